This is an optimization exercise on Yosys and OpenROAD, whose aim is small area, not a production implementation.
RTL that was checked went through simulation tests only; none was proved equivalent to the original.
Runs are listed by start time; runs that overlapped did not see each other's results, and the first one shown may already differ from the original design.
The series may have gaps, and a smaller design here may also do less where the tests do not look.
Only the layout flow was run in run 3; the RTL was not checked for function there.
In runs 4 to 9 the design's own scripts or RTL, not TritonCTS, make the clock network.
The clock port is modelled as an ideal driver, which makes a skipped or thinned clock tree look cheaper than it is; a real chip needs a root buffer or a tree.
No activity file was given, so power comes from the tool's default toggle rates.

--- flow/run.sh ---
#!/bin/bash
# synth_recipe.tcl (not shown) runs the flow's synth.tcl, then flattens the netlist and writes it again
# the make line also repeats each setting of config.mk as NAME=value (left out here)
make -C /OpenROAD-flow-scripts/flow DESIGN_CONFIG=/design/flow/config.mk WORK_HOME=/design/flow/orfs CLKGATE_MAP_FILE= SYNTH_SCRIPT=/design/flow/synth_recipe.tcl finish
--- flow/constraint.sdc ---
create_clock -name core_clock -period 10.0 [get_ports {clk}]
set_input_delay 2.0000 -clock core_clock [delete_from_list [all_inputs] [get_ports {clk}]]
set_output_delay 2.0000 -clock core_clock [all_outputs]
set_load 0.01 [all_outputs]
--- flow/config.mk ---
export PLATFORM = sky130hd
export DESIGN_NAME = safecrack_final_version
export DESIGN_NICKNAME = safecrack_final_version
export VERILOG_FILES = /design/flow/design.v
export SDC_FILE = /design/flow/constraint.sdc
export NUM_CORES = 4
export LEC_CHECK = 0
export CAP_MARGIN = 20
export CORE_MARGIN = 2
export CORE_UTILIZATION = 40
export SLEW_MARGIN = 20
--- flow/design.v ---
module safecrack_final_version (
    input             clk,          
    input             rst,          
    input             confirm,      
    input      [3:0]  btn_n,        
    output reg        led_green,    
    output reg        led_red       
);
    localparam CLK_FREQ = 10_000;                          
    localparam LOCK_TIME_SECONDS = 10;                      
    localparam LOCK_MAX_CYCLES = CLK_FREQ * LOCK_TIME_SECONDS;  
    localparam BLINK_FREQ_HZ = 10;                          
    localparam BLINK_PERIOD_CYCLES = CLK_FREQ / BLINK_FREQ_HZ;  
    localparam FEEDBACK_DURATION_CYCLES = CLK_FREQ / 2;     
    localparam [3:0] S_IDLE       = 4'd0;   
    localparam [3:0] S_PROGRAM    = 4'd1;   
    localparam [3:0] S_INPUT_1    = 4'd2;   
    localparam [3:0] S_FEEDBACK_1 = 4'd3;   
    localparam [3:0] S_INPUT_2    = 4'd4;   
    localparam [3:0] S_FEEDBACK_2 = 4'd5;   
    localparam [3:0] S_INPUT_3    = 4'd6;   
    localparam [3:0] S_FEEDBACK_3 = 4'd7;   
    localparam [3:0] S_CHECK      = 4'd8;   
    localparam [3:0] S_UNLOCKED   = 4'd9;   
    localparam [3:0] S_LOCKED     = 4'd10;  
    reg  [3:0] state, next_state;           
    reg  [3:0] password_reg [0:2];         
    reg  [3:0] attempt_reg [0:2];          
    reg        password_set;               
    reg  [1:0] password_idx;               
    reg  [31:0] lock_counter;               
    reg  [31:0] feedback_timer;             
    reg        correct_digit_flag;         
    reg  [3:0] btn_s1, btn_s2, btn_s2_prev;  
    reg        confirm_s1, confirm_s2, confirm_s2_prev;  
    reg  [31:0] blink_counter;              
    reg  [3:0] current_digit;              
    wire [3:0] btn_fall_edge;              
    wire       confirm_fall_edge;          
    wire       password_is_correct;        
    wire       blink_on;                   
    wire       is_feedback_state;          
    always @(posedge clk or posedge rst) begin
        if (rst) begin btn_s1 <= 4'hF; btn_s2 <= 4'hF; end
        else begin btn_s1 <= btn_n; btn_s2 <= btn_s1; end
    end
    always @(posedge clk or posedge rst) begin
        if (rst) begin confirm_s1 <= 1'b0; confirm_s2 <= 1'b0; end
        else begin confirm_s1 <= confirm; confirm_s2 <= confirm_s1; end
    end
    always @(posedge clk or posedge rst) begin
        if (rst) begin btn_s2_prev <= 4'hF; confirm_s2_prev <= 1'b0; end
        else begin btn_s2_prev <= btn_s2; confirm_s2_prev <= confirm_s2; end
    end
    assign btn_fall_edge = btn_s2_prev & ~btn_s2;
    assign confirm_fall_edge = confirm_s2_prev & ~confirm_s2;
    always @(posedge clk or posedge rst) begin
        if (rst) state <= S_IDLE;
        else     state <= next_state;
    end
    assign password_is_correct = (password_reg[0] == attempt_reg[0]) &&
                                 (password_reg[1] == attempt_reg[1]) &&
                                 (password_reg[2] == attempt_reg[2]);
    always @(*) begin
        next_state = state;  
        case (state)
            S_IDLE:
                if (confirm_s2) next_state = S_PROGRAM;
                else if (password_set) next_state = S_INPUT_1;
            S_PROGRAM:
                if (confirm_fall_edge) next_state = S_IDLE;
            S_INPUT_1:    if (|btn_fall_edge) next_state = S_FEEDBACK_1;
            S_FEEDBACK_1: if (feedback_timer == 0) next_state = S_INPUT_2;
            S_INPUT_2:    if (|btn_fall_edge) next_state = S_FEEDBACK_2;
            S_FEEDBACK_2: if (feedback_timer == 0) next_state = S_INPUT_3;
            S_INPUT_3:    if (|btn_fall_edge) next_state = S_FEEDBACK_3;
            S_FEEDBACK_3: if (feedback_timer == 0) next_state = S_CHECK;
            S_CHECK: begin
                if (password_is_correct)
                    next_state = S_UNLOCKED; 
                else
                    next_state = S_LOCKED;   
            end
            S_UNLOCKED:
                if (confirm_s2) next_state = S_PROGRAM;
            S_LOCKED:
                if (lock_counter >= LOCK_MAX_CYCLES - 1) next_state = S_IDLE;
        endcase
    end
    always @(posedge clk or posedge rst) begin
        if (rst) begin
            password_set <= 1'b0; password_idx <= 0;
            lock_counter <= 0; feedback_timer <= 0;
            attempt_reg[0] <= 0; attempt_reg[1] <= 0; attempt_reg[2] <= 0;
        end else begin
            if (feedback_timer > 0) feedback_timer <= feedback_timer - 1;
            if (state == S_LOCKED)  lock_counter <= lock_counter + 1;
            case (state)
                S_IDLE: begin lock_counter <= 0; end  
                S_PROGRAM: begin
                    if (!confirm_s2_prev) begin password_idx <= 0; password_set <= 1'b0; end  
                    if (|btn_fall_edge && password_idx < 3) begin
                        if      (btn_fall_edge[0]) password_reg[password_idx] <= 4'd0; else if (btn_fall_edge[1]) password_reg[password_idx] <= 4'd1; else if (btn_fall_edge[2]) password_reg[password_idx] <= 4'd2; else if (btn_fall_edge[3]) password_reg[password_idx] <= 4'd3;
                        password_idx <= password_idx + 1;
                    end
                    if (confirm_fall_edge) begin if (password_idx == 3) password_set <= 1'b1; end  
                end
                S_INPUT_1: begin
                    if (|btn_fall_edge) begin
                        if      (btn_fall_edge[0]) current_digit = 4'd0; else if (btn_fall_edge[1]) current_digit = 4'd1; else if (btn_fall_edge[2]) current_digit = 4'd2; else current_digit = 4'd3;
                        attempt_reg[0] <= current_digit;  
                        correct_digit_flag <= (current_digit == password_reg[0]);  
                        feedback_timer <= FEEDBACK_DURATION_CYCLES;  
                    end
                end
                S_INPUT_2: begin
                    if (|btn_fall_edge) begin
                        if      (btn_fall_edge[0]) current_digit = 4'd0; else if (btn_fall_edge[1]) current_digit = 4'd1; else if (btn_fall_edge[2]) current_digit = 4'd2; else current_digit = 4'd3;
                        attempt_reg[1] <= current_digit;  
                        correct_digit_flag <= (current_digit == password_reg[1]);
                        feedback_timer <= FEEDBACK_DURATION_CYCLES;
                    end
                end
                S_INPUT_3: begin
                    if (|btn_fall_edge) begin
                        if      (btn_fall_edge[0]) current_digit = 4'd0; else if (btn_fall_edge[1]) current_digit = 4'd1; else if (btn_fall_edge[2]) current_digit = 4'd2; else current_digit = 4'd3;
                        attempt_reg[2] <= current_digit;  
                        correct_digit_flag <= (current_digit == password_reg[2]);
                        feedback_timer <= FEEDBACK_DURATION_CYCLES;
                    end
                end
            endcase
        end
    end
    always @(posedge clk or posedge rst) begin
        if (rst) blink_counter <= 0;
        else if (blink_counter >= BLINK_PERIOD_CYCLES - 1) blink_counter <= 0;
        else blink_counter <= blink_counter + 1;
    end
    assign blink_on = blink_counter > (BLINK_PERIOD_CYCLES / 2);
    assign is_feedback_state = (state == S_FEEDBACK_1) || (state == S_FEEDBACK_2) || (state == S_FEEDBACK_3);
    always @(*) begin
        led_green = 1'b0;  
        led_red   = 1'b0;  
        if ((state == S_UNLOCKED) || (is_feedback_state && correct_digit_flag && blink_on)) begin
            led_green = 1'b1;
        end
        if (state == S_LOCKED) begin
            led_red = 1'b1;
        end
    end
endmodule
==> run_results.csv, run 1 <==
group,metric,value,unit
synth,synth-edff-count,7,
worst_setup_path,worst_path_largest_cell_delay,0.51,ns
clocking,clock_path_buffers,2,
route,via_count,4545,
final_layout,num_antenna_cells,0,
synth,async_reset_ff_share,94.7,%
worst_setup_path,crit_fanout,2,
sta,relSlewSlack,35.4,%
global_routing,grt_start_max_net_pins,73,
synth,ys_types,57,
clocking,insertion_delay,0.42,ns
floorplanning,die_w,128,µm
worst_setup_path,end_kind,"primary output",
sta,finalHoldViolations,0,
clocking,clk_pin_slew,0.06,ns
synth,synthFlopType,"dfrtp_1",
final_layout,largestRegisters,"blink_counter: 32 flops, feedback_timer: 32 flops, lock_counter: 32 flops",
flow_run,drv_cap,0,
power_and_ir_drop,power_leakage,2.98,nW
route,dr.pass1.iters,4,
status,outcome,"timing/DRC/antenna clean",
synth,ys_ff_latch,131,
synth,ys_top_cells_by_count,"112 x dfrtp_1, 65 x nor2_1, 38 x nand2_1",
synth,netlist_area,0.00620,mm²
worst_setup_path,worstPathArrival,2.46,ns
sta,min_period,4.46,ns
clocking,numCtsBuffers,17,
final_layout,multi_input_area,0.00280,mm²
clocking,cts_root_buffer,"clkbuf_16",
floorplanning,rows,45,
worst_setup_path,worstSetupPathType,"reg2out",
synth,yosysMostFrequentCell,"dfrtp_1",
worst_setup_path,cp_num_buf_inv,1,
synth,yosysWarnings,3,
final_layout,layout.cells.non_filler,830,
final_layout,syn_to_final_growth,14.6,%
synth,yosysSeqAreaShare,53.7,%
global_routing,met1_usage,21.7,%
worst_setup_path,cp_cell_sequence,"or4_1 -> nor4_1 -> a21o_1 -> a21boi_0 -> clkdlybuf4s50_1",
global_routing,grt_pass1_vias,4438,
worst_setup_path,worstSetupStartpointType,"register",
clocking,cts_hold_buf,0,
sta,slew_violations,0,
floorplanning,die-area,0.0165,mm²
sta,setup_violations,0,
sta,tns,0,ns
clocking,cts_max_level,4,
global_routing,grt_pass1_wl,21300,µm
synth,syn_area_per_cell,10.3,µm²
global_routing,grtUsageMet2,25.1,%
global_routing,grt_overflow,0,
global_routing,antenna_found_initial,0,
floorplanning,coreArea,0.0151,mm²
sta,grt_setup_unrepaired,"no",
floorplanning,die_h,128,µm
synth,synth_top_cell_area_share,45.2,%
sta,clock_skew,0.00606,ns
floorplanning,start_util,40.9,%
global_routing,busiest_layer,"met2",
floorplanning,ioPinCount,9,
sta,min_period_over_period,44.6,%
placed_design,dpl.cell_count,798,
power_and_ir_drop,cellPowerDensity,198,mW/mm²
clocking,cts_sinks,131,
sta,worstMarginPinSlew,0.961,ns
min_path,hp-class,"reg2reg",
clocking,post_cts_buffers,0,
route,drc,0,
route,drtIter0Drc,283,
route,postRouteAntennaNets,0,
final_layout,finalNetCount,645,
final_layout,fillers,1404,
synth,synth_area_leaders,"dfrtp_1 45%, dfstp_2 5.1%, xor2_1 4.1%",
synth,yosysTopAreaCell,"dfrtp_1",
worst_setup_path,cp_slowest_cell,"or4_1",
final_layout,drive_above_1_share,9.81,%
route,routed_wl,12300,µm
final_layout,regArea,0.00333,mm²
worst_setup_path,cp_top_family,"simple AND/OR/NAND/NOR gates",
route,wl_per_cell,14.8,µm
placed_design,dp.final_hpwl,7940,µm
clocking,cts_tree,"yes",
sta,max_freq,224,MHz
synth,synth_cells,602,
placed_design,port_buffers,8,
worst_setup_path,worst_ep_required_time,8.00,ns
global_routing,gr-usage-all-layers,16.2,%
clocking,cts_resized,0,
placed_design,place_congestion,0.821,
global_routing,gr-usage-met3,4.62,%
power_and_ir_drop,max-vdd-ir-drop,0.136,mV
route,post_drt_via_cell_ratio,5.48,
==> cells in the final DEF, fill, tap and decap left out, types with 14 or more instances in the layout <==
cell type,instances
xor2_1,29
dfrtp_1,112
nand4_1,15
nand2_1,38
or4_1,19
xnor2_1,16
clkbuf_16,18
nor4_1,19
a21oi_1,32
nand3_1,19
nor3_1,15
conb_1,22
nor2_1,65
o31ai_1,16
or3_1,16
o21ai_0,14
==> metrics by stage <==
step	setup slack, ns	util (%)	cell area, µm²	power [mW]	hold slack, ns
final	5.54	46.9	7100	1.41	0.352
after CTS	5.51	46.9	7100	1.42	0.355
after global routing	5.29	46.9	7100	1.49	0.357
after global placement	6.00	43.2	6540	0.826	0.335
after detailed placement	5.97	43.2	6540	0.835	0.342
after floorplan	4.72	-	6280	0.787	0.331
==> routing by layer <==
metal	wire length, µm	vias up
met5	0	-
met4	194	0
met3	352	17
met2	5720	42
met1	6000	2261
li1	-	2225
==> cell families (layout without fill, tap and decap cells) <==
family | after synthesis | in the layout | synth area share (%)
xor gates and xnor gates | 45 | 45 | 6.36
AOI/OAI and AO/OA | 105 | 105 | 10.8
adders and majority gates | 9 | 9 | 1.82
buffers and inverters | 40 | 59 | 2.60
other | 1 | 22 | 0.0605
and+or+nand+nor | 263 | 263 | 23.2
DFF | 131 | 131 | 53.7
muxes | 8 | 8 | 1.37
==> power breakdown <==
part / internal, mW / switching, mW / leakage, nW
combinational: 0.0836 / 0.106 / 1.06
sequential: 0.584 / 0.0536 / 1.64
clock: 0.357 / 0.225 / 0.284
total: 1.02 / 0.384 / 2.98
==> area by class of cell <==
type / count / share of cell area [%]
Timing Repair Buffer: 14 / 1.76
Clock buffer: 25 / 7.28
Clock inverter: 7 / 0.581
Sequential cell: 131 / 46.9
Tap cell: 188 / 3.31
Multi-Input combinational cell: 452 / 39.5
Inverter: 13 / 0.722
==> path summary, 6_finish.rpt <==
kind                                     from            endpoint  depth (start not counted)  slack, ns
max                         blink_counter[25]           led_green                          5       5.54
min                                confirm_s1          confirm_s2                          0       0.35
max reg2reg                feedback_timer[20]            state[0]                          5       6.76
min reg2reg                        confirm_s1          confirm_s2                          0       0.35
max in group asynchronous                 rst    lock_counter[26]                          3       6.55
min in group asynchronous                 rst  feedback_timer[11]                          2       2.11
==> run 2, diff against run 1 <==
==> flow/design.v (replaced) <==
module safecrack_final_version (
    input             clk,
    input             rst,
    input             confirm,
    input      [3:0]  btn_n,
    output reg        led_green,
    output reg        led_red
);
    localparam [3:0] S_IDLE=0, S_PROG=1, S_IN1=2, S_FB1=3, S_IN2=4, S_FB2=5, S_IN3=6, S_FB3=7,
                     S_CHECK=8, S_UNL=9, S_LOCK=10;
    reg [3:0] bs1, bs2;
    reg       fe_any;
    reg [1:0] fe_dig;
    reg       cs1, cs2;
    reg [3:0] state;
    reg [1:0] idx;
    reg       pset;
    reg [1:0] pw0, pw1, pw2;
    reg       flag, ok;
    reg [16:0] cnt;
    reg [9:0] blink;
    wire [3:0] fall = bs2 & ~bs1;
    always @(posedge clk) begin
        bs1 <= btn_n; bs2 <= bs1;
        fe_any <= |fall;
        fe_dig <= fall[0] ? 2'd0 : fall[1] ? 2'd1 : fall[2] ? 2'd2 : 2'd3;
    end
    always @(posedge clk or posedge rst)
        if (rst) begin cs1 <= 1'b0; cs2 <= 1'b0; end
        else begin cs1 <= confirm; cs2 <= cs1; end
    wire in_st = (state == S_IN1) | (state == S_IN2) | (state == S_IN3);
    wire fb_st = (state == S_FB1) | (state == S_FB2) | (state == S_FB3);
    wire match = (fe_dig == pw0);
    wire cz = (cnt == 0);
    always @(posedge clk or posedge rst)
        if (rst) begin state <= S_IDLE; idx <= 2'd0; pset <= 1'b0; end
        else begin
            case (state)
                S_IDLE:  if (cs2) state <= S_PROG; else if (pset) state <= S_IN1;
                S_PROG: begin
                    if (!cs2) begin state <= S_IDLE; if (idx == 2'd3) pset <= 1'b1; end
                    if (fe_any && idx != 2'd3) idx <= idx + 2'd1;
                end
                S_IN1:  if (fe_any) state <= S_FB1;
                S_FB1:  if (cz) state <= S_IN2;
                S_IN2:  if (fe_any) state <= S_FB2;
                S_FB2:  if (cz) state <= S_IN3;
                S_IN3:  if (fe_any) state <= S_FB3;
                S_FB3:  if (cz) state <= S_CHECK;
                S_CHECK: state <= ok ? S_UNL : S_LOCK;
                S_UNL:  if (cs2) state <= S_PROG;
                S_LOCK: if (cz) state <= S_IDLE;
                default: state <= S_IDLE;
            endcase
        end
    always @(posedge clk) begin
        if (state == S_PROG && fe_any && idx != 2'd3) begin
            pw0 <= pw1; pw1 <= pw2; pw2 <= fe_dig;
        end else if (in_st && fe_any) begin
            pw0 <= pw1; pw1 <= pw2; pw2 <= pw0;
        end
        if (in_st && fe_any) begin
            flag <= match;
            ok <= match & (ok | (state == S_IN1));
        end
        if (in_st) cnt <= 17'd5000;
        else if (state == S_CHECK) cnt <= 17'd99999;
        else cnt <= cnt - 17'd1;
    end
    always @(posedge clk or posedge rst)
        if (rst) blink <= 10'd0;
        else if (blink == 10'd999) blink <= 10'd0;
        else blink <= blink + 10'd1;
    always @(*) begin
        led_green = (state == S_UNL) | (fb_st & flag & (blink > 10'd500));
        led_red = (state == S_LOCK);
    end
endmodule
==> run_results.csv, run 2 <==
group,metric,value,unit
status,outcome,"timing/DRC/antenna clean",
clocking,cts_sinks,55,
final_layout,largest_register,"cnt",
final_layout,final_area,0.00265,mm²
min_path,hp-class,"reg2reg",
floorplanning,start_util,40.9,%
global_routing,grt_overflow,0,
synth,synth_cells,237,
floorplanning,rows,28,
power_and_ir_drop,power_leakage,1.00,nW
global_routing,grt_pass1_wl,6670,µm
clocking,cts_hold_buf,0,
placed_design,dpl.cell_count,314,
worst_setup_path,rrSetupSlack,7.83,ns
route,dr.pass1.iters,4,
final_layout,layout.cells.non_filler,322,
synth,synth_area_leaders,"dfxtp_1 23%, dfrtp_1 20%, edfxtp_1 10%",
global_routing,antenna_found_initial,0,
sta,max_freq,246,MHz
placed_design,port_buffers,8,
synth,yosysSeqAreaShare,53.3,%
global_routing,grt_pass1_vias,1458,
final_layout,num_antenna_cells,0,
floorplanning,coreArea,0.00585,mm²
sta,finalHoldViolations,0,
floorplanning,die_w,81.3,µm
sta,slew_violations,0,
final_layout,fillers,544,
sta,min_period_over_period,40.7,%
final_layout,largestRegisters,"cnt: 17 flops, blink: 10 flops",
route,post_drt_via_cell_ratio,4.95,
route,wl_per_cell,12.0,µm
sta,holdWs,0.352,ns
synth,synth-edff-count,8,
synth,synth_top_cell_area_share,23.4,%
clocking,post_cts_buffers,0,
sta,clock_skew,0.00389,ns
route,postRouteAntennaNets,0,
synth,ys_ff_latch,55,
worst_setup_path,worstPathArrival,2.07,ns
sta,tns,0,ns
synth,syn_area_per_cell,10.1,µm²
flow_run,drv_cap,0,
synth,yosysTopAreaCell,"dfxtp_1",
sta,relSlewSlack,51.6,%
final_layout,drive_above_1_share,8.50,%
final_layout,layout_common_cells,"28 x nor2_1, 28 x dfxtp_1, 23 x nand2_1",
sta,worstMarginPinSlew,0.725,ns
synth,yosysWarnings,1,
worst_setup_path,crit_fanout,11,
floorplanning,die_h,81.3,µm
placed_design,dp_slack,6.30,ns
route,drtIter0Drc,69,
synth,ys_types,46,
placed_design,dp.final_hpwl,2730,µm
clocking,insertion_delay,0.30,ns
final_layout,finalNetCount,258,
placed_design,place_area,0.00253,mm²
route,drc,0,
synth,netlist_area,0.00239,mm²
synth,ys_top_cells_by_count,"28 x dfxtp_1, 28 x nor2_1, 23 x nand2_1",
floorplanning,ioPinCount,9,
route,routed_wl,3870,µm
clocking,cts_resized,0,
power_and_ir_drop,cellPowerDensity,255,mW/mm²
sta,setup_violations,0,
clocking,cts_root_buffer,"clkbuf_8",
final_layout,regArea,0.00128,mm²
sta,grt_setup_unrepaired,"no",
clocking,numCtsBuffers,5,
floorplanning,die-area,0.00662,mm²
final_layout,syn_to_final_growth,10.6,%
clocking,cts_max_level,2,
global_routing,gr-usage-all-layers,13.2,%
worst_setup_path,worstSetupStartpointType,"register",
synth,synthFlopType,"dfxtp_1",
global_routing,grt_start_max_net_pins,20,
sta,finalWorstSetupSlack,5.93,ns
worst_setup_path,worstSetupPathType,"reg2out",
worst_setup_path,end_kind,"primary output",
power_and_ir_drop,max-vdd-ir-drop,0.129,mV
clocking,clock_path_buffers,2,
clocking,clk_pin_slew,0.10,ns
worst_setup_path,worst_ep_required_time,8.00,ns
final_layout,multi_input_area,0.00103,mm²
final_layout,largest_reg_flops,17,
clocking,cts_tree,"yes",
synth,async_reset_ff_share,34.5,%
placed_design,place_congestion,0.785,
sta,min_period,4.07,ns
route,via_count,1594,
[run 2: cell types whose count changed after synthesis, moves of 14 or more]
cell / before / now
a21oi_1: 32 / 11
dfxtp_1: 0 / 28
nor2_1: 65 / 28
nor4_1: 21 / 4
or4_1: 19 / 1
nand2_1: 38 / 23
clkbuf_1: 21 / 3
o31ai_1: 17 / 1
or3_1: 16 / 2
dfrtp_1: 112 / 19
xor2_1: 29 / 10
[run 2: routing by layer]
| layer | vias up | part of all wire, % | global-route usage [%] |
|---|---|---|---|
| met2 | 20 | 43 | 19.3 |
| met3 | 4 | 2.6 | 3.67 |
| met5 | - | 0 | 0 |
| met1 | 730 | 53 | 18.7 |
| li1 | 840 | - | - |
| met4 | 0 | 1.2 | 4.58 |
[run 2: power by group]
group	switching, mW	internal (mW)
clock	0.0734	0.0748
combinational	0.104	0.0868
sequential	0.0498	0.285
[run 2: final cells by class]
cell class / instances / share of cell area [%]
flip-flops and latches: 55 / 48.2
multi-input cells: 163 / 39.1
repair buffers: 8 / 3.03
clock buffers: 5 / 2.60
inverters: 13 / 1.84
well taps: 75 / 3.55
clock inverters: 3 / 1.61
[run 2: worst paths after layout]
| kind | cells past startpoint | startpoint | to |
|---|---|---|---|
| min in group asynchronous | 2 | rst | state[1] |
| hold reg to reg | 0 | cs1 | cs2 |
| hold / removal | 0 | cs1 | cs2 |
| setup / recovery | 4 | state[2] | led_green |
| max in group asynchronous | 2 | rst | cs1 |
| setup reg to reg | 7 | cnt[0] | cnt[16] |
[run 2: logic make-up after synthesis]
group | Yosys count | synth area share [%]
buffers and inverters | 19 | 3.61
xor gates and xnor gates | 22 | 8.05
adders and majority gates | 5 | 2.62
muxes | 4 | 2.04
AOI/OAI and AO/OA | 38 | 10.1
and+or+nand+nor | 94 | 20.2
DFF | 55 | 53.3
[run 2: worst max-delay path, cell delays in order, from the launching register on]
cell and delay, ns:
dfrtp_1 0.50, nor2_1 0.40, nand2_1 0.09, a21boi_0 0.21, clkdlybuf4s50_1 0.57
[run 2: metrics by stage]
step,power (mW),util (%)
detailed placement,0.529,43.2
finish,0.674,45.2
floorplan,0.490,-
global route,0.720,45.2
CTS,0.678,45.1
global placement,0.528,43.2
==> run 3, diff against run 2 <==
==> flow/design.v (replaced) <==
module safecrack_final_version (
    input             clk,
    input             rst,
    input             confirm,
    input      [3:0]  btn_n,
    output reg        led_green,
    output reg        led_red
);
    localparam [3:0] S_IDLE_U = 4'd0;
    localparam [3:0] S_PROG_U = 4'd1;
    localparam [3:0] S_IDLE_S = 4'd2;
    localparam [3:0] S_PROG_S = 4'd3;
    localparam [3:0] S_IN1 = 4'd4;
    localparam [3:0] S_FB1 = 4'd5;
    localparam [3:0] S_IN2 = 4'd6;
    localparam [3:0] S_FB2 = 4'd7;
    localparam [3:0] S_IN3 = 4'd8;
    localparam [3:0] S_FB3 = 4'd9;
    localparam [3:0] S_CHECK = 4'd10;
    localparam [3:0] S_UNL = 4'd11;
    localparam [3:0] S_LOCK = 4'd12;
    reg [3:0] bs1, bs2;
    reg       fe_any;
    reg [1:0] fe_dig;
    wire [3:0] fall = bs2 & ~bs1;
    always @(posedge clk) begin
        bs1 <= btn_n;
        bs2 <= bs1;
        fe_any <= |fall;
        fe_dig <= fall[0] ? 2'd0 : fall[1] ? 2'd1 : fall[2] ? 2'd2 : 2'd3;
    end
    reg cs1, cs2;
    always @(posedge clk or posedge rst)
        if (rst) begin cs1 <= 1'b0; cs2 <= 1'b0; end
        else begin cs1 <= confirm; cs2 <= cs1; end
    reg [3:0] state;
    reg [1:0] aux;
    reg [1:0] pw0, pw1, pw2;    
    reg [16:0] cnt;           
    reg [9:0] bl;           
    reg       bon;               
    wire in_st = (state == S_IN1) | (state == S_IN2) | (state == S_IN3);
    wire fb_st = (state == S_FB1) | (state == S_FB2) | (state == S_FB3);
    wire match = (fe_dig == pw0);
    wire fb_done = ~cnt[0] & cnt[1] & ~cnt[3] & ~cnt[4] & ~cnt[5] & cnt[6] & cnt[10] & cnt[13] & ~cnt[15];
    wire lk_done = ~cnt[0] & ~cnt[1] & cnt[2] & ~cnt[4] & cnt[5] & ~cnt[6] & cnt[8] & ~cnt[9] & ~cnt[10] & cnt[11] & ~cnt[12] & cnt[13] & cnt[14] & ~cnt[15] & cnt[16];
    wire store = (state == S_PROG_U) & fe_any & (aux != 2'd3);
    always @(posedge clk or posedge rst)
        if (rst) begin state <= S_IDLE_U; aux <= 2'd0; end
        else begin
            case (state)
                S_IDLE_U: if (cs2) state <= S_PROG_U;
                S_PROG_U: begin
                    if (!cs2) state <= (aux == 2'd3) ? S_IDLE_S : S_IDLE_U;
                    if (store) aux <= aux + 2'd1;
                end
                S_IDLE_S: begin
                    aux[1] <= 1'b1;
                    state <= cs2 ? S_PROG_S : S_IN1;
                end
                S_PROG_S: if (!cs2) state <= S_IDLE_S;
                S_IN1:  if (fe_any) state <= S_FB1;
                S_FB1:  if (fb_done) state <= S_IN2;
                S_IN2:  if (fe_any) state <= S_FB2;
                S_FB2:  if (fb_done) state <= S_IN3;
                S_IN3:  if (fe_any) state <= S_FB3;
                S_FB3:  if (fb_done) state <= S_CHECK;
                S_CHECK: state <= aux[1] ? S_UNL : S_LOCK;
                S_UNL:  if (cs2) state <= S_PROG_S;
                S_LOCK: if (lk_done) state <= S_IDLE_S;
                default: state <= S_IDLE_U;
            endcase
            if (in_st & fe_any) aux <= {aux[1] & match, match};
        end
    always @(posedge clk) begin
        if (store) begin
            pw0 <= pw1; pw1 <= pw2; pw2 <= fe_dig;
        end else if (in_st & fe_any) begin
            pw0 <= pw1; pw1 <= pw2; pw2 <= pw0;
        end
    end
    wire run = fb_st | (state == S_LOCK);
    wire [16:0] cq = cnt ^ 17'd87381;
    wire [16:0] cnext = run ? {cq[15:0], cq[16] ^ cq[13]} : 17'd2119;
    always @(posedge clk) cnt <= cnext ^ 17'd87381;
    wire bjump = ~bl[0] & ~bl[1] & ~bl[2] & bl[3] & bl[4] & bl[5] & ~bl[6] & ~bl[7] & ~bl[8];
    wire b500 = ~bl[0] & bl[1] & bl[2] & bl[3] & bl[4] & bl[5] & ~bl[6] & ~bl[7] & ~bl[8] & ~bl[9];
    always @(posedge clk or posedge rst)
        if (rst) begin bl <= 10'd112; bon <= 1'b0; end
        else begin
            bl <= {bl[8:0], bl[9] ^ bl[6] ^ bjump};
            bon <= b500 | (bon & ~bjump);
        end
    always @(*) begin
        led_green = (state == S_UNL) | (fb_st & aux[0] & bon);
        led_red = (state == S_LOCK);
    end
endmodule
==> flow/flow/run.sh (new file) <==
#!/bin/bash
bash standard.sh > standard.log 2>&1
==> flow/standard.sh (new file) <==
#!/bin/bash
# synth_recipe.tcl (not shown) runs the flow's synth.tcl, then flattens the netlist and writes it again
# the make line also repeats each setting of config.mk as NAME=value (left out here)
make -C /OpenROAD-flow-scripts/flow DESIGN_CONFIG=/design/flow/config.mk WORK_HOME=/design/flow/orfs CLKGATE_MAP_FILE= SYNTH_SCRIPT=/design/flow/synth_recipe.tcl "${@:-finish}"
removed: flow/run.sh
==> run_results.csv, run 3 <==
group,metric,value,unit
status,outcome,"timing/DRC/antenna clean",
synth,synth_area_leaders,"dfxtp_1 29%, dfrtp_1 21%, edfxtp_1 9.3%",
final_layout,final_area,0.00216,mm²
final_layout,syn_to_final_growth,12.0,%
power_and_ir_drop,cellPowerDensity,286,mW/mm²
global_routing,antenna_found_initial,0,
clocking,post_cts_buffers,0,
clocking,cts_sinks,53,
synth,syn_area_per_cell,11.2,µm²
clocking,cts_tree,"yes",
global_routing,grt_start_max_net_pins,22,
route,drc,0,
synth,yosysMostFrequentCell,"dfxtp_1",
sta,min_period,3.95,ns
synth,yosysWarnings,1,
clocking,numCtsBuffers,5,
sta,grt_setup_unrepaired,"no",
synth,synth_top_cell_area_share,29.0,%
worst_setup_path,crit_fanout,16,
clocking,clock_path_buffers,2,
final_layout,largest_register,"cnt",
global_routing,grt_overflow,0,
placed_design,dpl.cell_count,228,
placed_design,place_area,0.00205,mm²
sta,slew_violations,0,
final_layout,finish.utilization,46.1,%
clocking,insertion_delay,0.30,ns
sta,setup_violations,0,
final_layout,layout_commonest_cell,"dfxtp_1",
clocking,cts_hold_buf,0,
floorplanning,start_util,41.2,%
global_routing,grt_pass1_vias,1232,
floorplanning,rows,25,
synth,ys_ff_latch,53,
synth,netlist_area,0.00193,mm²
route,wl_per_cell,13.3,µm
route,wl_met2,1550,µm
route,drtIter0Drc,59,
global_routing,grt_pass1_wl,5420,µm
worst_setup_path,worstSetupPathType,"reg2out",
synth,ys_types,44,
floorplanning,die-area,0.00540,mm²
route,routed_wl,3140,µm
synth,synth-edff-count,6,
route,dr.pass1.iters,4,
route,wl_met3,101,µm
final_layout,num_antenna_cells,0,
clocking,cts_max_level,2,
power_and_ir_drop,power_leakage,0.897,nW
min_path,hp-class,"reg2reg",
worst_setup_path,r2r_cells,5,
sta,min_period_over_period,39.5,%
synth,async_reset_ff_share,35.8,%
final_layout,largestRegisters,"cnt: 17 flops, bl: 10 flops",
min_path,worstHoldPathCells,0,
final_layout,layout_common_cells,"28 x dfxtp_1, 22 x nand2_1, 16 x dfrtp_1",
worst_setup_path,worst_ep_required_time,8.00,ns
sta,finalHoldViolations,0,
sta,max_freq,253,MHz
final_layout,layout.cells.non_filler,236,
route,m1WireLength,1450,µm
clocking,clk_pin_slew,0.09,ns
placed_design,port_buffers,8,
placed_design,dp.final_hpwl,2240,µm
floorplanning,die_w,73.5,µm
power_and_ir_drop,max-vdd-ir-drop,0.129,mV
route,postRouteAntennaNets,0,
sta,worstMarginPinSlew,0.710,ns
flow_run,drv_cap,0,
global_routing,gr-usage-all-layers,13.2,%
synth,yosysTopAreaCell,"dfxtp_1",
floorplanning,die_h,73.5,µm
sta,tns,0,ns
synth,synth_cells,172,
floorplanning,ioPinCount,9,
worst_setup_path,worstPathArrival,1.95,ns
final_layout,finalNetCount,189,
route,via_count,1232,
worst_setup_path,end_kind,"primary output",
route,highest_layer,"met4",
sta,clock_skew,0.00381,ns
clocking,cts_root_buffer,"clkbuf_8",
synth,yosysSeqAreaShare,63.1,%
final_layout,fillers,437,
worst_setup_path,worstSetupStartpointType,"register",
floorplanning,coreArea,0.00469,mm²
placed_design,place_congestion,0.859,
clocking,cts_resized,0,
sta,relSlewSlack,52.7,%
synth,ys_top_cells_by_count,"28 x dfxtp_1, 22 x nand2_1, 16 x dfrtp_1",
route,post_drt_via_cell_ratio,5.22,
final_layout,drive_above_1_share,8.24,%
synth,synthFlopType,"dfxtp_1",
final_layout,largest_reg_flops,17,
run 3: changes by cell type after synthesis, sizes merged, moves of 4 or more:
cell    before  now
nand3        6    1
nor4         4    0
xor2        10    0
nand2b       1    6
nor2        28   14
ha           5    1
inv         13    6
nor3        12    5
xnor2       12    6
a21oi       11    6
run 3: routing by layer:
layer,up-vias,track usage [%]
li1,614,-
met1,594,17.3
met2,20,21.0
met3,4,3.29
met4,0,5.45
met5,-,0
run 3: per-stage QoR:
step / setup WS (ns) / hold slack (ns) / power [mW]
2_1_floorplan: 6.98 / 0.331 / 0.449
3_3_place_gp: 6.44 / 0.337 / 0.482
3_5_place_dp: 6.40 / 0.336 / 0.490
4_1_cts: 6.05 / 0.355 / 0.623
5_1_grt: 5.94 / 0.361 / 0.661
6_report: 6.05 / 0.353 / 0.619
run 3: area by class of cell:
cell class	instances	area, µm²	share of cell area (%)
Clock inverter	2	16.3	0.751
Clock buffer	6	93.8	4.34
Multi-Input combinational cell	107	664	30.7
Sequential cell	53	1220	56.4
Inverter	6	22.5	1.04
Tap cell	54	67.6	3.12
Timing Repair Buffer	8	80.1	3.70
run 3: logic make-up (layout without fill, tap and decap cells):
family	count (synthesis)	count (layout)	synth area share (%)
compound gates	31	31	10.4
xor+xnor	6	6	2.72
fa+ha+maj	1	1	0.648
buf+inv	12	22	2.46
flops	53	53	63.1
mux	5	5	3.50
simple gates	64	64	17.1
run 3: report_power, final:
part	switching (mW)	leakage [nW]	total, mW	internal [mW]
logic	0.0909	0.318	0.179	0.0883
registers	0.0481	0.527	0.308	0.260
clock network	0.0669	0.0525	0.132	0.0648
run 3: path summary, 6_finish.rpt:
kind                           from         to  slack [ns]
setup / recovery           state[3]  led_green        6.05
hold / removal               bs1[1]     bs2[1]        0.35
setup reg to reg           state[3]   state[2]        7.90
hold reg to reg              bs1[1]     bs2[1]        0.35
max in group asynchronous       rst        cs2        7.46
min in group asynchronous       rst   state[3]        2.10
run 3: critical path, stage by stage, from the launching register on:
cell             delay, ns
dfrtp_1               0.54
nand2b_1              0.25
o22ai_1               0.17
and2_1                0.15
clkdlybuf4s50_1       0.53
==> run 4, diff against run 3 <==
--- a/flow/design.v
+++ b/flow/design.v
@@ -9,14 +9,14 @@
     localparam [3:0] S_IDLE_U = 4'd0;
-    localparam [3:0] S_PROG_U = 4'd1;
+    localparam [3:0] S_PROG_U = 4'd4;
     localparam [3:0] S_IDLE_S = 4'd2;
-    localparam [3:0] S_PROG_S = 4'd3;
-    localparam [3:0] S_IN1 = 4'd4;
-    localparam [3:0] S_FB1 = 4'd5;
-    localparam [3:0] S_IN2 = 4'd6;
-    localparam [3:0] S_FB2 = 4'd7;
-    localparam [3:0] S_IN3 = 4'd8;
-    localparam [3:0] S_FB3 = 4'd9;
-    localparam [3:0] S_CHECK = 4'd10;
-    localparam [3:0] S_UNL = 4'd11;
-    localparam [3:0] S_LOCK = 4'd12;
+    localparam [3:0] S_PROG_S = 4'd6;
+    localparam [3:0] S_IN1 = 4'd10;
+    localparam [3:0] S_FB1 = 4'd11;
+    localparam [3:0] S_IN2 = 4'd12;
+    localparam [3:0] S_FB2 = 4'd13;
+    localparam [3:0] S_IN3 = 4'd14;
+    localparam [3:0] S_FB3 = 4'd15;
+    localparam [3:0] S_CHECK = 4'd8;
+    localparam [3:0] S_UNL = 4'd1;
+    localparam [3:0] S_LOCK = 4'd9;
     reg [3:0] bs1, bs2;
==> flow/flow/run.sh (replaced) <==
#!/bin/bash
# Layout flow: the standard ORFS flow (standard.sh) with three changes that
# only affect how the layout is built:
#  - synthesis is synth_recipe.tcl unchanged, except that Yosys's abc call uses an
#    area-oriented ABC script (flow/abc_area.script); flip-flop mapping is untouched;
#  - port buffers use sky130_fd_sc_hd__buf_1;
#  - the clock tree is one level of CLKBUF_N buffers (flow/cts_hook.tcl), each at the
#    centroid of its share of the registers, all driven from the clock port.
set -euo pipefail
W=$(pwd)
{
  echo 'proc abc {args} {'
  echo '  set i [lsearch -exact $args -script]'
  echo "  if {\$i >= 0} { lset args [expr {\$i+1}] $W/flow/abc_area.script }"
  echo '  yosys abc {*}$args'
  echo '}'
  cat synth_recipe.tcl
} > synth_area.tcl
export PRE_CTS_TCL=$W/flow/cts_hook.tcl
export CLKBUF_CELL=sky130_fd_sc_hd__buf_6
export CLKBUF_N=3
bash standard.sh SYNTH_SCRIPT=$W/synth_area.tcl \
  'BUFFER_PORTS_ARGS=-buffer_cell sky130_fd_sc_hd__buf_1' finish > standard.log 2>&1
==> flow/flow/abc_area.script (new file) <==
&get -n
&st
&syn2
&dch
&nf -a
&st
&dch
&nf -a
&put
==> flow/flow/cts_hook.tcl (new file) <==
# Clock tree for a small design: the clock sinks are split by recursive bisection
# into CLKBUF_N groups; each group gets one clock buffer at its centroid, driven
# straight from the clock port (one buffer level, no dummy loads).
rename clock_tree_synthesis __orfs_clock_tree_synthesis

proc _bisect {items n} {
  # items: list of {iterm x y}; returns list of n groups
  if {$n <= 1} { return [list $items] }
  set xs [lmap it $items {lindex $it 1}]
  set ys [lmap it $items {lindex $it 2}]
  set dx [expr {[tcl::mathfunc::max {*}$xs] - [tcl::mathfunc::min {*}$xs]}]
  set dy [expr {[tcl::mathfunc::max {*}$ys] - [tcl::mathfunc::min {*}$ys]}]
  set k [expr {$dx >= $dy ? 1 : 2}]
  set sorted [lsort -integer -index $k $items]
  set n1 [expr {$n / 2}]
  set cut [expr {[llength $sorted] * $n1 / $n}]
  return [concat [_bisect [lrange $sorted 0 [expr {$cut - 1}]] $n1] \
                 [_bisect [lrange $sorted $cut end] [expr {$n - $n1}]]]
}

proc clock_tree_synthesis {args} {
  set cell $::env(CLKBUF_CELL)
  set nbuf $::env(CLKBUF_N)
  set block [ord::get_db_block]
  set db [ord::get_db]
  set clk [$block findNet clk]
  set master [$db findMaster $cell]
  set items {}
  foreach it [$clk getITerms] {
    set loc [[$it getInst] getLocation]
    lappend items [list $it [lindex $loc 0] [lindex $loc 1]]
  }
  set g 0
  foreach grp [_bisect $items $nbuf] {
    set inst [odb::dbInst_create $block $master clkbuf_root_$g]
    set net [odb::dbNet_create $block clknet_root_$g]
    $net setSigType CLOCK
    set sx 0; set sy 0; set n 0
    foreach item $grp {
      set it [lindex $item 0]
      set sx [expr {$sx + [lindex $item 1]}]
      set sy [expr {$sy + [lindex $item 2]}]
      incr n
      $it disconnect
      $it connect $net
    }
    [$inst findITerm A] connect $clk
    [$inst findITerm X] connect $net
    $inst setLocation [expr {$sx / $n}] [expr {$sy / $n}]
    $inst setPlacementStatus PLACED
    puts "clock buffer clkbuf_root_$g ($cell) drives $n sinks"
    incr g
  }
  set_propagated_clock [all_clocks]
}
--- a/flow/config.mk
+++ b/flow/config.mk
@@ -8,4 +8,4 @@
 export CAP_MARGIN = 20
-export CORE_MARGIN = 2
-export CORE_UTILIZATION = 40
+export CORE_AREA = 2 2 60 60
+export DIE_AREA = 0 0 62 62
 export SLEW_MARGIN = 20
==> run_results.csv, run 4 <==
group,metric,value,unit
status,outcome,"timing/DRC/antenna clean",
synth,synth-edff-count,6,
synth,ys_top_cells_by_count,"28 x dfxtp_1, 23 x nor2_1, 17 x nand2_1",
final_layout,num_antenna_cells,0,
placed_design,dp_slack,6.71,ns
final_layout,largestRegisters,"cnt: 17 flops, bl: 10 flops",
worst_setup_path,worstSetupPathType,"reg2out",
placed_design,port_buffers,8,
sta,slew_violations,0,
floorplanning,rows,21,
sta,setup_violations,0,
global_routing,grt_pass1_vias,1029,
placed_design,dp.final_hpwl,1870,µm
clocking,cts_resized,0,
synth,synthFlopType,"dfxtp_1",
route,drc,0,
worst_setup_path,worstPathArrival,1.48,ns
final_layout,largest_reg_flops,17,
clocking,post_cts_buffers,0,
route,drtIter0Drc,79,
floorplanning,die_h,62,µm
sta,relSlewSlack,56.9,%
floorplanning,die_w,62,µm
power_and_ir_drop,cellPowerDensity,253,mW/mm²
global_routing,antenna_found_initial,0,
synth,yosysWarnings,1,
flow_run,drv_cap,0,
sta,finalHoldViolations,0,
clocking,cts_hold_buf,0,
final_layout,finalNetCount,174,
synth,netlist_area,0.00178,mm²
synth,synth_top_cell_area_share,31.5,%
floorplanning,coreArea,0.00328,mm²
synth,synth_cells,153,
worst_setup_path,end_kind,"primary output",
placed_design,place_congestion,0.831,
final_layout,largest_register,"cnt",
worst_setup_path,cp_slowest_cell,"dfrtp_1",
clocking,insertion_delay,0.14,ns
power_and_ir_drop,max-vdd-ir-drop,0.130,mV
worst_setup_path,crit_fanout,8,
synth,ys_types,31,
route,wl_per_cell,12.3,µm
route,postRouteAntennaNets,0,
synth,yosysMostFrequentCell,"dfxtp_1",
synth,yosysSeqAreaShare,68.5,%
clocking,clk_pin_slew,0.12,ns
global_routing,grt_overflow,0,
sta,finalWorstSetupSlack,6.52,ns
sta,grt_setup_unrepaired,"no",
global_routing,gr-usage-all-layers,14.8,%
worst_setup_path,cp_cell_sequence,"or2_0 -> nand4_1 -> o21ai_0 -> and2_0 -> buf_1",
floorplanning,die-area,0.00384,mm²
sta,clock_skew,0.0137,ns
synth,synth_area_leaders,"dfxtp_1 31%, dfrtp_1 22%, edfxtp_1 10%",
synth,syn_area_per_cell,11.6,µm²
worst_setup_path,worstSetupStartpointType,"register",
sta,tns,0,ns
synth,yosysTopAreaCell,"dfxtp_1",
floorplanning,start_util,54.2,%
final_layout,syn_to_final_growth,6.82,%
power_and_ir_drop,power_leakage,0.738,nW
sta,max_freq,287,MHz
worst_setup_path,worst_ep_required_time,8.00,ns
sta,min_period_over_period,34.8,%
synth,ys_ff_latch,53,
final_layout,layout_common_cells,"28 x dfxtp_1, 23 x nor2_1, 17 x nand2_1",
final_layout,layout_commonest_cell,"dfxtp_1",
route,via_count,1082,
floorplanning,ioPinCount,9,
sta,min_period,3.48,ns
global_routing,grt_pass1_wl,4410,µm
sta,worstMarginPinSlew,0.643,ns
synth,async_reset_ff_share,35.8,%
global_routing,grt_start_max_net_pins,20,
final_layout,drive_above_1_share,3.66,%
route,post_drt_via_cell_ratio,5.15,
min_path,hp-class,"reg2reg",
worst_setup_path,worst_path_largest_cell_delay,0.47,ns
route,dr.pass1.iters,4,
route,routed_wl,2590,µm
run 4: cell types whose count changed in the layout (fill, tap and decap cells not counted), moves of 4 or more:
cell             change
buf_1                +8
clkbuf_8             -5
clkdlybuf4s50_1      -8
clkinv_1            +10
inv_1                -6
nand2_1              -5
nand2b_1             -6
nand3_1              +5
nor2_1               +9
nor3_1               -4
o21ai_0              -4
run 4: kinds of logic (layout without fill, tap and decap cells):
| family | Yosys count | in the layout | synth area share, % |
|---|---|---|---|
| mux | 6 | 6 | 3.72 |
| compound gates | 13 | 13 | 5.06 |
| simple gates | 64 | 64 | 16.9 |
| flops | 53 | 53 | 68.5 |
| xor+xnor | 6 | 6 | 2.95 |
| fa+ha+maj | 1 | 1 | 0.703 |
| buf+inv | 10 | 21 | 2.11 |
run 4: critical path: cells and delay by family, from the launching register on:
family                 cells  cell delay [ns]
flip-flops                 1             0.47
AO/OA/AOI/OAI              1             0.09
AND/OR/NAND/NOR            3             0.64
buffers and inverters      1             0.14
run 4: metal layers:
layer / vias up / share of wire (%) / GRT usage [%]
met2: 13 / 46 / 26.5
met3: 4 / 2.6 / 0.828
met5: - / 0 / 0
li1: 550 / - / -
met4: 0 / 1.8 / 2.43
met1: 515 / 49 / 20.0
run 4: layout make-up:
type                            count  area, µm²
Timing Repair Buffer                8       30.0
Buffer                              3       33.8
Tap cell                           46       57.6
Inverter                           10       37.5
Fill cell                         299       1380
Multi-Input combinational cell     90        523
Sequential cell                    53       1220
run 4: power by group:
part	switching, mW	leakage (nW)	internal, mW
sequential	0.0313	0.526	0.260
combinational	0.0682	0.194	0.0492
clock	0.0487	0.0182	0.0243
total	0.148	0.738	0.334
run 4: per-stage QoR:
step	cells	util (%)	instance area, µm²	hold slack (ns)	power (mW)
2_1_floorplan	153	-	1780	0.331	0.383
3_3_place_gp	207	56.9	1870	0.337	0.410
3_5_place_dp	207	56.9	1870	0.339	0.414
4_1_cts	210	57.9	1900	0.360	0.485
5_1_grt	210	57.9	1900	0.375	0.516
6_report	210	57.9	1900	0.359	0.482
run 4: final timing paths:
check                              start        end  slack [ns]  depth (start not counted)
worst max-delay path            state[2]  led_green        6.52                          5
worst max register to register  state[2]   state[2]        8.09                          5
min in group asynchronous            rst   state[3]        1.82                          2
worst min register to register    bs1[0]     bs2[0]        0.36                          0
max in group asynchronous            rst      bl[4]        7.82                          2
worst min-delay path              bs1[0]     bs2[0]        0.36                          0
==> run 5, diff against run 4 <==
--- a/flow/design.v
+++ b/flow/design.v
@@ -39,4 +39,4 @@
     reg [16:0] cnt;           
-    reg [9:0] bl;           
-    reg       bon;               
+    reg [8:0] bq;            
+    reg       bh;                
     wire in_st = (state == S_IN1) | (state == S_IN2) | (state == S_IN3);
@@ -44,4 +44,4 @@
     wire match = (fe_dig == pw0);
-    wire fb_done = ~cnt[0] & cnt[1] & ~cnt[3] & ~cnt[4] & ~cnt[5] & cnt[6] & cnt[10] & cnt[13] & ~cnt[15];
-    wire lk_done = ~cnt[0] & ~cnt[1] & cnt[2] & ~cnt[4] & cnt[5] & ~cnt[6] & cnt[8] & ~cnt[9] & ~cnt[10] & cnt[11] & ~cnt[12] & cnt[13] & cnt[14] & ~cnt[15] & cnt[16];
+    wire fb_done = ~cnt[0] & cnt[1] & cnt[2] & cnt[3] & cnt[4] & ~cnt[6] & cnt[9] & cnt[10] & ~cnt[14];
+    wire lk_done = fb_done & cnt[5] & cnt[7] & cnt[11] & cnt[12] & cnt[13] & ~cnt[16];
     wire store = (state == S_PROG_U) & fe_any & (aux != 2'd3);
@@ -54,3 +54,3 @@
                     if (!cs2) state <= (aux == 2'd3) ? S_IDLE_S : S_IDLE_U;
-                    if (store) aux <= aux + 2'd1;
+                    if (store) aux <= (aux == 2'd0) ? 2'd1 : (aux == 2'd1) ? 2'd2 : 2'd3;
                 end
@@ -83,14 +83,13 @@
     wire [16:0] cq = cnt ^ 17'd87381;
-    wire [16:0] cnext = run ? {cq[15:0], cq[16] ^ cq[13]} : 17'd2119;
+    wire [16:0] cnext = run ? {cq[15:0], cq[16] ^ cq[13]} : 17'd3073;
     always @(posedge clk) cnt <= cnext ^ 17'd87381;
-    wire bjump = ~bl[0] & ~bl[1] & ~bl[2] & bl[3] & bl[4] & bl[5] & ~bl[6] & ~bl[7] & ~bl[8];
-    wire b500 = ~bl[0] & bl[1] & bl[2] & bl[3] & bl[4] & bl[5] & ~bl[6] & ~bl[7] & ~bl[8] & ~bl[9];
+    wire bjump = ~bq[0] & ~bq[1] & bq[2] & bq[3] & ~bq[4] & ~bq[5] & bq[7] & (bq[8] ~^ bh);
     always @(posedge clk or posedge rst)
-        if (rst) begin bl <= 10'd112; bon <= 1'b0; end
+        if (rst) begin bq <= 9'd409; bh <= 1'b0; end
         else begin
-            bl <= {bl[8:0], bl[9] ^ bl[6] ^ bjump};
-            bon <= b500 | (bon & ~bjump);
+            bq <= {bq[7:0], bq[8] ^ bq[1] ^ bq[4] ^ bq[6] ^ bjump};
+            bh <= bh ^ bjump;
         end
     always @(*) begin
-        led_green = (state == S_UNL) | (fb_st & aux[0] & bon);
+        led_green = (state == S_UNL) | (fb_st & aux[0] & bh);
         led_red = (state == S_LOCK);
==> flow/flow/abc_area.script (replaced) <==
&get -n
&st
&dc2
&dch -x
&nf -a -R 1000
&st
&dc2
&dch -x
&nf -a -R 1000
&put
==> run_results.csv, run 5 <==
group,metric,value,unit
final_layout,drive_above_1_share,5.16,%
global_routing,grt_start_max_net_pins,19,
sta,relSlewSlack,59.4,%
synth,async_reset_ff_share,34.6,%
final_layout,largest_reg_flops,17,
synth,ys_top_cells_by_count,"28 x dfxtp_1, 17 x nand2_1, 14 x nor2_1",
placed_design,dp.final_hpwl,1900,µm
synth,synth_area_leaders,"dfxtp_1 33%, dfrtp_1 19%, edfxtp_1 10%",
worst_setup_path,worst_path_largest_cell_delay,0.53,ns
synth,synthFlopType,"dfxtp_1",
power_and_ir_drop,power_leakage,0.699,nW
clocking,insertion_delay,0.13,ns
sta,min_period,3.63,ns
final_layout,final_area,0.00184,mm²
route,drtIter0Drc,51,
route,routed_wl,2590,µm
clocking,cts_resized,0,
sta,tns,0,ns
worst_setup_path,end_kind,"primary output",
global_routing,gr-usage-all-layers,14.6,%
route,post_drt_via_cell_ratio,5.13,
floorplanning,start_util,52.3,%
sta,slew_violations,0,
clocking,clk_pin_slew,0.10,ns
floorplanning,coreArea,0.00328,mm²
route,postRouteAntennaNets,0,
final_layout,syn_to_final_growth,7.06,%
route,dr.pass1.iters,4,
synth,synth_top_cell_area_share,32.6,%
worst_setup_path,worst_ep_required_time,8.00,ns
final_layout,finalNetCount,164,
synth,yosysTopAreaCell,"dfxtp_1",
status,outcome,"timing/DRC/antenna clean",
clocking,post_cts_buffers,0,
route,via_count,1032,
global_routing,antenna_found_initial,0,
sta,max_freq,275,MHz
placed_design,place_congestion,0.830,
final_layout,fillers,289,
sta,min_period_over_period,36.3,%
synth,ys_ff_latch,52,
global_routing,grt_overflow,0,
flow_run,drv_cap,0,
final_layout,num_antenna_cells,0,
synth,synth_cells,144,
sta,clock_skew,0.00928,ns
placed_design,port_buffers,8,
min_path,hp-class,"reg2reg",
floorplanning,die-area,0.00384,mm²
synth,yosysWarnings,1,
final_layout,layout_common_cells,"28 x dfxtp_1, 17 x nand2_1, 14 x nor2_1",
power_and_ir_drop,max-vdd-ir-drop,0.135,mV
worst_setup_path,worstPathArrival,1.63,ns
worst_setup_path,crit_fanout,11,
worst_setup_path,cp_cell_sequence,"and2_0 -> o2111ai_1 -> nand2_1 -> buf_1",
floorplanning,ioPinCount,9,
final_layout,largestRegisters,"cnt: 17 flops, bq: 9 flops",
floorplanning,rows,21,
worst_setup_path,worstSetupStartpointType,"register",
synth,netlist_area,0.00172,mm²
worst_setup_path,cp_slowest_cell,"dfrtp_1",
worst_setup_path,worstSetupPathType,"reg2out",
placed_design,place_area,0.00181,mm²
synth,syn_area_per_cell,11.9,µm²
worst_setup_path,cp_top_family,"simple AND/OR/NAND/NOR gates",
sta,worstMarginPinSlew,0.606,ns
floorplanning,die_w,62,µm
synth,yosysSeqAreaShare,69.7,%
sta,setup_violations,0,
route,wl_per_cell,12.9,µm
clocking,cts_hold_buf,0,
global_routing,grt_pass1_vias,929,
power_and_ir_drop,cellPowerDensity,243,mW/mm²
sta,grt_setup_unrepaired,"no",
synth,yosysMostFrequentCell,"dfxtp_1",
final_layout,layout_commonest_cell,"dfxtp_1",
worst_setup_path,cp_num_buf_inv,1,
final_layout,largest_register,"cnt",
synth,ys_types,33,
global_routing,grt_pass1_wl,4240,µm
sta,finalHoldViolations,0,
floorplanning,die_h,62,µm
synth,synth-edff-count,6,
route,drc,0,
-- run 5: changes by cell type in the layout (fill, tap and decap cells not counted), moves of 3 or more --
cell and delta:
o21ai_0 +5, nand4_1 -3, xnor2_1 +3, nor2_1 -9, mux2_1 -3, nor3_1 +3
dfrtp_1 -3, clkinv_1 -3, nand2b_1 +4
-- run 5: where the power goes --
| group | switching (mW) | internal [mW] |
|---|---|---|
| Clock | 0.0466 | 0.0242 |
| Sequential | 0.0330 | 0.250 |
| Combinational | 0.0544 | 0.0388 |
-- run 5: cell families after synthesis --
kind of cell | Yosys count | share of synthesized area (%)
DFF | 52 | 69.7
buffers and inverters | 7 | 1.53
AOI/OAI and AO/OA | 23 | 9.03
xor gates and xnor gates | 8 | 4.08
and+or+nand+nor | 52 | 14.3
muxes | 2 | 1.31
-- run 5: cell type report --
type / instances / area, µm² / share of cell area, %
flip-flops and latches: 52 / 1200 / 65.1
repair buffers: 8 / 30.0 / 1.63
multi-input cells: 85 / 494 / 26.9
plain buffers: 3 / 33.8 / 1.84
inverters: 7 / 26.3 / 1.43
well taps: 46 / 57.6 / 3.13
-- run 5: layer usage --
metal	track usage (%)	vias up	part of all wire, %
met3	1.24	5	3.7
met4	2.13	0	1.7
met1	21.7	489	47
li1	-	519	-
met2	24.0	19	47
met5	0	-	0
-- run 5: worst paths after layout --
check	slack, ns	end	start	depth (start not counted)
setup reg to reg	8.19	state[1]	state[0]	6
hold / removal	0.35	cs2	cs1	0
min in group asynchronous	1.82	state[0]	rst	2
setup / recovery	6.37	led_green	state[0]	4
max in group asynchronous	7.84	bq[3]	rst	2
hold reg to reg	0.35	cs2	cs1	0
-- run 5: per-stage QoR --
step                      worst slack (ns)  power (mW)  utilization, %  hold slack [ns]  std cells
after global routing                  6.20       0.478            56.0            0.352        201
final                                 6.37       0.448            56.0            0.348        201
after global placement                6.61       0.378            55.0            0.334        198
after CTS                             6.35       0.451            56.0            0.348        201
after detailed placement              6.54       0.382            55.0            0.336        198
after floorplan                       6.92       0.354               -            0.331        144
==> run 6, diff against run 5 <==
--- a/flow/design.v
+++ b/flow/design.v
@@ -38,3 +38,3 @@
     reg [1:0] pw0, pw1, pw2;    
-    reg [16:0] cnt;           
+    reg [14:0] cnt;           
     reg [8:0] bq;            
@@ -44,4 +44,4 @@
     wire match = (fe_dig == pw0);
-    wire fb_done = ~cnt[0] & cnt[1] & cnt[2] & cnt[3] & cnt[4] & ~cnt[6] & cnt[9] & cnt[10] & ~cnt[14];
-    wire lk_done = fb_done & cnt[5] & cnt[7] & cnt[11] & cnt[12] & cnt[13] & ~cnt[16];
+    wire fb_done = ~cnt[1] & ~cnt[4] & cnt[5] & cnt[6] & ~cnt[7] & cnt[8] & ~cnt[10] & cnt[11] & cnt[13] & ~cnt[14];
+    wire lk_done = fb_done & cnt[2] & ~cnt[3] & ~cnt[9] & cnt[12] & ~aux[0];
     wire store = (state == S_PROG_U) & fe_any & (aux != 2'd3);
@@ -67,5 +67,11 @@
                 S_FB3:  if (fb_done) state <= S_CHECK;
-                S_CHECK: state <= aux[1] ? S_UNL : S_LOCK;
+                S_CHECK: begin
+                    state <= aux[1] ? S_UNL : S_LOCK;
+                    aux <= 2'd0;
+                end
                 S_UNL:  if (cs2) state <= S_PROG_S;
-                S_LOCK: if (lk_done) state <= S_IDLE_S;
+                S_LOCK: begin
+                    if (lk_done) state <= S_IDLE_S;
+                    aux <= {aux[0], cq[14]};
+                end
                 default: state <= S_IDLE_U;
@@ -82,5 +88,6 @@
     wire run = fb_st | (state == S_LOCK);
-    wire [16:0] cq = cnt ^ 17'd87381;
-    wire [16:0] cnext = run ? {cq[15:0], cq[16] ^ cq[13]} : 17'd3073;
-    always @(posedge clk) cnt <= cnext ^ 17'd87381;
+    wire [14:0] cq = cnt ^ 15'd10922;
+    wire cfb = cq[13] ^ ((state == S_LOCK) ? aux[1] : cq[14]);
+    wire [14:0] cnext = run ? {cq[13:0], cfb} : 15'd834;
+    always @(posedge clk) cnt <= cnext ^ 15'd10922;
     wire bjump = ~bq[0] & ~bq[1] & bq[2] & bq[3] & ~bq[4] & ~bq[5] & bq[7] & (bq[8] ~^ bh);
==> flow/flow/abc_area.script (replaced) <==
&get -n
&st
&deepsyn -T 10
&dch
&nf -a -R 1000
&put
==> run_results.csv, run 6 <==
group,metric,value,unit
placed_design,dpl.cell_count,191,
global_routing,gr-usage-all-layers,12.4,%
clocking,cts_hold_buf,0,
worst_setup_path,end_kind,"primary output",
worst_setup_path,worstPathArrival,1.44,ns
placed_design,dp.final_hpwl,1680,µm
synth,async_reset_ff_share,36.0,%
clocking,cts_resized,0,
sta,max_freq,291,MHz
worst_setup_path,crit_fanout,9,
final_layout,finalNetCount,157,
final_layout,layout_common_cells,"26 x dfxtp_1, 21 x nand2_1, 14 x nor2_1",
sta,finalHoldViolations,0,
floorplanning,coreArea,0.00328,mm²
sta,worstMarginPinSlew,0.588,ns
worst_setup_path,worstSetupStartpointType,"register",
synth,synth_cells,137,
sta,relSlewSlack,60.6,%
global_routing,grt_overflow,0,
synth,ys_ff_latch,50,
floorplanning,die_w,62,µm
route,post_drt_via_cell_ratio,4.89,
power_and_ir_drop,p_sw,0.124,mW
final_layout,layout.cells.non_filler,194,
clocking,clk_pin_slew,0.11,ns
final_layout,drive_above_1_share,5.41,%
placed_design,port_buffers,8,
min_path,hp-class,"reg2reg",
synth,yosysMostFrequentCell,"dfxtp_1",
power_and_ir_drop,power_leakage,0.676,nW
sta,grt_setup_unrepaired,"no",
sta,clock_skew,0.0117,ns
synth,synth_area_leaders,"dfxtp_1 32%, dfrtp_1 20%, edfxtp_1 11%",
worst_setup_path,rrSetupSlack,7.94,ns
final_layout,num_antenna_cells,0,
global_routing,grt_pass1_vias,844,
global_routing,grt_start_max_net_pins,19,
sta,tns,0,ns
floorplanning,ioPinCount,9,
power_and_ir_drop,internal_power,0.302,mW
synth,ys_types,30,
flow_run,drv_cap,0,
floorplanning,rows,21,
final_layout,largest_register,"cnt",
global_routing,antenna_found_initial,0,
power_and_ir_drop,max-vdd-ir-drop,0.148,mV
final_layout,largestRegisters,"cnt: 15 flops, bq: 9 flops",
route,dr.pass1.iters,3,
clocking,insertion_delay,0.13,ns
power_and_ir_drop,cellPowerDensity,245,mW/mm²
synth,synth-edff-count,6,
final_layout,largest_reg_flops,15,
power_and_ir_drop,switching_share,29.2,%
sta,slew_violations,0,
synth,yosysWarnings,1,
power_and_ir_drop,p_comb_share,19.9,%
synth,synth_top_cell_area_share,32.1,%
route,via_count,948,
worst_setup_path,worst_ep_required_time,8.00,ns
power_and_ir_drop,pwr-share-seq,64.0,%
floorplanning,start_util,49.3,%
final_layout,syn_to_final_growth,7.49,%
route,wl_per_cell,11.6,µm
power_and_ir_drop,clock_power_share,16.1,%
sta,min_period_over_period,34.4,%
clocking,post_cts_buffers,0,
route,routed_wl,2250,µm
synth,synthFlopType,"dfxtp_1",
sta,setup_violations,0,
sta,min_period,3.44,ns
power_and_ir_drop,p_total,0.426,mW
synth,ys_top_cells_by_count,"26 x dfxtp_1, 21 x nand2_1, 14 x nor2_1",
final_layout,layout_commonest_cell,"dfxtp_1",
status,outcome,"timing/DRC/antenna clean",
synth,netlist_area,0.00162,mm²
synth,syn_area_per_cell,11.8,µm²
floorplanning,die_h,62,µm
synth,yosysSeqAreaShare,71.4,%
route,postRouteAntennaNets,0,
global_routing,grt_pass1_wl,3710,µm
route,drtIter0Drc,33,
synth,yosysTopAreaCell,"dfxtp_1",
placed_design,place_congestion,0.780,
floorplanning,die-area,0.00384,mm²
worst_setup_path,worstSetupPathType,"reg2out",
route,drc,0,
[run 6: area by class of cell]
cell class,instances,area [µm²]
repair buffers,8,30.0
inverters,6,22.5
multi-input cells,81,440
fillers,298,1540
flip-flops and latches,50,1160
plain buffers,3,33.8
well taps,46,57.6
[run 6: cells by family (layout without fill, tap and decap cells)]
family / Yosys count / after routing / synth area share, %
xor gates and xnor gates: 6 / 6 / 3.24
buffers and inverters: 6 / 17 / 1.39
and+or+nand+nor: 54 / 54 / 15.7
DFF: 50 / 50 / 71.4
AOI/OAI and AO/OA: 20 / 20 / 7.64
muxes: 1 / 1 / 0.618
[run 6: worst max-delay path, stage by stage (launching register included)]
cell and delay [ns]:
dfrtp_1 0.46, and2_0 0.39, nand3_1 0.12, o22ai_1 0.16, buf_1 0.17
[run 6: worst paths after layout]
| kind | endpoint | cells after the start | from |
|---|---|---|---|
| worst max-delay path | led_green | 4 | state[0] |
| min in group asynchronous | state[0] | 2 | rst |
| max in group asynchronous | bq[8] | 2 | rst |
| worst min register to register | bs2[3] | 0 | bs1[3] |
| worst min-delay path | bs2[3] | 0 | bs1[3] |
| worst max register to register | state[2] | 6 | aux[0] |
[run 6: routing by layer]
| layer | track usage (%) | routed length, µm | vias to the layer above |
|---|---|---|---|
| met5 | 0 | 0 | - |
| met4 | 2.13 | 50 | 0 |
| met3 | 1.04 | 60 | 5 |
| met2 | 19.6 | 940 | 10 |
| met1 | 19.0 | 1200 | 442 |
| li1 | - | - | 491 |
[run 6: power groups by stage]
stage / registers [mW] / clock network (mW) / logic [mW]
after floorplan: 0.268 / 0 / 0.0697
after global placement: 0.276 / 0 / 0.0840
after detailed placement: 0.276 / 0 / 0.0861
after CTS: 0.273 / 0.0725 / 0.0858
after global routing: 0.277 / 0.0802 / 0.0969
final: 0.273 / 0.0686 / 0.0849
[run 6: through the flow]
step                      util (%)  hold slack, ns  worst slack (ns)  cell area [µm²]
final                         53.0           0.350              6.56             1740
after global routing          53.0           0.373              6.38             1740
after CTS                     53.0           0.356              6.53             1740
after detailed placement      52.0           0.335              6.71             1710
after global placement        52.0           0.331              6.72             1710
after floorplan                  -           0.323              6.93             1620
==> run 7, diff against run 6 <==
--- a/flow/design.v
+++ b/flow/design.v
@@ -25,2 +25,3 @@
     wire [3:0] fall = bs2 & ~bs1;
+    wire [1:0] fdig = fall[0] ? 2'd0 : fall[1] ? 2'd1 : fall[2] ? 2'd2 : 2'd3;
     always @(posedge clk) begin
@@ -28,4 +29,2 @@
         bs2 <= bs1;
-        fe_any <= |fall;
-        fe_dig <= fall[0] ? 2'd0 : fall[1] ? 2'd1 : fall[2] ? 2'd2 : 2'd3;
     end
@@ -38,3 +37,3 @@
     reg [1:0] pw0, pw1, pw2;    
-    reg [14:0] cnt;           
+    reg [12:0] cnt;           
     reg [8:0] bq;            
@@ -44,4 +43,4 @@
     wire match = (fe_dig == pw0);
-    wire fb_done = ~cnt[1] & ~cnt[4] & cnt[5] & cnt[6] & ~cnt[7] & cnt[8] & ~cnt[10] & cnt[11] & cnt[13] & ~cnt[14];
-    wire lk_done = fb_done & cnt[2] & ~cnt[3] & ~cnt[9] & cnt[12] & ~aux[0];
+    wire fb_done = cnt[0] & ~cnt[1] & cnt[3] & ~cnt[4] & cnt[5] & cnt[7] & cnt[9] & ~cnt[10] & ~cnt[11] & cnt[12];
+    wire lk_done = fb_done & cnt[2] & cnt[8] & fe_any & fe_dig[0] & ~aux[1];
     wire store = (state == S_PROG_U) & fe_any & (aux != 2'd3);
@@ -74,3 +73,3 @@
                     if (lk_done) state <= S_IDLE_S;
-                    aux <= {aux[0], cq[14]};
+                    aux <= {aux[0], fe_dig[0]};
                 end
@@ -88,6 +87,16 @@
     wire run = fb_st | (state == S_LOCK);
-    wire [14:0] cq = cnt ^ 15'd10922;
-    wire cfb = cq[13] ^ ((state == S_LOCK) ? aux[1] : cq[14]);
-    wire [14:0] cnext = run ? {cq[13:0], cfb} : 15'd834;
-    always @(posedge clk) cnt <= cnext ^ 15'd10922;
+    wire [12:0] cq = cnt ^ 13'd2730;
+    wire cfb = cq[2] ^ ((state == S_LOCK) ? aux[1] : cq[12]);
+    wire [12:0] cnext = run ? {cq[11:0], cfb} : 13'd5136;
+    always @(posedge clk) cnt <= cnext ^ 13'd2730;
+    always @(posedge clk) begin
+        fe_dig[1] <= fdig[1];
+        if (state == S_LOCK) begin
+            fe_any <= cq[12]; fe_dig[0] <= fe_any;
+        end else if (state == S_CHECK) begin
+            fe_any <= 1'b1; fe_dig[0] <= 1'b1;
+        end else begin
+            fe_any <= |fall; fe_dig[0] <= fdig[0];
+        end
+    end
     wire bjump = ~bq[0] & ~bq[1] & bq[2] & bq[3] & ~bq[4] & ~bq[5] & bq[7] & (bq[8] ~^ bh);
==> run_results.csv, run 7 <==
group,metric,value,unit
status,outcome,"timing/DRC/antenna clean",
sta,relSlewSlack,59.4,%
final_layout,final_area,0.00173,mm²
clocking,cts_hold_buf,0,
final_layout,finish.utilization,52.8,%
global_routing,grt_pass1_wl,4310,µm
clocking,cts_resized,0,
sta,grt_setup_unrepaired,"no",
sta,slew_violations,0,
sta,min_period,3.60,ns
sta,finalHoldViolations,0,
worst_setup_path,cp_num_buf_inv,2,
route,wl_per_cell,13.1,µm
synth,async_reset_ff_share,37.5,%
synth,synth_top_cell_area_share,29.8,%
sta,finalWorstSetupSlack,6.40,ns
floorplanning,rows,21,
worst_setup_path,cp_cell_sequence,"and2_0 -> nand2_1 -> clkinv_1 -> buf_1",
floorplanning,die_h,62,µm
global_routing,grt_overflow,0,
synth,synth-edff-count,6,
floorplanning,ioPinCount,9,
global_routing,grt_pass1_vias,888,
power_and_ir_drop,p_total,0.469,mW
route,via_count,974,
sta,worstMarginPinSlew,0.605,ns
synth,synthFlopType,"dfxtp_1",
final_layout,drive_above_1_share,5.52,%
worst_setup_path,worstSetupPathType,"reg2out",
power_and_ir_drop,power_leakage,0.667,nW
power_and_ir_drop,cellPowerDensity,271,mW/mm²
route,postRouteAntennaNets,0,
synth,ys_types,36,
worst_setup_path,worst_ep_required_time,8.00,ns
global_routing,gr-usage-all-layers,14.7,%
route,dr.pass1.iters,5,
min_path,hp-class,"reg2reg",
final_layout,layout_commonest_cell,"dfxtp_1",
sta,tns,0,ns
sta,clock_skew,0.00448,ns
synth,syn_area_per_cell,12.0,µm²
route,post_drt_via_cell_ratio,5.10,
route,routed_wl,2510,µm
sta,min_period_over_period,36.0,%
synth,synth_area_leaders,"dfxtp_1 30%, dfrtp_1 20%, edfxtp_1 11%",
placed_design,dpl.cell_count,188,
sta,holdWs,0.357,ns
route,drtIter0Drc,30,
worst_setup_path,end_kind,"primary output",
final_layout,layout.cells.non_filler,191,
final_layout,finalNetCount,154,
floorplanning,die_w,62,µm
worst_setup_path,crit_fanout,10,
sta,max_freq,278,MHz
worst_setup_path,worst_path_largest_cell_delay,0.52,ns
placed_design,dp_slack,6.57,ns
synth,synth_cells,134,
global_routing,antenna_found_initial,0,
final_layout,largestRegisters,"cnt: 13 flops, bq: 9 flops",
synth,netlist_area,0.00161,mm²
worst_setup_path,worstSetupStartpointType,"register",
worst_setup_path,cp_top_family,"simple AND/OR/NAND/NOR gates",
worst_setup_path,worstPathArrival,1.60,ns
placed_design,place_area,0.00170,mm²
clocking,insertion_delay,0.13,ns
floorplanning,die-area,0.00384,mm²
power_and_ir_drop,max-vdd-ir-drop,0.141,mV
worst_setup_path,cp_slowest_cell,"dfrtp_1",
placed_design,port_buffers,8,
sta,setup_violations,0,
clocking,post_cts_buffers,0,
final_layout,largest_register,"cnt",
synth,yosysSeqAreaShare,69.3,%
synth,yosysMostFrequentCell,"dfxtp_1",
flow_run,drv_cap,0,
synth,yosysWarnings,1,
placed_design,dp.final_hpwl,1780,µm
synth,ys_top_cells_by_count,"24 x dfxtp_1, 20 x nand2_1, 13 x dfrtp_1, 13 x nor2_1",
final_layout,num_antenna_cells,0,
synth,ys_ff_latch,48,
final_layout,layout_common_cells,"24 x dfxtp_1, 20 x nand2_1, 13 x nor2_1, 13 x dfrtp_1, 8 x buf_1",
final_layout,largest_reg_flops,13,
synth,yosysTopAreaCell,"dfxtp_1",
placed_design,place_congestion,0.847,
floorplanning,coreArea,0.00328,mm²
global_routing,grt_start_max_net_pins,19,
final_layout,syn_to_final_growth,7.53,%
route,drc,0,
clocking,clk_pin_slew,0.10,ns
floorplanning,start_util,49.1,%
-- run 7: cell types whose count changed after synthesis, sizes merged, moves of 2 or more --
| cell | change |
|---|---|
| a31oi | +2 |
| dfxtp | -2 |
| mux2 | +2 |
| nand2b | -2 |
| nand3 | -3 |
| o21ai | -2 |
| or4 | -2 |
-- run 7: final timing paths --
| check | start | to | slack, ns | cells past startpoint |
|---|---|---|---|---|
| max | state[3] | led_red | 6.40 | 4 |
| min | cs1 | cs2 | 0.36 | 0 |
| max reg2reg | state[3] | aux[0] | 7.65 | 7 |
| min reg2reg | cs1 | cs2 | 0.36 | 0 |
| max in group asynchronous | rst | bq[0] | 7.84 | 2 |
| min in group asynchronous | rst | aux[0] | 1.82 | 2 |
-- run 7: routing by layer --
metal | up-vias | track usage, % | routed length (µm)
li1 | 493 | - | -
met1 | 452 | 23.3 | 1270
met2 | 24 | 22.0 | 1080
met3 | 5 | 1.66 | 117
met4 | 0 | 2.13 | 41
met5 | - | 0 | 0
-- run 7: cell type report --
| class | instances | area (µm²) |
|---|---|---|
| repair buffers | 8 | 30.0 |
| plain buffers | 3 | 33.8 |
| inverters | 5 | 18.8 |
| flip-flops and latches | 48 | 1120 |
| fillers | 316 | 1550 |
| multi-input cells | 81 | 475 |
| well taps | 46 | 57.6 |
-- run 7: logic make-up (layout without fill, tap and decap cells) --
| logic type | after synthesis | after routing | synth area share, % |
|---|---|---|---|
| AOI/OAI and AO/OA | 23 | 23 | 9.47 |
| xor gates and xnor gates | 6 | 6 | 3.26 |
| buffers and inverters | 5 | 16 | 1.16 |
| DFF | 48 | 48 | 69.3 |
| muxes | 3 | 3 | 2.02 |
| and+or+nand+nor | 49 | 49 | 14.8 |
-- run 7: power breakdown --
part | leakage (nW) | total [mW] | switching [mW] | internal, mW
combinational | 0.179 | 0.112 | 0.0647 | 0.0474
sequential | 0.470 | 0.287 | 0.0367 | 0.250
clock | 0.0182 | 0.0702 | 0.0460 | 0.0242
==> run 8, diff against run 7 <==
--- a/flow/design.v
+++ b/flow/design.v
@@ -25,3 +25,3 @@
     wire [3:0] fall = bs2 & ~bs1;
-    wire [1:0] fdig = fall[0] ? 2'd0 : fall[1] ? 2'd1 : fall[2] ? 2'd2 : 2'd3;
+    wire [1:0] fdig = fall[0] ? 2'd1 : fall[1] ? 2'd2 : fall[2] ? 2'd3 : 2'd0;
     always @(posedge clk) begin
==> run_results.csv, run 8 <==
group,metric,value,unit
floorplanning,rows,21,
synth,yosysSeqAreaShare,70.1,%
final_layout,layout_common_cells,"25 x nand2_1, 24 x dfxtp_1, 16 x nor2_1",
worst_setup_path,crit_fanout,12,
final_layout,largest_register,"cnt",
min_path,hp-class,"reg2reg",
sta,setup_violations,0,
synth,ys_ff_latch,48,
flow_run,drv_cap,0,
final_layout,num_antenna_cells,0,
sta,slew_violations,0,
sta,tns,0,ns
sta,relSlewSlack,34.2,%
sta,min_period_over_period,36.8,%
power_and_ir_drop,max-vdd-ir-drop,0.151,mV
floorplanning,die_h,62,µm
power_and_ir_drop,p_total,0.479,mW
synth,yosysTopAreaCell,"dfxtp_1",
worst_setup_path,worst_path_largest_cell_delay,0.51,ns
worst_setup_path,end_kind,"primary output",
worst_setup_path,worstSetupPathType,"reg2out",
synth,synthFlopType,"dfxtp_1",
floorplanning,die-area,0.00384,mm²
global_routing,grt_pass1_wl,4150,µm
clocking,post_cts_buffers,0,
route,dr.pass1.iters,4,
floorplanning,ioPinCount,9,
final_layout,largestRegisters,"cnt: 13 flops, bq: 9 flops",
sta,grt_setup_unrepaired,"no",
synth,yosysMostFrequentCell,"nand2_1",
clocking,insertion_delay,0.13,ns
clocking,clk_pin_slew,0.10,ns
final_layout,layout_commonest_cell,"nand2_1",
sta,min_period,3.68,ns
route,postRouteAntennaNets,0,
sta,max_freq,272,MHz
floorplanning,coreArea,0.00328,mm²
synth,netlist_area,0.00159,mm²
global_routing,antenna_found_initial,0,
synth,yosysWarnings,1,
synth,synth_area_leaders,"dfxtp_1 30%, dfrtp_1 20%, edfxtp_1 11%",
route,wl_per_cell,12.8,µm
synth,ys_top_cells_by_count,"25 x nand2_1, 24 x dfxtp_1, 16 x nor2_1",
placed_design,dpl.cell_count,193,
power_and_ir_drop,power_leakage,0.686,nW
floorplanning,die_w,62,µm
route,via_count,989,
synth,ys_types,27,
sta,clock_skew,0.00570,ns
route,routed_wl,2510,µm
route,drtIter0Drc,55,
power_and_ir_drop,cellPowerDensity,280,mW/mm²
global_routing,grt_pass1_vias,920,
synth,synth_cells,139,
final_layout,drive_above_1_share,5.33,%
worst_setup_path,worst_ep_required_time,8.00,ns
final_layout,largest_reg_flops,13,
clocking,cts_resized,0,
status,outcome,"timing/DRC/antenna clean",
final_layout,finalNetCount,159,
route,post_drt_via_cell_ratio,5.05,
final_layout,finish.utilization,52.2,%
synth,synth-edff-count,6,
worst_setup_path,cp_slowest_cell,"dfrtp_1",
floorplanning,start_util,48.5,%
global_routing,gr-usage-all-layers,14.1,%
placed_design,place_congestion,0.881,
final_layout,final_area,0.00171,mm²
sta,worstMarginPinSlew,0.977,ns
worst_setup_path,cp_cell_sequence,"and2_0 -> nand2_1 -> clkinv_1 -> buf_1",
placed_design,port_buffers,8,
placed_design,place_area,0.00168,mm²
final_layout,syn_to_final_growth,7.62,%
clocking,cts_hold_buf,0,
route,drc,0,
final_layout,layout.cells.non_filler,196,
synth,async_reset_ff_share,37.5,%
synth,syn_area_per_cell,11.5,µm²
placed_design,dp.final_hpwl,1830,µm
global_routing,grt_overflow,0,
worst_setup_path,worstSetupStartpointType,"register",
synth,synth_top_cell_area_share,30.2,%
worst_setup_path,worstPathArrival,1.68,ns
sta,finalHoldViolations,0,
global_routing,grt_start_max_net_pins,19,
[run 8: metal layers]
layer  vias up  track usage (%)  routed length (µm)
met5         -                0                   0
met4         0             3.04                  59
met3         7             1.04                  74
met2        19             22.8                1160
met1       466             20.9                1210
li1        497                -                   -
[run 8: cell type report]
| class | count | area (µm²) |
|---|---|---|
| flip-flops and latches | 48 | 1120 |
| inverters | 4 | 15.0 |
| fillers | 301 | 1570 |
| multi-input cells | 87 | 460 |
| repair buffers | 8 | 30.0 |
| plain buffers | 3 | 33.8 |
| well taps | 46 | 57.6 |
[run 8: path summary, 6_finish.rpt]
path	startpoint	end	slack, ns	cells after the start
min in group asynchronous	rst	state[3]	1.83	2
worst max-delay path	state[3]	led_red	6.32	4
max in group asynchronous	rst	bq[3]	7.83	2
worst min-delay path	bs1[3]	bs2[3]	0.35	0
worst max register to register	state[3]	state[1]	7.84	8
worst min register to register	bs1[3]	bs2[3]	0.35	0
[run 8: through the flow]
| stage | setup WS, ns | hold WS [ns] |
|---|---|---|
| 2_1_floorplan | 6.86 | 0.323 |
| 3_3_place_gp | 6.54 | 0.332 |
| 3_5_place_dp | 6.47 | 0.336 |
| 4_1_cts | 6.29 | 0.356 |
| 5_1_grt | 6.17 | 0.370 |
| 6_report | 6.32 | 0.353 |
[run 8: kinds of logic (layout without fill, tap and decap cells)]
family                    count (synthesis)  count (layout)  synth area share, %
and+or+nand+nor                          59              59                 17.4
buffers and inverters                     4              15                0.942
DFF                                      48              48                 70.1
xor gates and xnor gates                  5               5                 2.75
AOI/OAI and AO/OA                        21              21                 7.31
muxes                                     2               2                 1.41
[run 8: worst max-delay path: cells and delay by family (launching register included)]
| family | cells | cell delay, ns |
|---|---|---|
| and+or+nand+nor | 2 | 0.78 |
| DFF | 1 | 0.51 |
| buffers and inverters | 2 | 0.26 |
[run 8: power breakdown]
part | internal [mW] | switching (mW)
sequential | 0.252 | 0.0366
clock | 0.0242 | 0.0458
combinational | 0.0452 | 0.0749
total | 0.322 | 0.157
==> run 9, diff against run 8 <==
--- a/flow/flow/run.sh
+++ b/flow/flow/run.sh
@@ -19,4 +19,4 @@
 export PRE_CTS_TCL=$W/flow/cts_hook.tcl
-export CLKBUF_CELL=sky130_fd_sc_hd__buf_6
-export CLKBUF_N=3
+export CLKBUF_CELL=sky130_fd_sc_hd__buf_8
+export CLKBUF_N=2
 bash standard.sh SYNTH_SCRIPT=$W/synth_area.tcl \
==> run_results.csv, run 9 <==
group,metric,value,unit
status,outcome,"timing/DRC/antenna clean",
synth,ys_ff_latch,48,
sta,min_period,3.70,ns
worst_setup_path,end_kind,"primary output",
synth,ys_top_cells_by_count,"25 x nand2_1, 24 x dfxtp_1, 16 x nor2_1",
clocking,cts_hold_buf,0,
synth,synth_area_leaders,"dfxtp_1 30%, dfrtp_1 20%, edfxtp_1 11%",
synth,synthFlopType,"dfxtp_1",
route,via_count,974,
sta,worstMarginPinSlew,0.946,ns
sta,slew_violations,0,
worst_setup_path,crit_fanout,12,
clocking,insertion_delay,0.14,ns
global_routing,grt_start_max_net_pins,25,
route,routed_wl,2490,µm
worst_setup_path,worstSetupStartpointType,"register",
synth,yosysTopAreaCell,"dfxtp_1",
sta,min_period_over_period,37.0,%
final_layout,num_antenna_cells,0,
final_layout,largest_reg_flops,13,
worst_setup_path,worstPathArrival,1.70,ns
synth,yosysMostFrequentCell,"nand2_1",
final_layout,layout_common_cells,"25 x nand2_1, 24 x dfxtp_1, 16 x nor2_1",
global_routing,gr-usage-all-layers,14.0,%
placed_design,dp.final_hpwl,1830,µm
power_and_ir_drop,cellPowerDensity,279,mW/mm²
clocking,post_cts_buffers,0,
worst_setup_path,cp_cell_sequence,"and2_0 -> nand2_1 -> clkinv_1 -> buf_1",
synth,synth-edff-count,6,
route,post_drt_via_cell_ratio,4.99,
floorplanning,ioPinCount,9,
floorplanning,rows,21,
min_path,worstHoldPathCells,0,
sta,setup_violations,0,
synth,async_reset_ff_share,37.5,%
final_layout,drive_above_1_share,4.70,%
synth,syn_area_per_cell,11.5,µm²
floorplanning,coreArea,0.00328,mm²
worst_setup_path,worst_path_largest_cell_delay,0.51,ns
placed_design,dp_slack,6.47,ns
worst_setup_path,worstSetupPathType,"reg2out",
sta,grt_setup_unrepaired,"no",
synth,yosysWarnings,1,
global_routing,antenna_found_initial,0,
route,wl_per_cell,12.8,µm
synth,yosysSeqAreaShare,70.1,%
final_layout,finalNetCount,158,
sta,finalHoldViolations,0,
synth,netlist_area,0.00159,mm²
floorplanning,die_w,62,µm
synth,synth_cells,139,
floorplanning,die-area,0.00384,mm²
final_layout,syn_to_final_growth,7.38,%
placed_design,place_congestion,0.881,
global_routing,grt_pass1_wl,4140,µm
sta,clock_skew,0.00244,ns
power_and_ir_drop,max-vdd-ir-drop,0.107,mV
synth,synth_top_cell_area_share,30.2,%
global_routing,grt_pass1_vias,912,
sta,tns,0,ns
placed_design,port_buffers,8,
clocking,cts_resized,0,
floorplanning,die_h,62,µm
worst_setup_path,worst_ep_required_time,8.00,ns
final_layout,largestRegisters,"cnt: 13 flops, bq: 9 flops",
synth,ys_types,27,
clocking,clk_pin_slew,0.12,ns
route,drtIter0Drc,41,
global_routing,grt_overflow,0,
sta,relSlewSlack,36.3,%
sta,finalWorstSetupSlack,6.30,ns
route,postRouteAntennaNets,0,
route,drc,0,
sta,max_freq,270,MHz
final_layout,largest_register,"cnt",
final_layout,layout_commonest_cell,"nand2_1",
floorplanning,start_util,48.5,%
worst_setup_path,cp_slowest_cell,"dfrtp_1",
route,dr.pass1.iters,4,
power_and_ir_drop,power_leakage,0.683,nW
flow_run,drv_cap,0,
min_path,hp-class,"reg2reg",
worst_setup_path,r2r_cells,8,
==> run 9: critical path, delay by kind of cell (launching register included) <==
kind	cells	cell delay, ns
and+or+nand+nor	2	0.78
DFF	1	0.51
buffers and inverters	2	0.26
==> run 9: path summary, 6_finish.rpt <==
check	from	endpoint	slack, ns
worst max-delay path	state[3]	led_red	6.30
worst min-delay path	bs1[3]	bs2[3]	0.36
worst max register to register	state[3]	state[1]	7.83
worst min register to register	bs1[3]	bs2[3]	0.36
max in group asynchronous	rst	bq[8]	7.84
min in group asynchronous	rst	cs2	1.82
==> run 9: cell type report <==
type / instances / area [µm²]
inverter: 4 / 15.0
tap: 46 / 57.6
fill: 300 / 1570
timing repair buffer: 8 / 30.0
sequential: 48 / 1120
multi-input combinational: 87 / 460
buffer: 2 / 30.0
==> run 9: routing by layer <==
| metal | global-route usage [%] | part of all wire, % | vias to the layer above |
|---|---|---|---|
| li1 | - | - | 494 |
| met1 | 21.1 | 49 | 462 |
| met2 | 22.6 | 47 | 13 |
| met3 | 0.828 | 2.2 | 5 |
| met4 | 2.43 | 2.1 | 0 |
| met5 | 0 | 0 | - |
==> run 9: where the power goes <==
part,internal [mW],switching (mW)
clock,0.0230,0.0444
sequential,0.252,0.0370
combinational,0.0452,0.0750
==> run 9: through the flow <==
step,hold WS [ns],cells,utilization (%),total power [mW],area (µm²)
6_report,0.356,195,52.1,0.477,1710
5_1_grt,0.372,195,52.1,0.513,1710
4_1_cts,0.359,195,52.1,0.481,1710
3_5_place_dp,0.336,193,51.2,0.414,1680
3_3_place_gp,0.332,193,51.2,0.411,1680
2_1_floorplan,0.323,139,-,0.376,1590
==> run 9: logic make-up (layout without fill, tap and decap cells) <==
kind of cell	Yosys count	after routing	synth area share (%)
muxes	2	2	1.41
AOI/OAI and AO/OA	21	21	7.31
xor gates and xnor gates	5	5	2.75
buffers and inverters	4	14	0.942
and+or+nand+nor	59	59	17.4
DFF	48	48	70.1

## static timing again, ports no longer ideal
Ports are ideal in the flow. The routed layouts listed here were re-timed in OpenROAD. Step 1 (the two cells are an assumption about what drives the block):
set clk [get_ports {clk}]
set_driving_cell -lib_cell sky130_fd_sc_hd__clkbuf_16 $clk
set_driving_cell -lib_cell sky130_fd_sc_hd__buf_2 [delete_from_list [all_inputs] $clk]
Step 2, shift: input delay + t, output delay - t, t = (earliest + latest rising clock arrival at the registers) / 2. This alone moves slack from input paths to output paths. a / b / c = ideal / step 1 / step 2; a / b = the first two.
run	shift t [ns]	setup WS [ns]	worst setup path at the end
run 1	0.459	5.543 / 5.505 / 5.964	register to output
run 2	0.328	5.931 / 5.905 / 6.233	register to output
run 3	0.320	6.051 / 6.026 / 6.346	register to output
run 4	0.179	6.515 / 6.469 / 6.648	register to output
run 5	0.175	6.369 / 6.322 / 6.497	register to output
run 6	0.171	6.561 / 6.517 / 6.688	register to output
run 7	0.175	6.399 / 6.352 / 6.527	register to output
run 8	0.172	6.321 / 6.276 / 6.448	register to output
run 9	0.182	6.302 / 6.259 / 6.441	register to output
After both steps setup and hold are still met in every run listed.
